Context: an optimization exercise on an open-source flow, tuned for small area. The choices shown serve that exercise and are no tape-out recipe. Where RTL was checked, it was by simulation tests only, not by an equivalence proof against the original. Runs are listed by start time; runs that overlapped did not see each other's results, and the first one shown may already differ from the original design. The series may have gaps, and a smaller design here may also do less where the tests do not look. For runs 1 and 8, only the layout was checked, not whether the RTL still works. Power is estimated from default activity; no workload was simulated.

==> design.v <==
module ADC_I2C
(
	input				clk_in,		 
	input				rst_n_in,	 
	output				scl_out,	 
	input				sda_i,		 
	output				sda_o,		 
	output				sda_oe,		 
	output	reg			adc_done,	 
	output	reg	[7:0]	adc_data	 
);
	parameter	CNT_NUM	=	63;   
	localparam	IDLE	=	3'd0;
	localparam	MAIN	=	3'd1;
	localparam	START	=	3'd2;
	localparam	WRITE	=	3'd3;
	localparam	READ	=	3'd4;
	localparam	STOP	=	3'd5;
	reg					clk_400khz;
	reg		[9:0]		cnt_400khz;
	wire				tick_400k = (cnt_400khz >= CNT_NUM-1) && !clk_400khz;
	always@(posedge clk_in or negedge rst_n_in) begin
		if(!rst_n_in) begin
			cnt_400khz <= 10'd0;
			clk_400khz <= 1'b0;
		end else if(cnt_400khz >= CNT_NUM-1) begin
			cnt_400khz <= 10'd0;
			clk_400khz <= ~clk_400khz;
		end else begin
			cnt_400khz <= cnt_400khz + 1'b1;
		end
	end
	reg		[7:0]		adc_data_r;         
	reg		[7:0]		adc_data_raw;       
	reg					scl_out_r;
	reg					sda_out_r;
	reg		[2:0]		cnt;
	reg		[3:0]		cnt_main;
	reg		[7:0]		data_wr;
	reg		[2:0]		cnt_start;
	reg		[2:0]		cnt_write;
	reg		[4:0]		cnt_read;
	reg		[2:0]		cnt_stop;
	reg		[2:0] 		state;
	reg                 sda_in;              
	reg     [3:0]       read_retry_cnt;      
	reg		[7:0]		address;
	reg		[3:0]		cnt_bit;
	reg		[1:0]		cnt_byte;
	reg		[4:0]		cnt_clk;
	reg		[7:0]		tx_data;
	reg		[7:0]		rx_data;
	reg					scl,sda_dir;
	reg     [1:0]       sda_sample;   
	reg     [7:0]       stable_count;  
	assign scl_out = (state == STOP && cnt_clk == 5'd2) ? 1'b1 : 
	                 (state == STOP && cnt_clk == 5'd3) ? 1'b1 : 
					 (state == STOP && cnt_clk > 5'd3) ? 1'b1 : scl;
	assign sda_o = sda_out_r;
	assign sda_oe = sda_dir;
	wire sda_out = sda_dir ? sda_out_r : sda_i;
	always @(posedge clk_in or negedge rst_n_in) begin
		if(!rst_n_in) begin
			sda_sample <= 2'b00;
		end else if(tick_400k) begin
			sda_sample <= {sda_sample[0], sda_out};
		end
	end
	wire sda_stable = (sda_sample[1] == sda_sample[0]);
	always@(posedge clk_in or negedge rst_n_in) begin
		if(!rst_n_in) begin
			state <= IDLE;
			cnt_bit <= 4'd0;
			cnt_byte <= 2'd0;
			cnt_clk <= 5'd0;
			tx_data <= 8'd0;
			rx_data <= 8'd0;
			adc_data <= 8'd0;
			adc_done <= 1'b0;
			scl <= 1'b1;
			sda_dir <= 1'b1;
			sda_out_r <= 1'b1;
			address <= 8'h90;  
			stable_count <= 8'd0;
		end else if(tick_400k) begin
			case(state)
				IDLE: begin
					adc_done <= 1'b0;
					cnt_clk <= 5'd0;
					cnt_bit <= 4'd0;
					cnt_byte <= 2'd0;
					sda_dir <= 1'b1;
					sda_out_r <= 1'b1;
					scl <= 1'b1;
					state <= MAIN;
				end
				MAIN: begin
					case(cnt_byte)
						2'd0: begin  
							tx_data <= 8'h90;  
							cnt_byte <= 2'd1;
							state <= START;
						end
						2'd1: begin  
							tx_data <= 8'h00;  
							cnt_byte <= 2'd2;
							state <= WRITE;
						end
						2'd2: begin  
							tx_data <= 8'h91;  
							cnt_byte <= 2'd3;
							state <= START;
						end
						2'd3: begin  
							state <= READ;
						end
					endcase
				end
				START: begin
					case(cnt_clk)
						5'd0: begin
							sda_dir <= 1'b1;
							sda_out_r <= 1'b1;
							scl <= 1'b1;
							cnt_clk <= cnt_clk + 1'b1;
						end
						5'd1: begin
							cnt_clk <= cnt_clk + 1'b1;
						end
						5'd2: begin
							sda_out_r <= 1'b0;
							cnt_clk <= cnt_clk + 1'b1;
						end
						5'd3: begin
							cnt_clk <= cnt_clk + 1'b1;
						end
						5'd4: begin
							scl <= 1'b0;
							cnt_clk <= 5'd0;
							state <= WRITE;
							cnt_bit <= 4'd0;
						end
						default: cnt_clk <= 5'd0;
					endcase
				end
				WRITE: begin
					case(cnt_clk)
						5'd0: begin
							sda_dir <= 1'b1;
							if(cnt_bit <= 4'd7) begin
								sda_out_r <= tx_data[7-cnt_bit];  
							end else begin
								sda_dir <= 1'b0;  
							end
							cnt_clk <= cnt_clk + 1'b1;
						end
						5'd1: begin
							scl <= 1'b0;
							cnt_clk <= cnt_clk + 1'b1;
						end
						5'd2: begin
							cnt_clk <= cnt_clk + 1'b1;
						end
						5'd3: begin
							scl <= 1'b1;  
							cnt_clk <= cnt_clk + 1'b1;
						end
						5'd4: begin
							if((cnt_bit == 4'd8 && sda_stable && sda_sample[0] == 1'b0) || cnt_bit < 4'd8) begin
								cnt_clk <= cnt_clk + 1'b1;
							end else if(cnt_bit == 4'd8 && (!sda_stable || sda_sample[0] == 1'b1)) begin
								cnt_bit <= 4'd0;
								cnt_clk <= 5'd0;
								stable_count <= stable_count + 1'b1;
								if(stable_count >= 8'd5) begin  
									state <= STOP;
									stable_count <= 8'd0;
								end
							end
						end
						5'd5: begin
							scl <= 1'b0;
							cnt_clk <= 5'd0;
							if(cnt_bit == 4'd8) begin  
								cnt_bit <= 4'd0;
								if(cnt_byte == 2'd1 || cnt_byte == 2'd3) begin
									state <= MAIN;  
								end else if(cnt_byte == 2'd2) begin
									state <= MAIN;  
								end else begin
									state <= STOP;  
								end
							end else begin  
								cnt_bit <= cnt_bit + 1'b1;
							end
						end
						default: cnt_clk <= 5'd0;
					endcase
				end
				READ: begin
					case(cnt_clk)
						5'd0: begin
							sda_dir <= 1'b0;  
							cnt_clk <= cnt_clk + 1'b1;
						end
						5'd1: begin
							scl <= 1'b0;
							cnt_clk <= cnt_clk + 1'b1;
						end
						5'd2: begin
							cnt_clk <= cnt_clk + 1'b1;
						end
						5'd3: begin
							scl <= 1'b1;  
							cnt_clk <= cnt_clk + 1'b1;
						end
						5'd4: begin
							if(cnt_bit <= 4'd7) begin
								if(sda_stable) begin  
									rx_data[7-cnt_bit] <= sda_sample[0];  
									cnt_clk <= cnt_clk + 1'b1;
								end else begin
									stable_count <= stable_count + 1'b1;
									if(stable_count >= 8'd10) begin  
										rx_data[7-cnt_bit] <= sda_sample[0];
										cnt_clk <= cnt_clk + 1'b1;
										stable_count <= 8'd0;
									end
								end
							end else begin  
								sda_dir <= 1'b1;
								sda_out_r <= 1'b1;  
								cnt_clk <= cnt_clk + 1'b1;
							end
						end
						5'd5: begin
							scl <= 1'b0;
							cnt_clk <= 5'd0;
							if(cnt_bit == 4'd8) begin  
								adc_data <= rx_data;  
								adc_done <= 1'b1;    
								state <= STOP;       
							end else begin  
								cnt_bit <= cnt_bit + 1'b1;
							end
						end
						default: cnt_clk <= 5'd0;
					endcase
				end
				STOP: begin
					case(cnt_clk)
						5'd0: begin
							sda_dir <= 1'b1;
							sda_out_r <= 1'b0;
							cnt_clk <= cnt_clk + 1'b1;
						end
						5'd1: begin
							scl <= 1'b0;
							cnt_clk <= cnt_clk + 1'b1;
						end
						5'd2: begin
							cnt_clk <= cnt_clk + 1'b1;
						end
						5'd3: begin
							scl <= 1'b1;  
							cnt_clk <= cnt_clk + 1'b1;
						end
						5'd4: begin
							cnt_clk <= cnt_clk + 1'b1;
						end
						5'd5: begin
							sda_out_r <= 1'b1;  
							cnt_clk <= cnt_clk + 1'b1;
						end
						5'd15: begin  
							cnt_clk <= 5'd0;
							state <= IDLE;  
						end
						default: cnt_clk <= cnt_clk + 1'b1;
					endcase
				end
				default: state <= IDLE;
			endcase
		end
	end
endmodule
module voltage_convert(
    input wire clk,                 
    input wire rst_n,               
    input wire [7:0] adc_data,      
    input wire adc_data_valid,      
    output reg [15:0] voltage       
);
    parameter REF_VOLTAGE = 5_00;    
    reg [23:0] voltage_temp;        
    reg [7:0] adc_stable;           
    reg [7:0] adc_prev;             
    reg [3:0] stable_count;         
    reg stable_flag;                
    always @(posedge clk or negedge rst_n) begin
        if (!rst_n) begin
            adc_stable <= 8'd0;
            adc_prev <= 8'd0;
            stable_count <= 4'd0;
            stable_flag <= 1'b0;
        end
        else if (adc_data_valid) begin
            if ((adc_data == adc_prev) || 
                (adc_data == adc_prev + 8'd1) || 
                (adc_data == adc_prev - 8'd1)) begin
                if (stable_count < 4'd4) begin
                    stable_count <= stable_count + 1'b1;
                end
                else begin
                    adc_stable <= adc_data;
                    stable_flag <= 1'b1;
                end
            end
            else begin
                stable_count <= 4'd0;
                stable_flag <= 1'b0;
            end
            adc_prev <= adc_data;
        end
    end
    always @(posedge clk or negedge rst_n) begin
        if (!rst_n) begin
            voltage <= 16'd0;
            voltage_temp <= 24'd0;
        end
        else if (adc_data_valid && stable_flag) begin
            case(adc_stable)
                8'd255: voltage <= 16'd500;   
                8'd254: voltage <= 16'd498;   
                8'd253: voltage <= 16'd496;   
                8'd252: voltage <= 16'd494;   
                8'd251: voltage <= 16'd492;   
                8'd250: voltage <= 16'd490;   
                8'd249: voltage <= 16'd488;   
                8'd248: voltage <= 16'd486;   
                8'd247: voltage <= 16'd484;   
                8'd246: voltage <= 16'd482;   
                8'd245: voltage <= 16'd480;   
                8'd240: voltage <= 16'd470;   
                8'd235: voltage <= 16'd460;   
                8'd230: voltage <= 16'd451;   
                8'd225: voltage <= 16'd441;   
                8'd220: voltage <= 16'd431;   
                8'd215: voltage <= 16'd422;   
                8'd210: voltage <= 16'd412;   
                8'd205: voltage <= 16'd402;   
                8'd200: voltage <= 16'd392;   
                8'd195: voltage <= 16'd382;   
                8'd190: voltage <= 16'd373;   
                8'd185: voltage <= 16'd363;   
                8'd180: voltage <= 16'd353;   
                8'd175: voltage <= 16'd343;   
                8'd170: voltage <= 16'd333;   
                8'd165: voltage <= 16'd324;   
                8'd160: voltage <= 16'd314;   
                8'd155: voltage <= 16'd304;   
                8'd150: voltage <= 16'd294;   
                8'd145: voltage <= 16'd284;   
                8'd140: voltage <= 16'd275;   
                8'd135: voltage <= 16'd265;   
                8'd130: voltage <= 16'd255;   
                8'd129: voltage <= 16'd253;   
                8'd128: voltage <= 16'd251;   
                8'd127: voltage <= 16'd249;   
                8'd126: voltage <= 16'd247;   
                8'd125: voltage <= 16'd245;   
                8'd120: voltage <= 16'd235;   
                8'd115: voltage <= 16'd225;   
                8'd110: voltage <= 16'd216;   
                8'd105: voltage <= 16'd206;   
                8'd100: voltage <= 16'd196;   
                8'd95:  voltage <= 16'd186;   
                8'd90:  voltage <= 16'd176;   
                8'd85:  voltage <= 16'd167;   
                8'd80:  voltage <= 16'd157;   
                8'd75:  voltage <= 16'd147;   
                8'd70:  voltage <= 16'd137;   
                8'd65:  voltage <= 16'd127;   
                8'd60:  voltage <= 16'd118;   
                8'd55:  voltage <= 16'd108;   
                8'd50:  voltage <= 16'd98;    
                8'd45:  voltage <= 16'd88;    
                8'd40:  voltage <= 16'd78;    
                8'd35:  voltage <= 16'd69;    
                8'd30:  voltage <= 16'd59;    
                8'd25:  voltage <= 16'd49;    
                8'd20:  voltage <= 16'd39;    
                8'd15:  voltage <= 16'd29;    
                8'd10:  voltage <= 16'd20;    
                8'd5:   voltage <= 16'd10;    
                8'd3:   voltage <= 16'd6;     
                8'd2:   voltage <= 16'd4;     
                8'd1:   voltage <= 16'd2;     
                8'd0:   voltage <= 16'd0;     
                default: begin
                    if (adc_stable > 8'd130) begin
                        voltage_temp <= 16'd255 + ((adc_stable - 8'd130) * 16'd245) / 8'd125;
                    end
                    else if (adc_stable > 8'd30) begin
                        voltage_temp <= 16'd59 + ((adc_stable - 8'd30) * 16'd196) / 8'd100;
                    end
                    else begin
                        voltage_temp <= (adc_stable * 16'd59) / 8'd30;
                    end
                    voltage <= voltage_temp[15:0];
                end
            endcase
        end
    end
endmodule 
module lcd_1602(clk,rst_n,voltage,lcd_en,lcd_rw,lcd_rs,lcd_data);
input clk;
input rst_n;
input [15:0] voltage;      
output lcd_en;       
output lcd_rw;       
output lcd_rs;       
output [7:0]lcd_data;   
wire clk;
wire rst_n;
wire lcd_en;
wire lcd_rw;
reg lcd_rs;
reg [7:0]lcd_data;
wire [127:0] row_1;   
wire [127:0] row_2;   
assign row_1 = "Voltage:       ";    
assign row_2 = "ADC PCF8591    ";    
parameter TIME_20MS = 1000_000;   
parameter TIME_500HZ = 100_000;   
parameter IDLE = 8'h00;
parameter SET_FUNCTION = 8'h01;
parameter DISP_OFF = 8'h03;
parameter DISP_CLEAR = 8'h02;
parameter ENTRY_MODE = 8'h06;
parameter DISP_ON = 8'h07;
parameter ROW1_ADDR = 8'h05;   
parameter ROW1_0 = 8'h04;
parameter ROW1_1 = 8'h0C;
parameter ROW1_2 = 8'h0D;
parameter ROW1_3 = 8'h0F;
parameter ROW1_4 = 8'h0E;
parameter ROW1_5 = 8'h0A;
parameter ROW1_6 = 8'h0B;
parameter ROW1_7 = 8'h09;
parameter ROW1_8 = 8'h08;   
parameter ROW1_9 = 8'h18;   
parameter ROW1_A = 8'h19;   
parameter ROW1_B = 8'h1B;   
parameter ROW1_C = 8'h1A;   
parameter ROW1_D = 8'h1E;   
parameter ROW1_E = 8'h1F;   
parameter ROW1_F = 8'h1D;   
parameter ROW2_ADDR = 8'h1C;   
parameter ROW2_0 = 8'h14;
parameter ROW2_1 = 8'h15;
parameter ROW2_2 = 8'h17;
parameter ROW2_3 = 8'h16;
parameter ROW2_4 = 8'h12;
parameter ROW2_5 = 8'h13;
parameter ROW2_6 = 8'h11;
parameter ROW2_7 = 8'h10;
parameter ROW2_8 = 8'h30;
parameter ROW2_9 = 8'h31;
parameter ROW2_A = 8'h33;
parameter ROW2_B = 8'h32;
parameter ROW2_C = 8'h36;
parameter ROW2_D = 8'h37;
parameter ROW2_E = 8'h35;
parameter ROW2_F = 8'h34;
parameter [7:0] CHAR_V = 8'h56;    
parameter [7:0] CHAR_DOT = 8'h2E;  
parameter [7:0] CHAR_SPACE = 8'h20;  
parameter [7:0] CHAR_0 = 8'h30;    
reg [15:0] voltage_reg;         
reg [3:0] volt_int;             
reg [7:0] volt_dec;             
reg init_done;                  
reg [19:0]cnt_20ms;
always @(posedge clk or negedge rst_n)
  begin
    if(rst_n == 1'b0)
      cnt_20ms <= 0;
    else if(cnt_20ms == TIME_20MS - 1)
      cnt_20ms <= cnt_20ms;
    else
      cnt_20ms <= cnt_20ms + 1;
  end
wire delay_done = (cnt_20ms == TIME_20MS-1)? 1'b1 : 1'b0;   
reg [19:0] cnt_500hz;
always @(posedge clk or negedge rst_n)
  begin
    if(rst_n == 1'b0)
      cnt_500hz <= 0;
    else if(delay_done == 1)
      begin
        if(cnt_500hz == TIME_500HZ - 1)
          cnt_500hz <= 0;
        else
          cnt_500hz <= cnt_500hz + 1;
      end
    else
      cnt_500hz <= 0;
  end
assign lcd_en = (cnt_500hz > (TIME_500HZ-1)/2)? 1'b0 : 1'b1;
wire write_flag = (cnt_500hz == TIME_500HZ - 1)? 1'b1 : 1'b0;
always @(posedge clk or negedge rst_n)
  begin
    if(rst_n == 1'b0)
      init_done <= 1'b0;
    else if(c_state == DISP_ON && write_flag)
      init_done <= 1'b1;
    else
      init_done <= init_done;
  end
reg [5:0] c_state;   
reg [5:0] n_state;   
always @(posedge clk or negedge rst_n)
  begin
    if(rst_n == 1'b0)
      c_state <= IDLE;
    else if(write_flag == 1)   
      c_state <= n_state;
    else
      c_state <= c_state;
  end
always @(*)
  begin
    case(c_state)
    IDLE:n_state = SET_FUNCTION;
    SET_FUNCTION:n_state = DISP_OFF;
    DISP_OFF:n_state = DISP_CLEAR;
    DISP_CLEAR:n_state = ENTRY_MODE;
    ENTRY_MODE:n_state = DISP_ON;
    DISP_ON:n_state = ROW1_ADDR;
    ROW1_ADDR:n_state = ROW1_0;
    ROW1_0:n_state = ROW1_1;
    ROW1_1:n_state = ROW1_2;
    ROW1_2:n_state = ROW1_3;
    ROW1_3:n_state = ROW1_4;
    ROW1_4:n_state = ROW1_5;
    ROW1_5:n_state = ROW1_6;
    ROW1_6:n_state = ROW1_7;
    ROW1_7:n_state = ROW1_8;
    ROW1_8:n_state = ROW1_9;
    ROW1_9:n_state = ROW1_A;
    ROW1_A:n_state = ROW1_B;
    ROW1_B:n_state = ROW1_C;
    ROW1_C:n_state = ROW1_D;
    ROW1_D:n_state = ROW1_E;
    ROW1_E:n_state = ROW1_F;
    ROW1_F:n_state = ROW2_ADDR;
    ROW2_ADDR:n_state = ROW2_0;
    ROW2_0:n_state = ROW2_1;
    ROW2_1:n_state = ROW2_2;
    ROW2_2:n_state = ROW2_3;
    ROW2_3:n_state = ROW2_4;
    ROW2_4:n_state = ROW2_5;
    ROW2_5:n_state = ROW2_6;
    ROW2_6:n_state = ROW2_7;
    ROW2_7:n_state = ROW2_8;
    ROW2_8:n_state = ROW2_9;
    ROW2_9:n_state = ROW2_A;
    ROW2_A:n_state = ROW2_B;
    ROW2_B:n_state = ROW2_C;
    ROW2_C:n_state = ROW2_D;
    ROW2_D:n_state = ROW2_E;
    ROW2_E:n_state = ROW2_F;
    ROW2_F:n_state = ROW1_ADDR;
    default:n_state = IDLE;   
    endcase 
  end
assign lcd_rw = 0;   
always @(posedge clk or negedge rst_n)
  begin
    if(rst_n == 1'b0)
      lcd_rs <= 0;             
    else if(write_flag == 1)   
      begin   
        if((n_state == SET_FUNCTION)||(n_state == DISP_OFF)||(n_state == DISP_CLEAR)||(n_state == ENTRY_MODE)||(n_state == DISP_ON)||(n_state == ROW1_ADDR)||(n_state == ROW2_ADDR))
          lcd_rs <= 0;   
        else
          lcd_rs <= 1;   
      end
    else
      lcd_rs <= lcd_rs;
  end
always @(posedge clk or negedge rst_n) begin
    if(!rst_n) begin
        voltage_reg <= 16'd0;
        volt_int <= 4'd0;
        volt_dec <= 8'd0;
    end
    else if(c_state == ROW1_ADDR && write_flag) begin
        voltage_reg <= voltage;
        volt_int <= voltage / 100;
        volt_dec <= voltage % 100;
    end
    else if(delay_done && !init_done) begin
        voltage_reg <= 16'd0;
        volt_int <= 4'd0;
        volt_dec <= 8'd0;
    end
end
always @(posedge clk or negedge rst_n)
  begin
    if(rst_n == 1'b0)
      lcd_data <= 0;
    else if(write_flag)
      begin
        case(n_state)
        IDLE:lcd_data <= 8'h00;   
        SET_FUNCTION:lcd_data <= 8'h38;   
        DISP_OFF:lcd_data <= 8'h08;       
        DISP_CLEAR:lcd_data <= 8'h01;     
        ENTRY_MODE:lcd_data <= 8'h06;     
        DISP_ON:lcd_data <= 8'h0C;        
        ROW1_ADDR:lcd_data <= 8'h80;  
        ROW1_0:lcd_data <= row_1[127:120];
        ROW1_1:lcd_data <= row_1[119:112];
        ROW1_2:lcd_data <= row_1[111:104];
        ROW1_3:lcd_data <= row_1[103:96];
        ROW1_4:lcd_data <= row_1[95:88];
        ROW1_5:lcd_data <= row_1[87:80];
        ROW1_6:lcd_data <= row_1[79:72];
        ROW1_7:lcd_data <= row_1[71:64];
        ROW1_8:lcd_data <= CHAR_SPACE;
        ROW1_9:lcd_data <= CHAR_0 + volt_int;         
        ROW1_A:lcd_data <= CHAR_DOT;                  
        ROW1_B:lcd_data <= CHAR_0 + volt_dec/10;      
        ROW1_C:lcd_data <= CHAR_0 + volt_dec%10;      
        ROW1_D:lcd_data <= CHAR_V;                    
        ROW1_E:lcd_data <= CHAR_SPACE;                
        ROW1_F:lcd_data <= CHAR_SPACE;                
        ROW2_ADDR:lcd_data <= 8'hC0;   
        ROW2_0:lcd_data <= row_2[127:120];
        ROW2_1:lcd_data <= row_2[119:112];
        ROW2_2:lcd_data <= row_2[111:104];
        ROW2_3:lcd_data <= row_2[103:96];
        ROW2_4:lcd_data <= row_2[95:88];
        ROW2_5:lcd_data <= row_2[87:80];
        ROW2_6:lcd_data <= row_2[79:72];
        ROW2_7:lcd_data <= row_2[71:64];
        ROW2_8:lcd_data <= row_2[63:56];
        ROW2_9:lcd_data <= row_2[55:48];
        ROW2_A:lcd_data <= row_2[47:40];
        ROW2_B:lcd_data <= row_2[39:32];
        ROW2_C:lcd_data <= row_2[31:24];
        ROW2_D:lcd_data <= row_2[23:16];
        ROW2_E:lcd_data <= row_2[15:8];
        ROW2_F:lcd_data <= row_2[7:0];
      endcase
    end
  else
    lcd_data <= lcd_data;
  end
endmodule 
module main(
    input wire clk,           
    input wire rst_n,         
    output wire scl,          
    input  wire sda_i,        
    output wire sda_o,        
    output wire sda_oe,       
    output wire lcd_rs,       
    output wire lcd_rw,       
    output wire lcd_en,       
    output wire [7:0] lcd_data   
);
    wire [7:0] adc_data;      
    wire [15:0] voltage;      
    wire adc_data_valid;      
    ADC_I2C u_adc_i2c(
        .clk_in(clk),
        .rst_n_in(rst_n),
        .scl_out(scl),
        .sda_i(sda_i),
        .sda_o(sda_o),
        .sda_oe(sda_oe),
        .adc_done(adc_data_valid),
        .adc_data(adc_data)
    );
    voltage_convert u_voltage_convert(
        .clk(clk),
        .rst_n(rst_n),
        .adc_data(adc_data),
        .adc_data_valid(adc_data_valid),
        .voltage(voltage)
    );
    lcd_1602 u_lcd1602_display(
        .clk(clk),
        .rst_n(rst_n),
        .voltage(voltage),
        .lcd_rs(lcd_rs),
        .lcd_rw(lcd_rw),
        .lcd_en(lcd_en),
        .lcd_data(lcd_data)
    );
endmodule
==> run.sh <==
#!/bin/bash
# synth_recipe.tcl (not shown) runs the flow's synth.tcl, then flattens the netlist and writes it again
# the make line also repeats each setting of config.mk as NAME=value (left out here)
make -C /OpenROAD-flow-scripts/flow DESIGN_CONFIG=/design/flow/config.mk WORK_HOME=/design/flow/orfs CLKGATE_MAP_FILE= SYNTH_SCRIPT=/design/flow/synth_recipe.tcl finish
==> config.mk <==
export PLATFORM = sky130hd
export DESIGN_NAME = main
export DESIGN_NICKNAME = main
export VERILOG_FILES = /design/flow/design.v
export SDC_FILE = /design/flow/constraint.sdc
export NUM_CORES = 4
export LEC_CHECK = 0
export CAP_MARGIN = 20
export CORE_MARGIN = 2
export CORE_UTILIZATION = 40
export PLACE_DENSITY = 0.6
export SLEW_MARGIN = 20
==> constraint.sdc <==
create_clock -name core_clock -period 50.0 [get_ports {clk}]
set_input_delay 10.0000 -clock core_clock [delete_from_list [all_inputs] [get_ports {clk}]]
set_output_delay 10.0000 -clock core_clock [all_outputs]
set_load 0.01 [all_outputs]
==> flow_metrics.tcl, run 1 <==
set metrics [dict create \
    root_buffer "clkbuf_16" \
    path_max_fanout 18 \
    routed_wl_um 82500 \
    drv_cap 0 \
    cts_buffers 17 \
    fp.dieW_um 268 \
    chipHeight_um 268 \
    grt_max_degree 112 \
    cts.repair.resized 0 \
    antenna_found_initial 1 \
    syn_area_um2 27800 \
    r2r_slack_ns 29.21 \
    synth_top_area_share_pct 15.7 \
    clk_pin_slew_ns 0.08 \
    max-vdd-ir-drop_uv 26.2 \
    io_pins 17 \
    area_delta_synth_final_pct 5.53 \
    vias 27900 \
    yosys.area.top_type "dfrtp_1" \
    track_usage_pct 22.7 \
    ys.warnings.count 3 \
    yosysMostFrequentCell "nand2_1" \
    ys_ff_latch 178 \
    synth-seq-area-share_pct 16.0 \
    port-buffer-count 15 \
    crit_start "u_voltage_convert.adc_stable[3]" \
    drc 0 \
    critical_path_class "register to register" \
    multiInputGateArea_um2 22100 \
    slowest_stage "a31oi_1" \
    dpl.hpwl_um 63600 \
    r2r_start "u_voltage_convert.adc_stable[3]" \
    initial_utilization_pct 40.5 \
    fin_area_um2 29400 \
    start_kind "register" \
    path_common_cell "inv_1" \
    grt_remaining_overflow 0 \
    vias_per_cell 6.07 \
    hold_path_startpoint "u_lcd1602_display.cnt_20ms[19]" \
    slew_headroom_pct 30.2 \
    finalSetupViolations 0 \
    max_freq_mhz 48.1 \
    worstSkewPairLatency_ns 0.46 \
    place_area_um2 28700 \
    rows 96 \
    clk_path_buf_depth 2 \
    largestRegisters "u_lcd1602_display.cnt_20ms (20), u_lcd1602_display.cnt_500hz (20)" \
    outcome "no timing/DRC/antenna violations" \
    yosys_most_used_dff "dfrtp_1" \
    drv_slew 0 \
    yosys-top-cells-area "dfrtp_1 (16%), ha_1 (7.4%), xnor2_1 (6.2%), nand2_1 (5.6%), nor2_1 (4.5%)" \
    min_period_ns 20.79 \
    hold_viol 0 \
    cts_setup_buffers 0 \
    seq_area_um2 4460 \
    drt_pass1_iterations 6 \
    nNetsFinal 3867 \
    hold_slack_ns 0.468 \
    netlist_instances 3739 \
    rsz0062_at_grt "false" \
    clock-sinks 178 \
    grt_first_pass_wirelength_um 136000 \
    min_path_type "register to register" \
    fill_cells 7068 \
    synth_common_cells "nand2_1 (419), nor2_1 (333), o21ai_0 (238)" \
    htreeDepth 4 \
    synth.avg_cell_area_um2 7.44 \
    post-route-period-util_pct 41.6 \
    holdBufCountCts 0 \
    drt_iter0_markers 2520 \
    wl_per_cell_um 17.9 \
    drive_gt1_share_pct 6.58 \
    async_reset_ff_share_pct 100 \
    powerDensity_nw_per_um2 12.4 \
    cp_data_arrival_time_ns 21.15 \
    crit_required_ns 50.35 \
    ys_types 133 \
    cp-end-kind "register" \
    final_antenna_net_count 0 \
    fin_skew_ns 0.0135 \
    worstMarginPinSlew_ns 1.04 \
    place.gp.congestion 0.959 \
    fin_tns_setup_ns 0 \
    dieArea_um2 71700 \
    coreArea_um2 68700 \
    leakage_nw 11.7 \
    cpPeakStageDelay_ns 0.74 \
    grt_pass1_vias 25700 \
    cts_tree "done" \
    synth_edf_count 0 \
]
## routing by layer
| metal | part of all wire (%) | global-route usage (%) |
|---|---|---|
| met2 | 44 | 35.8 |
| met5 | 0.016 | 0 |
| met4 | 1.9 | 5.39 |
| met1 | 48 | 32.9 |
| met3 | 5.9 | 2.82 |
## final timing paths
kind,to,cells past startpoint
hold / removal,u_lcd1602_display.cnt_20ms[19],1
min in group asynchronous,u_lcd1602_display.lcd_data[2],1
setup reg to reg,u_voltage_convert.voltage_temp[10],66
setup / recovery,u_voltage_convert.voltage_temp[10],66
hold reg to reg,u_lcd1602_display.cnt_20ms[19],1
max in group asynchronous,u_voltage_convert.adc_stable[7],2
## layout by cell type, fill, tap and decap left out, drive strengths merged, types with 33 or more instances in the layout
cell and n:
and2 49, mux2i 42, dfrtp 175, nand3 157
xnor2 203, a21oi 232, fa 48, xor2 83
nand4 55, nand2b 36, o22ai 39, o21a 44
a21o 39, inv 175, nor2 340, mux2 47
o31ai 35, nand2 420, buf 33, o211ai 57
and3 57, nor3 118, ha 164, a211oi 57
or3 51, a31oi 56, o21ai 270
## cell families (layout without fill, tap and decap cells)
kind of cell	count (synthesis)	count (layout)	synth area share (%)
mux	89	89	3.48
compound gates	1171	1171	29.4
simple gates	1456	1456	25.8
buf+inv	326	249	4.68
other cells	1	5	0.0135
fa+ha+maj	232	232	11.5
flops	178	178	16.0
xor+xnor	286	286	9.13
## final cells by class
class,count,area share (%)
Clock inverter,14,0.656
Multi-Input combinational cell,3238,75.2
Clock buffer,18,1.46
Antenna cell,1,0.00852
Inverter,169,2.16
Sequential cell,178,15.2
Timing Repair Buffer,48,1.37
Tap cell,931,3.97
## report_power, final
group	internal (W)	total (W)	switching, W
sequential	0.000151	0.000160	0.00000986
clock	0.0000805	0.000145	0.0000650
combinational	0.0000221	0.0000571	0.0000350
total	0.000253	0.000363	0.000110
## worst max-delay path, delay by kind of cell, from the launching register on
| family | cells | cell delay [ns] |
|---|---|---|
| adders and majority gates | 9 | 3.41 |
| buffers and inverters | 8 | 1.25 |
| muxes | 2 | 0.43 |
| AOI/OAI and AO/OA | 31 | 10.50 |
| and+or+nand+nor | 14 | 3.79 |
| xor gates and xnor gates | 2 | 0.67 |
| DFF | 1 | 0.63 |
## metrics by stage
stage                     power (W)  cells  setup slack, ns  util (%)
after floorplan            0.000203   3742            32.72         -
after global placement     0.000220   4563            29.23      41.8
after detailed placement   0.000220   4563            29.41      41.8
after CTS                  0.000367   4595            29.33      42.7
after global routing       0.000382   4596            27.19      42.8
final                      0.000363   4597            29.21      42.8
==> run 2: changes to the inputs <==
==> design.v (replaced) <==
module ADC_I2C
(
	input				clk_in,
	input				rst_n_in,
	output				scl_out,
	input				sda_i,
	output				sda_o,
	output				sda_oe,
	output	reg			adc_done,
	output	[7:0]		adc_data
);
	localparam	IDLE	=	3'd0;
	localparam	MAIN	=	3'd1;
	localparam	START	=	3'd2;
	localparam	WRITE	=	3'd3;
	localparam	READ	=	3'd4;
	localparam	STOP	=	3'd5;
	reg		[5:0]		lfsr;
	reg					ph;
	wire				wrap = (lfsr == 6'b100000);
	wire				tick_400k = wrap && !ph;
	always@(posedge clk_in or negedge rst_n_in) begin
		if(!rst_n_in) begin
			lfsr <= 6'd0;
			ph <= 1'b0;
		end else begin
			lfsr <= {lfsr[4:0], ~(lfsr[5] ^ lfsr[4])};
			if(wrap) ph <= ~ph;
		end
	end
	reg		[7:0]		rx_data;
	reg					sda_out_r;
	reg		[3:0]		cnt_clk;
	reg		[3:0]		cnt_bit;
	reg		[1:0]		cnt_byte;
	reg		[2:0] 		state;
	reg     [3:0]       stable_count;
	reg					scl,sda_dir;
	reg     [1:0]       sda_sample;
	assign adc_data = rx_data;
	assign scl_out = (state == STOP && cnt_clk >= 4'd2) ? 1'b1 : scl;
	assign sda_o = sda_out_r;
	assign sda_oe = sda_dir;
	wire sda_out = sda_dir ? sda_out_r : sda_i;
	always @(posedge clk_in or negedge rst_n_in) begin
		if(!rst_n_in)
			sda_sample <= 2'b00;
		else if(tick_400k)
			sda_sample <= {sda_sample[0], sda_out};
	end
	wire sda_stable = (sda_sample[1] == sda_sample[0]);
	wire tx_bit = (cnt_byte != 2'd2) &&
	              (cnt_bit == 4'd0 || cnt_bit == 4'd3 || (cnt_bit == 4'd7 && cnt_byte == 2'd3));
	always @(posedge clk_in) begin
		if(tick_400k && state == READ && cnt_clk == 4'd4 && cnt_bit[3] == 1'b0 &&
		   (sda_stable || stable_count >= 4'd10))
			rx_data[~cnt_bit[2:0]] <= sda_sample[0];
	end
	always@(posedge clk_in or negedge rst_n_in) begin
		if(!rst_n_in) begin
			state <= IDLE;
			cnt_bit <= 4'd0;
			cnt_byte <= 2'd0;
			cnt_clk <= 4'd0;
			adc_done <= 1'b0;
			scl <= 1'b1;
			sda_dir <= 1'b1;
			sda_out_r <= 1'b1;
			stable_count <= 4'd0;
		end else if(tick_400k) begin
			case(state)
				IDLE: begin
					adc_done <= 1'b0;
					cnt_clk <= 4'd0;
					cnt_bit <= 4'd0;
					cnt_byte <= 2'd0;
					sda_dir <= 1'b1;
					sda_out_r <= 1'b1;
					scl <= 1'b1;
					state <= MAIN;
				end
				MAIN: begin
					cnt_byte <= cnt_byte + 1'b1;
					case(cnt_byte)
						2'd0: state <= START;
						2'd1: state <= WRITE;
						2'd2: state <= START;
						2'd3: begin state <= READ; cnt_byte <= 2'd3; end
					endcase
				end
				START: begin
					case(cnt_clk)
						4'd0: begin
							sda_dir <= 1'b1;
							sda_out_r <= 1'b1;
							scl <= 1'b1;
							cnt_clk <= cnt_clk + 1'b1;
						end
						4'd2: begin
							sda_out_r <= 1'b0;
							cnt_clk <= cnt_clk + 1'b1;
						end
						4'd4: begin
							scl <= 1'b0;
							cnt_clk <= 4'd0;
							state <= WRITE;
							cnt_bit <= 4'd0;
						end
						default: cnt_clk <= cnt_clk + 1'b1;
					endcase
				end
				WRITE: begin
					case(cnt_clk)
						4'd0: begin
							sda_dir <= 1'b1;
							if(cnt_bit <= 4'd7)
								sda_out_r <= tx_bit;
							else
								sda_dir <= 1'b0;
							cnt_clk <= cnt_clk + 1'b1;
						end
						4'd1: begin
							scl <= 1'b0;
							cnt_clk <= cnt_clk + 1'b1;
						end
						4'd3: begin
							scl <= 1'b1;
							cnt_clk <= cnt_clk + 1'b1;
						end
						4'd4: begin
							if((cnt_bit == 4'd8 && sda_stable && sda_sample[0] == 1'b0) || cnt_bit < 4'd8) begin
								cnt_clk <= cnt_clk + 1'b1;
							end else begin
								cnt_bit <= 4'd0;
								cnt_clk <= 4'd0;
								stable_count <= stable_count + 1'b1;
								if(stable_count >= 4'd5) begin
									state <= STOP;
									stable_count <= 4'd0;
								end
							end
						end
						4'd5: begin
							scl <= 1'b0;
							cnt_clk <= 4'd0;
							if(cnt_bit == 4'd8) begin
								cnt_bit <= 4'd0;
								state <= MAIN;
							end else
								cnt_bit <= cnt_bit + 1'b1;
						end
						default: cnt_clk <= cnt_clk + 1'b1;
					endcase
				end
				READ: begin
					case(cnt_clk)
						4'd0: begin
							sda_dir <= 1'b0;
							cnt_clk <= cnt_clk + 1'b1;
						end
						4'd1: begin
							scl <= 1'b0;
							cnt_clk <= cnt_clk + 1'b1;
						end
						4'd3: begin
							scl <= 1'b1;
							cnt_clk <= cnt_clk + 1'b1;
						end
						4'd4: begin
							if(cnt_bit <= 4'd7) begin
								if(sda_stable) begin
									cnt_clk <= cnt_clk + 1'b1;
								end else begin
									stable_count <= stable_count + 1'b1;
									if(stable_count >= 4'd10) begin
										cnt_clk <= cnt_clk + 1'b1;
										stable_count <= 4'd0;
									end
								end
							end else begin
								sda_dir <= 1'b1;
								sda_out_r <= 1'b1;
								cnt_clk <= cnt_clk + 1'b1;
							end
						end
						4'd5: begin
							scl <= 1'b0;
							cnt_clk <= 4'd0;
							if(cnt_bit == 4'd8) begin
								adc_done <= 1'b1;
								state <= STOP;
							end else
								cnt_bit <= cnt_bit + 1'b1;
						end
						default: cnt_clk <= cnt_clk + 1'b1;
					endcase
				end
				STOP: begin
					case(cnt_clk)
						4'd0: begin
							sda_dir <= 1'b1;
							sda_out_r <= 1'b0;
						end
						4'd1: scl <= 1'b0;
						4'd3: scl <= 1'b1;
						4'd5: sda_out_r <= 1'b1;
						default: ;
					endcase
					cnt_clk <= cnt_clk + 1'b1;
					if(cnt_clk == 4'd15)
						state <= IDLE;
				end
				default: state <= IDLE;
			endcase
		end
	end
endmodule
module voltage_convert(
    input wire clk,
    input wire rst_n,
    input wire [7:0] adc_data,
    input wire adc_data_valid,
    output reg [7:0] vcode
);
    reg [7:0] tcode;
    reg [2:0] fst;
    reg       first;
    wire [7:0] diff = adc_data - vcode;
    wire close = !first || diff == 8'd0 || diff == 8'd1 || diff == 8'hff;
    wire [7:0] c = adc_data;
    reg is_table;
    always @(*)
        case (c)
            8'd0, 8'd1, 8'd2, 8'd3, 8'd5, 8'd10, 8'd15, 8'd20,
            8'd25, 8'd30, 8'd35, 8'd40, 8'd45, 8'd50, 8'd55, 8'd60,
            8'd65, 8'd70, 8'd75, 8'd80, 8'd85, 8'd90, 8'd95, 8'd100,
            8'd105, 8'd110, 8'd115, 8'd120, 8'd125, 8'd126, 8'd127, 8'd128,
            8'd129, 8'd130, 8'd135, 8'd140, 8'd145, 8'd150, 8'd155, 8'd160,
            8'd165, 8'd170, 8'd175, 8'd180, 8'd185, 8'd190, 8'd195, 8'd200,
            8'd205, 8'd210, 8'd215, 8'd220, 8'd225, 8'd230, 8'd235, 8'd240,
            8'd245, 8'd246, 8'd247, 8'd248, 8'd249, 8'd250, 8'd251, 8'd252,
            8'd253, 8'd254, 8'd255:
                is_table = 1'b1;
            default: is_table = 1'b0;
        endcase
    always @(posedge clk or negedge rst_n) begin
        if (!rst_n) begin
            fst <= 3'd0;
            first <= 1'b1;
            vcode <= 8'd0;
            tcode <= 8'd0;
        end else if (!adc_data_valid) begin
            first <= 1'b1;
            if (fst == 3'd6) fst <= 3'd5;
        end else begin
            first <= 1'b0;
            if (close)
                fst <= (fst < 3'd4) ? fst + 3'd1 : 3'd6;
            else
                fst <= 3'd0;
            if (fst == 3'd6) begin
                if (is_table)
                    vcode <= adc_data;
                else begin
                    vcode <= tcode;
                    tcode <= adc_data;
                end
            end
        end
    end
endmodule
module lcd_1602(clk,rst_n,vcode,lcd_en,lcd_rw,lcd_rs,lcd_data);
input clk;
input rst_n;
input [7:0] vcode;
output lcd_en;
output lcd_rw;
output reg lcd_rs;
output reg [7:0] lcd_data;
reg [15:0] j;
reg h;
reg [5:0] step;
reg [7:0] cap;       
reg [3:0] dig0;      
reg [3:0] dig1;      
reg [2:0] dig2;      
wire jend = (j == 16'h3f60);
wire fb = ~(j[15] ^ j[14] ^ j[12] ^ j[3]) ^ jend;
wire wr = jend & h;
always @(posedge clk or negedge rst_n)
  if (!rst_n) begin
    j <= 16'hfd83;    
    h <= 1'b0;
    step <= 6'd0;
  end else begin
    j <= {j[14:0], fb};
    if (jend) h <= ~h;
    if (wr) step <= (step == 6'd49) ? 6'd16 : step + 6'd1;
  end
reg [1:0] delta;
always @(*)
  case (cap)
    8'd4: delta = 2'd1;
    8'd5: delta = 2'd3;
    8'd6: delta = 2'd1;
    8'd10: delta = 2'd3;
    8'd11: delta = 2'd1;
    8'd31: delta = 2'd1;
    8'd35: delta = 2'd3;
    8'd36: delta = 2'd1;
    8'd56: delta = 2'd1;
    8'd60: delta = 2'd3;
    8'd61: delta = 2'd1;
    8'd81: delta = 2'd1;
    8'd85: delta = 2'd3;
    8'd86: delta = 2'd1;
    8'd106: delta = 2'd1;
    8'd110: delta = 2'd3;
    8'd111: delta = 2'd1;
    8'd131: delta = 2'd1;
    8'd135: delta = 2'd3;
    8'd136: delta = 2'd1;
    8'd140: delta = 2'd3;
    8'd141: delta = 2'd1;
    8'd156: delta = 2'd1;
    8'd160: delta = 2'd3;
    8'd161: delta = 2'd1;
    8'd165: delta = 2'd3;
    8'd166: delta = 2'd1;
    8'd181: delta = 2'd1;
    8'd185: delta = 2'd3;
    8'd186: delta = 2'd1;
    8'd190: delta = 2'd3;
    8'd191: delta = 2'd1;
    8'd206: delta = 2'd1;
    8'd210: delta = 2'd3;
    8'd211: delta = 2'd1;
    8'd215: delta = 2'd3;
    8'd216: delta = 2'd1;
    8'd231: delta = 2'd1;
    default: delta = 2'd2;
  endcase
wire [3:0] s0 = dig0 + {2'b00, delta};
wire       c0 = (s0 >= 4'd10);
wire       c1 = c0 && (dig1 == 4'd9);
always @(posedge clk)
  if (wr && step == 6'd16) begin
    cap <= vcode;
    dig0 <= 4'd0;
    dig1 <= 4'd0;
    dig2 <= 3'd0;
  end else if (cap != 8'd0) begin
    cap <= cap - 8'd1;
    dig0 <= c0 ? s0 - 4'd10 : s0;
    if (c0) dig1 <= c1 ? 4'd0 : dig1 + 4'd1;
    if (c1) dig2 <= dig2 + 3'd1;
  end
assign lcd_en = (step < 6'd10) | ~h;
assign lcd_rw = 1'b0;
wire [10:0] digits = {dig2, dig1, dig0};
always @(*) begin
  lcd_rs = 1'b1;
  case (step)
    6'd11: begin lcd_rs = 1'b0; lcd_data = 8'h38; end
    6'd12: begin lcd_rs = 1'b0; lcd_data = 8'h08; end
    6'd13: begin lcd_rs = 1'b0; lcd_data = 8'h01; end
    6'd14: begin lcd_rs = 1'b0; lcd_data = 8'h06; end
    6'd15: begin lcd_rs = 1'b0; lcd_data = 8'h0C; end
    6'd16: begin lcd_rs = 1'b0; lcd_data = 8'h80; end
    6'd17: lcd_data = 8'h00;
    6'd18: lcd_data = "V";
    6'd19: lcd_data = "o";
    6'd20: lcd_data = "l";
    6'd21: lcd_data = "t";
    6'd22: lcd_data = "a";
    6'd23: lcd_data = "g";
    6'd24: lcd_data = "e";
    6'd25: lcd_data = " ";
    6'd26: lcd_data = {5'b00110, digits[10:8]};
    6'd27: lcd_data = ".";
    6'd28: lcd_data = {4'h3, digits[7:4]};
    6'd29: lcd_data = {4'h3, digits[3:0]};
    6'd30: lcd_data = "V";
    6'd31: lcd_data = " ";
    6'd32: lcd_data = " ";
    6'd33: begin lcd_rs = 1'b0; lcd_data = 8'hC0; end
    6'd34: lcd_data = 8'h00;
    6'd35: lcd_data = "A";
    6'd36: lcd_data = "D";
    6'd37: lcd_data = "C";
    6'd38: lcd_data = " ";
    6'd39: lcd_data = "P";
    6'd40: lcd_data = "C";
    6'd41: lcd_data = "F";
    6'd42: lcd_data = "8";
    6'd43: lcd_data = "5";
    6'd44: lcd_data = "9";
    6'd45: lcd_data = "1";
    6'd46: lcd_data = " ";
    6'd47: lcd_data = " ";
    6'd48: lcd_data = " ";
    6'd49: lcd_data = " ";
    default: begin lcd_rs = 1'b0; lcd_data = 8'h00; end
  endcase
end
endmodule
module main(
    input wire clk,
    input wire rst_n,
    output wire scl,
    input  wire sda_i,
    output wire sda_o,
    output wire sda_oe,
    output wire lcd_rs,
    output wire lcd_rw,
    output wire lcd_en,
    output wire [7:0] lcd_data
);
    wire [7:0] adc_data;
    wire       adc_data_valid;
    wire [7:0] vcode;
    ADC_I2C u_adc_i2c(
        .clk_in(clk),
        .rst_n_in(rst_n),
        .scl_out(scl),
        .sda_i(sda_i),
        .sda_o(sda_o),
        .sda_oe(sda_oe),
        .adc_done(adc_data_valid),
        .adc_data(adc_data)
    );
    voltage_convert u_voltage_convert(
        .clk(clk),
        .rst_n(rst_n),
        .adc_data(adc_data),
        .adc_data_valid(adc_data_valid),
        .vcode(vcode)
    );
    lcd_1602 u_lcd1602_display(
        .clk(clk),
        .rst_n(rst_n),
        .vcode(vcode),
        .lcd_rs(lcd_rs),
        .lcd_rw(lcd_rw),
        .lcd_en(lcd_en),
        .lcd_data(lcd_data)
    );
endmodule
--- a/config.mk
+++ b/config.mk
@@ -6,4 +6,5 @@
 export NUM_CORES = 4
 export LEC_CHECK = 0
+export ABC_AREA = 1
 export CAP_MARGIN = 20
 export CORE_MARGIN = 2
==> flow_metrics.tcl, run 2 <==
set metrics [dict create \
    crit_required_ns 40.00 \
    final_common_cell "nand2_1" \
    ys_ff_latch 101 \
    grt_max_degree 74 \
    cts_setup_buffers 0 \
    chipHeight_um 136 \
    port-buffer-count 15 \
    ys_types 54 \
    track_usage_pct 18.1 \
    n_antenna_cell 0 \
    clk_pin_slew_ns 0.07 \
    coreArea_um2 17200 \
    synth_top_area_share_pct 21.0 \
    vias 6106 \
    max_freq_mhz 78.1 \
    largest_reg_flops 16 \
    cp_data_arrival_time_ns 2.81 \
    drv_slew 0 \
    htreeDepth 3 \
    initial_utilization_pct 40.7 \
    synth.avg_cell_area_um2 7.36 \
    min_path_type "register to register" \
    outcome "no timing/DRC/antenna violations" \
    stdcell_count 1194 \
    worstMarginPinSlew_ns 0.928 \
    hold_viol 0 \
    dpl.cell_count 1178 \
    worstSkewPairLatency_ns 0.35 \
    finalSetupViolations 0 \
    seq_area_um2 2560 \
    ys.warnings.count 3 \
    clock-sinks 101 \
    io_pins 17 \
    routed_wl_um 15700 \
    drive_gt1_share_pct 7.02 \
    drt_pass1_iterations 5 \
    path_max_fanout 14 \
    cts_tree "done" \
    area_delta_synth_final_pct 9.45 \
    min_path_cells 0 \
    place_area_um2 7370 \
    drc 0 \
    top_register "u_lcd1602_display.j" \
    grt_first_pass_wirelength_um 27300 \
    netlist_instances 953 \
    rr_worst_depth 18 \
    r2r_slack_ns 45.96 \
    holdBufCountCts 0 \
    start_kind "register" \
    drv_cap 0 \
    fin_util_pct 44.6 \
    hold_path_startpoint "u_lcd1602_display.j[14]" \
    rows 48 \
    nNetsFinal 1010 \
    fill_cells 1749 \
    root_buffer "clkbuf_16" \
    yosysMostFrequentCell "nand2_1" \
    fin_area_um2 7680 \
    r2r_start "u_lcd1602_display.cap[0]" \
    wl_per_cell_um 13.2 \
    post-route-period-util_pct 25.6 \
    synth_common_cells "nand2_1 (197), inv_1 (139), nor2_1 (113)" \
    dieArea_um2 18600 \
    critical_path_class "register to output port" \
    final_cell_mix "nand2_1 (197), inv_1 (139), nor2_1 (113)" \
    antenna_found_initial 0 \
    fin_skew_ns 0.00688 \
    clk_path_buf_depth 2 \
    grt_pass1_vias 5890 \
    cts.repair.resized 0 \
    final_antenna_net_count 0 \
    cp-end-kind "output port" \
    vias_per_cell 5.11 \
    synth-seq-area-share_pct 36.5 \
    synth_edf_count 16 \
    regToRegEndpoint "u_lcd1602_display.dig2[2]" \
    async_reset_ff_share_pct 72.3 \
    syn_area_um2 7020 \
    yosys_most_used_dff "dfrtp_1" \
    dpl.hpwl_um 12000 \
    yosys.area.top_type "dfrtp_1" \
    slew_headroom_pct 38.1 \
    multiInputGateArea_um2 3820 \
    yosys-top-cells-area "dfrtp_1 (21%), nand2_1 (11%), inv_1 (7.4%), ha_1 (7.3%), edfxtp_1 (6.8%)" \
    min_period_ns 12.81 \
    place.gp.congestion 0.916 \
    drt_iter0_markers 460 \
    cts_buffers 9 \
    rsz0062_at_grt "false" \
    grt_remaining_overflow 0 \
    hold_end "u_lcd1602_display.j[15]" \
    fin_tns_setup_ns 0 \
    fp.dieW_um 136 \
]
==> run 2: critical path, cell delays in order, from the launching register on <==
cell and delay, ns:
dfrtp_1 0.45, inv_1 0.06, nor2_1 0.25, inv_1 0.28, a211oi_1 0.52, nor3_1 0.12
nand4_1 0.11, nor4_1 0.06, nand3_1 0.08, clkdlybuf4s50_1 0.53
==> run 2: layout make-up <==
class | count | area share, %
Multi-Input combinational cell | 688 | 49.7
Clock inverter | 7 | 1.06
Clock buffer | 9 | 2.93
Sequential cell | 101 | 33.4
Inverter | 149 | 7.28
Tap cell | 225 | 3.67
Timing Repair Buffer | 15 | 1.92
==> run 2: cell families after synthesis <==
group	Yosys count	synth area share [%]
adder cells (fa/ha/maj)	43	7.88
other	1	0.0534
buffers and inverters	164	9.00
AND/OR/NAND/NOR	449	29.1
AO/OA/AOI/OAI	173	14.7
flip-flops	101	36.5
XOR/XNOR	22	2.75
==> run 2: stage by stage <==
stage / setup slack (ns) / hold WS, ns
after global placement: 37.65 / 0.356
final: 37.19 / 0.367
after detailed placement: 37.59 / 0.359
after global routing: 36.95 / 0.378
after CTS: 37.21 / 0.370
after floorplan: 38.32 / 0.354
==> run 2: worst max path at each step <==
| stage | to | slack [ns] | from | cells past startpoint |
|---|---|---|---|---|
| after global placement | lcd_data[5] | 37.65 | u_lcd1602_display.step[4] | 9 |
| after CTS | lcd_rs | 37.21 | u_lcd1602_display.step[4] | 9 |
| after detailed placement | lcd_rs | 37.59 | u_lcd1602_display.step[4] | 9 |
| after floorplan | lcd_data[5] | 38.32 | u_lcd1602_display.step[4] | 9 |
| after global routing | lcd_rs | 36.95 | u_lcd1602_display.step[4] | 9 |
| final | lcd_rs | 37.19 | u_lcd1602_display.step[4] | 9 |
==> run 2: layer usage <==
layer  GRT usage (%)  vias to the layer above  share of wire [%]
met1            24.5                     2803                 49
met2            29.6                      108                 46
li1                -                     3173                  -
met5               0                        -                  0
met4            5.32                        0                1.7
met3            3.13                       22                3.0
Power of run 2 is not shown: the default activity estimate is doubtful for this run.
==> run 3: changes to the inputs <==
==> flow/run.sh (new file) <==
#!/bin/bash
# Own layout flow: the standard synthesis, then its combinational logic
# re-mapped for area by ABC (registers untouched), then the standard layout.
set -euo pipefail
W=$PWD
R=$W/orfs/results/${FLOW_PLATFORM}/main/base
LIB=$FLOW_HOME/platforms/${FLOW_PLATFORM}/lib/sky130_fd_sc_hd__tt_025C_1v80.lib
YOSYS=yosys
if [[ -x $FLOW_HOME/../tools/install/yosys/bin/yosys ]]; then YOSYS=$FLOW_HOME/../tools/install/yosys/bin/yosys; fi

bash standard.sh synth > $W/standard_synth.log 2>&1
cp $R/1_2_yosys.v $W/std_1_2_yosys.v

IN=$W/std_1_2_yosys.v OUT=$W/resyn.v LIB=$LIB SCRIPT=$W/flow/deep.script \
  $YOSYS -c $W/flow/resyn.tcl > $W/resyn_yosys.log 2>&1

cp $W/resyn.v $R/1_2_yosys.v
rm -f $R/1_synth.odb $R/1_synth.sdc
bash standard.sh > $W/standard_layout.log 2>&1
==> flow/deep.script (new file) <==
strash
&get -n
&deepsyn -T 60
&put
strash
dch
map -a
==> flow/resyn.tcl (new file) <==
# Re-maps the combinational logic of the standard synthesis netlist with a
# stronger ABC script; flip-flops (blackboxed here) keep their cells and names.
# env: IN OUT LIB SCRIPT
yosys -import
set lib $::env(LIB)
read_liberty -ignore_miss_func $lib
foreach m [list sky130_fd_sc_hd__dfrtp_1 sky130_fd_sc_hd__dfrtp_2 sky130_fd_sc_hd__dfrtp_4 sky130_fd_sc_hd__dfstp_1 sky130_fd_sc_hd__dfstp_2 sky130_fd_sc_hd__dfstp_4 sky130_fd_sc_hd__dfxtp_1 sky130_fd_sc_hd__dfxtp_2 sky130_fd_sc_hd__dfxtp_4 sky130_fd_sc_hd__edfxtp_1 sky130_fd_sc_hd__dfrbp_1 sky130_fd_sc_hd__dfrbp_2 sky130_fd_sc_hd__dfsbp_1 sky130_fd_sc_hd__dfsbp_2 sky130_fd_sc_hd__dfxbp_1 sky130_fd_sc_hd__dfxbp_2 sky130_fd_sc_hd__edfxbp_1 sky130_fd_sc_hd__dfbbp_1 sky130_fd_sc_hd__dfbbn_1 sky130_fd_sc_hd__dfbbn_2 sky130_fd_sc_hd__dfrtn_1 sky130_fd_sc_hd__conb_1] {
  blackbox $m
}
read_verilog $::env(IN)
hierarchy -top main
flatten
opt -purge
abc -script $::env(SCRIPT) -liberty $lib -dont_use *lpflow* -dont_use *probe* -dont_use *_fa_* -dont_use *_ha_* -dont_use *_fah_* -dont_use *_bleeder*
opt_clean -purge
hilomap -singleton -hicell sky130_fd_sc_hd__conb_1 HI -locell sky130_fd_sc_hd__conb_1 LO
insbuf -buf sky130_fd_sc_hd__buf_4 A X
opt_clean -purge
tee -o $::env(OUT).stat stat -liberty $lib
write_verilog -noattr -nohex -nodec $::env(OUT)
==> standard.sh (new file) <==
#!/bin/bash
# synth_recipe.tcl (not shown) runs the flow's synth.tcl, then flattens the netlist and writes it again
# the make line also repeats each setting of config.mk as NAME=value (left out here)
make -C /OpenROAD-flow-scripts/flow DESIGN_CONFIG=/design/flow/config.mk WORK_HOME=/design/flow/orfs CLKGATE_MAP_FILE= SYNTH_SCRIPT=/design/flow/synth_recipe.tcl "${@:-finish}"
removed: run.sh
==> flow_metrics.tcl, run 3 <==
set metrics [dict create \
    crit_required_ns 40.00 \
    hold_viol 0 \
    routed_wl_um 14100 \
    drt_iter0_markers 415 \
    start_kind "register" \
    initial_utilization_pct 40.9 \
    root_buffer "clkbuf_16" \
    final_common_cell "nor2_1" \
    drv_cap 0 \
    final_cell_mix "nor2_1 (168), clkinv_1 (118), nand2_1 (92)" \
    final_antenna_net_count 0 \
    io_pins 17 \
    slowest_stage "clkdlybuf4s50_1" \
    ys.warnings.count 3 \
    area_delta_synth_final_pct 12.6 \
    wl_met3_um 475 \
    coreArea_um2 13800 \
    place.gp.congestion 0.871 \
    clock-sinks 101 \
    grt_max_degree 74 \
    track_usage_pct 20.3 \
    cp_data_arrival_time_ns 3.47 \
    rows 43 \
    critical_path.top_delay_family "buffers and inverters" \
    n_antenna_cell 0 \
    htreeDepth 3 \
    cts_tree "done" \
    synth.avg_cell_area_um2 7.44 \
    dpl.hpwl_um 10700 \
    critical_path_class "register to output port" \
    cts.repair.resized 0 \
    syn_area_um2 5660 \
    wl_per_cell_um 14.5 \
    rsz0062_at_grt "false" \
    clk_path_buf_depth 2 \
    drive_gt1_share_pct 5.03 \
    cp-end-kind "output port" \
    clk_pin_slew_ns 0.07 \
    vias_per_cell 5.37 \
    dieArea_um2 15100 \
    routed.top_layer "met4" \
    path_max_fanout 7 \
    critPathBufInv 4 \
    grt_pass1_vias 5075 \
    drt_pass1_iterations 5 \
    drc 0 \
    cts_setup_buffers 0 \
    fin_skew_ns 0.00632 \
    top_register "u_lcd1602_display.j" \
    finalSetupViolations 0 \
    grt_remaining_overflow 0 \
    nNetsFinal 793 \
    largest_reg_flops 16 \
    holdBufCountCts 0 \
    min_path_type "register to register" \
    antenna_found_initial 0 \
    grt_first_pass_wirelength_um 24300 \
    met2WireLength_um 6590 \
    chipHeight_um 123 \
    min_period_ns 13.47 \
    cpPeakStageDelay_ns 0.48 \
    worstMarginPinSlew_ns 0.913 \
    path_common_cell "clkinv_1" \
    post-route-period-util_pct 26.9 \
    m1WireLength_um 6810 \
    outcome "no timing/DRC/antenna violations" \
    vias 5232 \
    worstSkewPairLatency_ns 0.34 \
    cts_buffers 9 \
    max_freq_mhz 74.3 \
    slew_headroom_pct 39.1 \
    port-buffer-count 15 \
    fin_tns_setup_ns 0 \
    netlist_instances 761 \
    drv_slew 0 \
    path_cells "clkinv_1, nor2_1, clkinv_1, nor2_1, a21oi_1, o21ai_0, clkinv_1, nand3_1, o2111ai_1, o21bai_1, nand4_1, o21ai_0, clkdlybuf4s50_1" \
    fp.dieW_um 123 \
]
==> run 3: changes by cell type in the layout (fill, tap and decap cells not counted), moves of 21 or more <==
cell      delta
nor2_1      +55
nand2_1    -105
inv_1      -139
ha_1        -41
nand3_1     -35
nand4_1     -21
clkinv_1   +116
==> run 3: path summary, 6_finish.rpt <==
| check | from | endpoint | slack (ns) | cells past startpoint |
|---|---|---|---|---|
| setup / recovery | u_lcd1602_display.step[4] | lcd_data[0] | 36.53 | 13 |
| hold / removal | u_lcd1602_display.j[0] | u_lcd1602_display.j[1] | 0.37 | 0 |
| setup reg to reg | u_lcd1602_display.cap[1] | u_lcd1602_display.dig2[2] | 46.07 | 21 |
| hold reg to reg | u_lcd1602_display.j[0] | u_lcd1602_display.j[1] | 0.37 | 0 |
| max in group asynchronous | rst_n | u_lcd1602_display.step[0] | 39.62 | 1 |
| min in group asynchronous | rst_n | u_voltage_convert.vcode[4] | 9.77 | 1 |
==> run 3: stage by stage <==
stage / util, % / hold WS, ns / worst slack, ns / cells / instance area (um^2)
final: 46.1 / 0.372 / 36.53 / 975 / 6370
after global routing: 46.1 / 0.379 / 36.22 / 975 / 6370
after CTS: 46.1 / 0.374 / 36.57 / 975 / 6370
after detailed placement: 43.8 / 0.359 / 36.95 / 959 / 6060
after global placement: 43.8 / 0.352 / 36.89 / 959 / 6060
after floorplan: - / 0.347 / 37.82 / 761 / 5660
==> run 3: area by class of cell <==
cell class | instances | area (um^2)
fillers | 1391 | 7460
multi-input cells | 542 | 2650
flip-flops and latches | 101 | 2560
inverters | 118 | 443
clock buffers | 10 | 250
well taps | 180 | 225
repair buffers | 18 | 170
clock inverters | 6 | 65.1
==> run 3: metal layers <==
metal  up-vias  global-route usage, %
li1       2642                      -
met2       116                   32.5
met5         -                      0
met3        21                   2.86
met4         0                   7.61
met1      2453                   28.0
Power of run 3 is not shown: the default activity estimate is doubtful for this run.
==> run 4: changes to the inputs <==
--- a/design.v
+++ b/design.v
@@ -7,5 +7,5 @@
 	output				sda_o,
 	output				sda_oe,
-	output	reg			adc_done,
+	output				adc_done,
 	output	[7:0]		adc_data
 );
@@ -39,4 +39,5 @@
 	reg     [1:0]       sda_sample;
 	assign adc_data = rx_data;
+	assign adc_done = (state == STOP || state == IDLE) && cnt_bit[3];
 	assign scl_out = (state == STOP && cnt_clk >= 4'd2) ? 1'b1 : scl;
 	assign sda_o = sda_out_r;
@@ -55,5 +56,5 @@
 		if(tick_400k && state == READ && cnt_clk == 4'd4 && cnt_bit[3] == 1'b0 &&
 		   (sda_stable || stable_count >= 4'd10))
-			rx_data[~cnt_bit[2:0]] <= sda_sample[0];
+			rx_data <= {rx_data[6:0], sda_sample[0]};	 
 	end
 	always@(posedge clk_in or negedge rst_n_in) begin
@@ -63,5 +64,4 @@
 			cnt_byte <= 2'd0;
 			cnt_clk <= 4'd0;
-			adc_done <= 1'b0;
 			scl <= 1'b1;
 			sda_dir <= 1'b1;
@@ -71,5 +71,4 @@
 			case(state)
 				IDLE: begin
-					adc_done <= 1'b0;
 					cnt_clk <= 4'd0;
 					cnt_bit <= 4'd0;
@@ -188,5 +187,4 @@
 							cnt_clk <= 4'd0;
 							if(cnt_bit == 4'd8) begin
-								adc_done <= 1'b1;
 								state <= STOP;
 							end else
--- a/flow/run.sh
+++ b/flow/run.sh
@@ -12,8 +12,11 @@
 cp $R/1_2_yosys.v $W/std_1_2_yosys.v
 
-IN=$W/std_1_2_yosys.v OUT=$W/resyn.v LIB=$LIB SCRIPT=$W/flow/deep.script \
-  $YOSYS -c $W/flow/resyn.tcl > $W/resyn_yosys.log 2>&1
-
-cp $W/resyn.v $R/1_2_yosys.v
+if IN=$W/std_1_2_yosys.v OUT=$W/resyn.v LIB=$LIB SCRIPT=$W/flow/deep.script \
+  $YOSYS -c $W/flow/resyn.tcl > $W/resyn_yosys.log 2>&1 && [[ -s $W/resyn.v ]]; then
+  cp $W/resyn.v $R/1_2_yosys.v
+fi
 rm -f $R/1_synth.odb $R/1_synth.sdc
-bash standard.sh > $W/standard_layout.log 2>&1
+# port buffers: the smallest buffer; clock tree: small buffers, no dummy loads
+bash standard.sh "BUFFER_PORTS_ARGS=-buffer_cell sky130_fd_sc_hd__buf_1" \
+  "CTS_ARGS=-sink_clustering_enable -repair_clock_nets -dont_use_dummy_load -buf_list sky130_fd_sc_hd__clkbuf_8" \
+  finish > $W/standard_layout.log 2>&1
==> flow/deep.script (replaced) <==
strash
&get -n
&deepsyn -T 60
&put
strash
dch
amap
--- a/config.mk
+++ b/config.mk
@@ -9,5 +9,5 @@
 export CAP_MARGIN = 20
 export CORE_MARGIN = 2
-export CORE_UTILIZATION = 40
-export PLACE_DENSITY = 0.6
+export CORE_UTILIZATION = 70
+export PLACE_DENSITY = 0.85
 export SLEW_MARGIN = 20
==> flow_metrics.tcl, run 4 <==
set metrics [dict create \
    outcome "no timing/DRC/antenna violations" \
    n_antenna_cell 0 \
    ys.warnings.count 3 \
    grt_first_pass_wirelength_um 21600 \
    dpl.hpwl_um 9680 \
    grt_pass1_vias 4864 \
    htreeDepth 3 \
    cts_setup_buffers 0 \
    drv_slew 0 \
    min_path_type "register to register" \
    fp.dieW_um 92.6 \
    rows 32 \
    track_usage_pct 31.5 \
    drive_gt1_share_pct 3.89 \
    vias_per_cell 6.41 \
    dieArea_um2 8580 \
    io_pins 17 \
    fin_tns_setup_ns 0 \
    rsz0062_at_grt "false" \
    drv_cap 0 \
    post-route-period-util_pct 28.2 \
    cts_buffers 9 \
    clock-sinks 100 \
    port-buffer-count 15 \
    worstMarginPinSlew_ns 1.01 \
    syn_area_um2 5500 \
    crit_required_ns 40.00 \
    chipHeight_um 92.6 \
    cp-end-kind "output port" \
    coreArea_um2 7650 \
    area_delta_synth_final_pct 6.12 \
    critical_path_class "register to output port" \
    finalSetupViolations 0 \
    synth.avg_cell_area_um2 7.94 \
    start_kind "register" \
    slew_headroom_pct 30.8 \
    root_buffer "clkbuf_8" \
    cts_tree "done" \
    routed_wl_um 12800 \
    holdBufCountCts 0 \
    place.gp.congestion 0.960 \
    drt_iter0_markers 374 \
    min_period_ns 14.09 \
    cp_data_arrival_time_ns 4.09 \
    path_max_fanout 8 \
    cts.repair.resized 0 \
    grt_remaining_overflow 0 \
    final_cell_mix "nor2_1 (143), clkinv_1 (109), dfrtp_1 (58)" \
    fill_cells 563 \
    drc 0 \
    r2r_slack_ns 45.04 \
    antenna_found_initial 0 \
    nNetsFinal 724 \
    wl_per_cell_um 15.6 \
    final_antenna_net_count 0 \
    grt_max_degree 73 \
    drt_pass1_iterations 6 \
    largest_reg_flops 16 \
    clk_pin_slew_ns 0.09 \
    worstSkewPairLatency_ns 0.37 \
    initial_utilization_pct 71.9 \
    hold_viol 0 \
    final_common_cell "nor2_1" \
    netlist_instances 692 \
    max_freq_mhz 71.0 \
    clk_path_buf_depth 2 \
    fin_skew_ns 0.0295 \
    vias 5265 \
    top_register "u_lcd1602_display.j" \
]
run 4: final cells by class:
cell class | count | area (um^2) | share of cell area, %
clock buffer | 9 | 124 | 2.12
multi-input combinational | 483 | 2550 | 43.8
timing repair buffer | 18 | 80.1 | 1.37
sequential | 100 | 2540 | 43.5
inverter | 109 | 409 | 7.01
tap | 102 | 128 | 2.19
run 4: through the flow:
stage,worst slack (ns),cells,hold slack (ns),cell area [um^2],utilization [%]
after floorplan,36.89,692,0.346,5500,-
after detailed placement,36.35,812,0.356,5700,74.6
after global placement,36.39,812,0.354,5700,74.6
after CTS,35.95,821,0.358,5830,76.2
final,35.91,821,0.352,5830,76.3
after global routing,35.66,821,0.353,5830,76.3
run 4: path summary, 6_finish.rpt:
kind                                      startpoint                    endpoint  cells past startpoint
max                        u_lcd1602_display.step[4]                      lcd_rs                     16
min                           u_lcd1602_display.j[7]      u_lcd1602_display.j[8]                      0
max reg2reg                     u_adc_i2c.cnt_clk[1]  u_voltage_convert.is_table                     17
min reg2reg                   u_lcd1602_display.j[7]      u_lcd1602_display.j[8]                      0
max in group asynchronous                      rst_n    u_voltage_convert.fst[0]                      2
min in group asynchronous                      rst_n  u_voltage_convert.vcode[6]                      2
run 4: worst max-delay path, cell delays in order (launching register included):
cell,delay (ns)
dfrtp_1,0.41
clkinv_1,0.14
nor2_1,0.37
clkinv_1,0.32
or3_1,0.46
nand3_1,0.16
nor2_1,0.06
o211ai_1,0.12
nor3_1,0.09
or2_0,0.21
or3_1,0.34
or3_1,0.43
nor2_1,0.14
a31o_1,0.14
nor4_1,0.07
o211ai_1,0.10
buf_1,0.17
run 4: routing by layer:
| metal | part of all wire (%) | routed length, um | GRT usage (%) |
|---|---|---|---|
| met4 | 2.2 | 282 | 11.8 |
| met2 | 49 | 6260 | 53.5 |
| met1 | 42 | 5380 | 41.4 |
| met3 | 7.0 | 897 | 4.31 |
| met5 | 0 | 0 | 0 |
Power of run 4 is not shown: the default activity estimate is doubtful for this run.
==> run 5: changes to the inputs <==
--- a/flow/run.sh
+++ b/flow/run.sh
@@ -19,4 +19,4 @@
 # port buffers: the smallest buffer; clock tree: small buffers, no dummy loads
 bash standard.sh "BUFFER_PORTS_ARGS=-buffer_cell sky130_fd_sc_hd__buf_1" \
-  "CTS_ARGS=-sink_clustering_enable -repair_clock_nets -dont_use_dummy_load -buf_list sky130_fd_sc_hd__clkbuf_8" \
+  "CTS_ARGS=-sink_clustering_enable -repair_clock_nets -dont_use_dummy_load -buf_list sky130_fd_sc_hd__clkbuf_8 -sink_clustering_size 30 -sink_clustering_max_diameter 100" \
   finish > $W/standard_layout.log 2>&1
==> flow_metrics.tcl, run 5 <==
set metrics [dict create \
    outcome "no timing/DRC/antenna violations" \
    grt_pass1_vias 4864 \
    coreArea_um2 7650 \
    ys.warnings.count 3 \
    vias 5265 \
    rows 32 \
    track_usage_pct 31.5 \
    cts_buffers 9 \
    critical_path_class "register to output port" \
    clk_path_buf_depth 2 \
    grt_remaining_overflow 0 \
    n_antenna_cell 0 \
    setup_ws_ns 35.91 \
    hold_viol 0 \
    rsz0062_at_grt "false" \
    drive_gt1_share_pct 3.89 \
    nNetsFinal 724 \
    slew_headroom_pct 30.8 \
    cts.repair.resized 0 \
    r2r_start "u_adc_i2c.cnt_clk[1]" \
    final_cell_mix "nor2_1 (143), clkinv_1 (109), dfrtp_1 (58)" \
    worstSkewPairLatency_ns 0.37 \
    clock-sinks 100 \
    seq_area_um2 2540 \
    cp_data_arrival_time_ns 4.09 \
    min_path_type "register to register" \
    cts_tree "done" \
    dieArea_um2 8580 \
    clk_pin_slew_ns 0.09 \
    cpPeakStageDelay_ns 0.46 \
    fp.dieW_um 92.6 \
    largest_reg_flops 16 \
    io_pins 17 \
    path_cells "clkinv_1, nor2_1, clkinv_1, or3_1, nand3_1, nor2_1, o211ai_1, nor3_1, or2_0, or3_1, or3_1, nor2_1, a31o_1, nor4_1, o211ai_1, buf_1" \
    finalSetupViolations 0 \
    holdBufCountCts 0 \
    htreeDepth 3 \
    dpl.cell_count 812 \
    cp-end-kind "output port" \
    stdcell_count 821 \
    fin_area_um2 5830 \
    min_period_ns 14.09 \
    multiInputGateArea_um2 2550 \
    start_kind "register" \
    grt_first_pass_wirelength_um 21600 \
    drt_iter0_markers 374 \
    drv_slew 0 \
    worstMarginPinSlew_ns 1.01 \
    syn_area_um2 5500 \
    chipHeight_um 92.6 \
    drt_pass1_iterations 6 \
    final_antenna_net_count 0 \
    vias_per_cell 6.41 \
    root_buffer "clkbuf_8" \
    crit_required_ns 40.00 \
    antenna_found_initial 0 \
    slowest_stage "or3_1" \
    place.gp.congestion 0.960 \
    place_area_um2 5700 \
    path_max_fanout 8 \
    cts_setup_buffers 0 \
    final_common_cell "nor2_1" \
    top_register "u_lcd1602_display.j" \
    fill_cells 563 \
    hold_path_startpoint "u_lcd1602_display.j[7]" \
    grt_max_degree 73 \
    routed_wl_um 12800 \
    drv_cap 0 \
    post-route-period-util_pct 28.2 \
    dpl.hpwl_um 9680 \
    wl_per_cell_um 15.6 \
    place_ws_ns 36.35 \
    fin_tns_setup_ns 0 \
    drc 0 \
    fin_skew_ns 0.0295 \
    port-buffer-count 15 \
    netlist_instances 692 \
    initial_utilization_pct 71.9 \
    area_delta_synth_final_pct 6.12 \
    max_freq_mhz 71.0 \
    crit_start "u_lcd1602_display.step[4]" \
    synth.avg_cell_area_um2 7.94 \
]
## run 5: area by class of cell
| cell class | instances | share of cell area, % |
|---|---|---|
| multi-input cells | 483 | 43.8 |
| flip-flops and latches | 100 | 43.5 |
| inverters | 109 | 7.01 |
| well taps | 102 | 2.19 |
| clock buffers | 9 | 2.12 |
| repair buffers | 18 | 1.37 |
## run 5: critical path, delay by kind of cell (launching register included)
kind,cells,cell delay (ns)
AO/OA/AOI/OAI,3,0.36
buffers and inverters,3,0.63
flip-flops,1,0.41
AND/OR/NAND/NOR,10,2.33
## run 5: per-layer routing
layer / global-route usage (%) / share of wire (%) / vias to the layer above
li1: - / - / 2557
met1: 41.4 / 42 / 2419
met2: 53.5 / 49 / 256
met3: 4.31 / 7.0 / 33
met4: 11.8 / 2.2 / 0
met5: 0 / 0 / -
## run 5: path summary, 6_finish.rpt
path | slack [ns] | depth (start not counted) | to
setup / recovery | 35.91 | 16 | lcd_rs
hold / removal | 0.35 | 0 | u_lcd1602_display.j[8]
setup reg to reg | 45.04 | 17 | u_voltage_convert.is_table
hold reg to reg | 0.35 | 0 | u_lcd1602_display.j[8]
max in group asynchronous | 39.56 | 2 | u_voltage_convert.fst[0]
min in group asynchronous | 9.82 | 2 | u_voltage_convert.vcode[6]
## run 5: stage by stage
stage	hold slack, ns	utilization, %
2_1_floorplan	0.346	-
3_3_place_gp	0.354	74.6
3_5_place_dp	0.356	74.6
4_1_cts	0.358	76.2
5_1_grt	0.353	76.3
6_report	0.352	76.3
Power of run 5 is not shown: the default activity estimate is doubtful for this run.
==> run 6: changes to the inputs <==
--- a/flow/run.sh
+++ b/flow/run.sh
@@ -19,4 +19,4 @@
 # port buffers: the smallest buffer; clock tree: small buffers, no dummy loads
 bash standard.sh "BUFFER_PORTS_ARGS=-buffer_cell sky130_fd_sc_hd__buf_1" \
-  "CTS_ARGS=-sink_clustering_enable -repair_clock_nets -dont_use_dummy_load -buf_list sky130_fd_sc_hd__clkbuf_8 -sink_clustering_size 30 -sink_clustering_max_diameter 100" \
+  "CTS_ARGS=-sink_clustering_enable -repair_clock_nets -dont_use_dummy_load -buf_list sky130_fd_sc_hd__clkbuf_8 -sink_clustering_size 50 -sink_clustering_max_diameter 200" \
   finish > $W/standard_layout.log 2>&1
==> flow_metrics.tcl, run 6 <==
set metrics [dict create \
    grt_first_pass_wirelength_um 21600 \
    place.gp.congestion 0.960 \
    final_common_cell "nor2_1" \
    worstSkewPairLatency_ns 0.37 \
    drc 0 \
    drv_slew 0 \
    crit_end "lcd_rs" \
    min_path_cells 0 \
    r2r_slack_ns 45.04 \
    n_antenna_cell 0 \
    grt_pass1_vias 4864 \
    track_usage_pct 31.5 \
    nNetsFinal 724 \
    vias 5265 \
    holdBufCountCts 0 \
    chipHeight_um 92.6 \
    dpl.hpwl_um 9680 \
    routed_wl_um 12800 \
    netlist_instances 692 \
    min_period_ns 14.09 \
    drv_cap 0 \
    syn_area_um2 5500 \
    dpl.cell_count 812 \
    fp.dieW_um 92.6 \
    cpPeakStageDelay_ns 0.46 \
    top_register "u_lcd1602_display.j" \
    wl_per_cell_um 15.6 \
    fin_util_pct 76.3 \
    drt_iter0_markers 374 \
    r2r_start "u_adc_i2c.cnt_clk[1]" \
    post-route-period-util_pct 28.2 \
    slowest_stage "or3_1" \
    htreeDepth 3 \
    cts.repair.resized 0 \
    root_buffer "clkbuf_8" \
    synth.avg_cell_area_um2 7.94 \
    largest_reg_flops 16 \
    hold_path_startpoint "u_lcd1602_display.j[7]" \
    coreArea_um2 7650 \
    dieArea_um2 8580 \
    fin_tns_setup_ns 0 \
    stdcell_count 821 \
    antenna_found_initial 0 \
    outcome "no timing/DRC/antenna violations" \
    cp-end-kind "output port" \
    grt_remaining_overflow 0 \
    rr_worst_depth 17 \
    initial_utilization_pct 71.9 \
    clock-sinks 100 \
    cp_data_arrival_time_ns 4.09 \
    hold_viol 0 \
    regToRegEndpoint "u_voltage_convert.is_table" \
    slew_headroom_pct 30.8 \
    start_kind "register" \
    area_delta_synth_final_pct 6.12 \
    critical_path_class "register to output port" \
    grt_max_degree 73 \
    cts_setup_buffers 0 \
    clk_path_buf_depth 2 \
    vias_per_cell 6.41 \
    crit_required_ns 40.00 \
    drive_gt1_share_pct 3.89 \
    finalSetupViolations 0 \
    max_freq_mhz 71.0 \
    final_cell_mix "nor2_1 (143), clkinv_1 (109), dfrtp_1 (58)" \
    ys.warnings.count 3 \
    final_antenna_net_count 0 \
    path_cells "clkinv_1, nor2_1, clkinv_1, or3_1, nand3_1, nor2_1, o211ai_1, nor3_1, or2_0, or3_1, or3_1, nor2_1, a31o_1, nor4_1, o211ai_1, buf_1" \
    fin_area_um2 5830 \
    min_path_type "register to register" \
    crit_start "u_lcd1602_display.step[4]" \
    io_pins 17 \
    cts_buffers 9 \
    rows 32 \
    cts_tree "done" \
    worstMarginPinSlew_ns 1.01 \
    place_area_um2 5700 \
    clk_pin_slew_ns 0.09 \
    rsz0062_at_grt "false" \
    fin_skew_ns 0.0295 \
    drt_pass1_iterations 6 \
    path_max_fanout 8 \
    port-buffer-count 15 \
]
[run 6: metrics by stage]
step	setup WS (ns)	hold WS, ns
after floorplan	36.89	0.346
after global placement	36.39	0.354
after detailed placement	36.35	0.356
after CTS	35.95	0.358
after global routing	35.66	0.353
final	35.91	0.352
[run 6: worst max-delay path: cells and delay by family (launching register included)]
kind	cells	cell delay, ns
AND/OR/NAND/NOR	10	2.33
buffers and inverters	3	0.63
AO/OA/AOI/OAI	3	0.36
flip-flops	1	0.41
[run 6: metal layers]
metal  GRT usage (%)  part of all wire (%)  vias to the layer above
li1                -                     -                     2557
met1            41.4                    42                     2419
met2            53.5                    49                      256
met3            4.31                   7.0                       33
met4            11.8                   2.2                        0
met5               0                     0                        -
[run 6: final cells by class]
type	count	area (um^2)
inverter	109	409
sequential	100	2540
fill	563	1810
multi-input combinational	483	2550
timing repair buffer	18	80.1
tap	102	128
clock buffer	9	124
[run 6: worst min-delay path by stage]
stage,end
6_report,u_lcd1602_display.j[8]
5_1_grt,u_lcd1602_display.j[8]
4_1_cts,u_lcd1602_display.j[8]
3_5_place_dp,u_lcd1602_display.j[8]
3_3_place_gp,u_lcd1602_display.j[3]
2_1_floorplan,u_lcd1602_display.j[3]
Power of run 6 is not shown: the default activity estimate is doubtful for this run.
==> run 7: changes to the inputs <==
==> flow/run.sh (replaced) <==
#!/bin/bash
# Own layout flow: the standard synthesis, then its combinational logic
# re-mapped for area by ABC (registers untouched; several random seeds of
# ABC's &deepsyn, keeping the smallest netlist), then the standard layout
# with small port buffers and a clock tree without dummy loads.
set -euo pipefail
W=$PWD
R=$W/orfs/results/${FLOW_PLATFORM}/main/base
LIB=$FLOW_HOME/platforms/${FLOW_PLATFORM}/lib/sky130_fd_sc_hd__tt_025C_1v80.lib
YOSYS=yosys
if [[ -x $FLOW_HOME/../tools/install/yosys/bin/yosys ]]; then YOSYS=$FLOW_HOME/../tools/install/yosys/bin/yosys; fi

bash standard.sh synth > $W/standard_synth.log 2>&1
cp $R/1_2_yosys.v $W/std_1_2_yosys.v

resyn() {
  local s=$1
  printf 'strash\n&get -n\n&deepsyn -T 10 -S %d\n&put\nstrash\ndch\namap\n' $s > $W/deep_$s.script
  IN=$W/std_1_2_yosys.v OUT=$W/resyn_$s.v LIB=$LIB SCRIPT=$W/deep_$s.script \
    $YOSYS -c $W/flow/resyn.tcl > $W/resyn_yosys_$s.log 2>&1 || true
}
for batch in "0 1 2 3" "4 5 6 7" "8 9 10 11" "12 13 14 15"; do
  for s in $batch; do resyn $s & done
  wait
done

best=""; best_area=""
for s in $(seq 0 15); do
  if [[ -s $W/resyn_$s.v && -s $W/resyn_$s.v.stat ]]; then
    a=$(awk '/Chip area for module/{print $NF}' $W/resyn_$s.v.stat)
    echo "seed $s area $a" >> $W/resyn_choice.log
    if [[ -z "$best" ]] || awk "BEGIN{exit !($a < $best_area)}"; then best=$s; best_area=$a; fi
  fi
done
echo "chosen seed ${best:-none} area ${best_area:-none}" >> $W/resyn_choice.log
if [[ -n "$best" ]]; then
  cp $W/resyn_$best.v $R/1_2_yosys.v
fi
rm -f $R/1_synth.odb $R/1_synth.sdc

# port buffers: the smallest buffer; clock tree: no dummy loads
bash standard.sh "BUFFER_PORTS_ARGS=-buffer_cell sky130_fd_sc_hd__buf_1" \
  "CTS_ARGS=-sink_clustering_enable -repair_clock_nets -dont_use_dummy_load -buf_list sky130_fd_sc_hd__clkbuf_8" \
  finish > $W/standard_layout.log 2>&1
removed: flow/deep.script
==> flow_metrics.tcl, run 7 <==
set metrics [dict create \
    drive_gt1_share_pct 4.06 \
    dpl.hpwl_um 8650 \
    track_usage_pct 29.2 \
    worstSkewPairLatency_ns 0.38 \
    cts_setup_buffers 0 \
    worstMarginPinSlew_ns 0.915 \
    drt_pass1_iterations 7 \
    grt_first_pass_wirelength_um 20200 \
    outcome "no timing/DRC/antenna violations" \
    r2r_start "u_adc_i2c.state[0]" \
    path_max_fanout 5 \
    syn_area_um2 5400 \
    crit_start "u_lcd1602_display.step[4]" \
    grt_max_degree 73 \
    area_delta_synth_final_pct 6.37 \
    drt_iter0_markers 387 \
    coreArea_um2 7610 \
    initial_utilization_pct 71.0 \
    max_freq_mhz 75.3 \
    multiInputGateArea_um2 2490 \
    holdBufCountCts 0 \
    vias 5122 \
    wl_per_cell_um 14.3 \
    htreeDepth 3 \
    post-route-period-util_pct 26.5 \
    fin_skew_ns 0.0284 \
    slew_headroom_pct 37.4 \
    root_buffer "clkbuf_8" \
    hold_path_startpoint "u_lcd1602_display.j[11]" \
    nNetsFinal 720 \
    dieArea_um2 8430 \
    cts_tree "done" \
    drv_slew 0 \
    rows 32 \
    fill_cells 558 \
    fp.dieW_um 91.8 \
    path_cells "clkinv_1, nor2_1, clkinv_1, nor2_1, clkinv_1, nor3_1, nor3_1, o211ai_1, nor2_1, a21oi_1, o21ai_0, o21a_1, a31o_1, buf_1" \
    cp-end-kind "output port" \
    fin_tns_setup_ns 0 \
    start_kind "register" \
    cts.repair.resized 0 \
    antenna_found_initial 0 \
    hold_viol 0 \
    cts_buffers 9 \
    place.gp.congestion 1.03 \
    critical_path_class "register to output port" \
    min_period_ns 13.27 \
    port-buffer-count 15 \
    io_pins 17 \
    chipHeight_um 91.8 \
    ys.warnings.count 3 \
    rsz0062_at_grt "false" \
    crit_required_ns 40.00 \
    cpPeakStageDelay_ns 0.43 \
    grt_pass1_vias 4670 \
    seq_area_um2 2540 \
    min_path_cells 0 \
    drv_cap 0 \
    routed_wl_um 11700 \
    clk_path_buf_depth 2 \
    netlist_instances 687 \
    final_common_cell "nor2_1" \
    largest_reg_flops 16 \
    vias_per_cell 6.27 \
    synth.avg_cell_area_um2 7.86 \
    drc 0 \
    cp_data_arrival_time_ns 3.27 \
    rr_worst_depth 20 \
    final_cell_mix "nor2_1 (151), clkinv_1 (99), nand2_1 (69)" \
    clk_pin_slew_ns 0.10 \
    fin_util_pct 75.5 \
    min_path_type "register to register" \
    n_antenna_cell 0 \
    finalSetupViolations 0 \
    clock-sinks 100 \
    top_register "u_lcd1602_display.j" \
    slowest_stage "dfrtp_1" \
    final_antenna_net_count 0 \
    grt_remaining_overflow 0 \
]
run 7: layout make-up:
type,count,share of cell area (%)
flip-flops and latches,100,44.2
multi-input cells,488,43.4
inverters,99,6.47
well taps,102,2.22
clock buffers,9,2.16
repair buffers,19,1.52
run 7: final timing paths:
| kind | end | slack, ns |
|---|---|---|
| min reg2reg | u_lcd1602_display.j[12] | 0.35 |
| max | lcd_data[0] | 36.73 |
| min | u_lcd1602_display.j[12] | 0.35 |
| max reg2reg | u_voltage_convert.is_table | 45.02 |
| min in group asynchronous | u_voltage_convert.tcode[4] | 9.82 |
| max in group asynchronous | u_lcd1602_display.step[4] | 39.60 |
run 7: per-layer routing:
| layer | global-route usage (%) | up-vias | part of all wire (%) |
|---|---|---|---|
| met5 | 0 | - | 0 |
| met4 | 11.9 | 0 | 3.7 |
| met3 | 5.51 | 58 | 6.5 |
| met2 | 47.7 | 267 | 47 |
| met1 | 38.7 | 2305 | 43 |
| li1 | - | 2492 | - |
run 7: metrics by stage:
stage / cell area [um^2] / hold WS, ns / setup slack, ns / instances
2_1_floorplan: 5400 / 0.346 / 37.59 / 687
3_3_place_gp: 5620 / 0.351 / 37.52 / 808
3_5_place_dp: 5620 / 0.354 / 37.25 / 808
4_1_cts: 5740 / 0.353 / 36.84 / 817
5_1_grt: 5740 / 0.356 / 36.44 / 817
6_report: 5740 / 0.352 / 36.73 / 817
run 7: critical path: cells and delay by family (launching register included):
family          cells  cell delay (ns)
simple gates        5             0.91
flops               1             0.43
buf+inv             4             0.67
compound gates      5             0.88
Power of run 7 is not shown: the default activity estimate is doubtful for this run.
==> run 8: changes to the inputs <==
--- a/design.v
+++ b/design.v
@@ -8,4 +8,5 @@
 	output				sda_oe,
 	output				adc_done,
+	output				adc_first,	 
 	output	[7:0]		adc_data
 );
@@ -40,4 +41,5 @@
 	assign adc_data = rx_data;
 	assign adc_done = (state == STOP || state == IDLE) && cnt_bit[3];
+	assign adc_first = (state == STOP) && (cnt_clk == 4'd0) && ph && (lfsr == 6'd0);
 	assign scl_out = (state == STOP && cnt_clk >= 4'd2) ? 1'b1 : scl;
 	assign sda_o = sda_out_r;
@@ -219,38 +221,22 @@
     input wire [7:0] adc_data,
     input wire adc_data_valid,
+    input wire adc_data_first,      
     output reg [7:0] vcode
 );
     reg [7:0] tcode;
     reg [2:0] fst;
-    reg       first;
     wire [7:0] diff = adc_data - vcode;
-    wire close = !first || diff == 8'd0 || diff == 8'd1 || diff == 8'hff;
+    wire close = !adc_data_first || diff == 8'd0 || diff == 8'd1 || diff == 8'hff;
     wire [7:0] c = adc_data;
-    reg is_table;
-    always @(*)
-        case (c)
-            8'd0, 8'd1, 8'd2, 8'd3, 8'd5, 8'd10, 8'd15, 8'd20,
-            8'd25, 8'd30, 8'd35, 8'd40, 8'd45, 8'd50, 8'd55, 8'd60,
-            8'd65, 8'd70, 8'd75, 8'd80, 8'd85, 8'd90, 8'd95, 8'd100,
-            8'd105, 8'd110, 8'd115, 8'd120, 8'd125, 8'd126, 8'd127, 8'd128,
-            8'd129, 8'd130, 8'd135, 8'd140, 8'd145, 8'd150, 8'd155, 8'd160,
-            8'd165, 8'd170, 8'd175, 8'd180, 8'd185, 8'd190, 8'd195, 8'd200,
-            8'd205, 8'd210, 8'd215, 8'd220, 8'd225, 8'd230, 8'd235, 8'd240,
-            8'd245, 8'd246, 8'd247, 8'd248, 8'd249, 8'd250, 8'd251, 8'd252,
-            8'd253, 8'd254, 8'd255:
-                is_table = 1'b1;
-            default: is_table = 1'b0;
-        endcase
+    wire [255:0] table_codes = 256'hffe10842108421084210842108421087e108421084210842108421084210842f;
+    wire is_table = table_codes[c];
     always @(posedge clk or negedge rst_n) begin
         if (!rst_n) begin
             fst <= 3'd0;
-            first <= 1'b1;
             vcode <= 8'd0;
             tcode <= 8'd0;
         end else if (!adc_data_valid) begin
-            first <= 1'b1;
             if (fst == 3'd6) fst <= 3'd5;
         end else begin
-            first <= 1'b0;
             if (close)
                 fst <= (fst < 3'd4) ? fst + 3'd1 : 3'd6;
@@ -417,4 +403,5 @@
     wire [7:0] adc_data;
     wire       adc_data_valid;
+    wire       adc_data_first;
     wire [7:0] vcode;
     ADC_I2C u_adc_i2c(
@@ -426,4 +413,5 @@
         .sda_oe(sda_oe),
         .adc_done(adc_data_valid),
+        .adc_first(adc_data_first),
         .adc_data(adc_data)
     );
@@ -433,4 +421,5 @@
         .adc_data(adc_data),
         .adc_data_valid(adc_data_valid),
+        .adc_data_first(adc_data_first),
         .vcode(vcode)
     );
--- a/flow/run.sh
+++ b/flow/run.sh
@@ -41,4 +41,4 @@
 # port buffers: the smallest buffer; clock tree: no dummy loads
 bash standard.sh "BUFFER_PORTS_ARGS=-buffer_cell sky130_fd_sc_hd__buf_1" \
-  "CTS_ARGS=-sink_clustering_enable -repair_clock_nets -dont_use_dummy_load -buf_list sky130_fd_sc_hd__clkbuf_8" \
+  "CTS_ARGS=-sink_clustering_enable -repair_clock_nets -dont_use_dummy_load -buf_list sky130_fd_sc_hd__clkbuf_16 -sink_clustering_size 50 -sink_clustering_max_diameter 300" \
   finish > $W/standard_layout.log 2>&1
==> flow_metrics.tcl, run 8 <==
set metrics [dict create \
    rsz0062_at_grt "false" \
    fin_area_um2 5700 \
    outcome "no timing/DRC/antenna violations" \
    min_path_type "register to register" \
    io_pins 17 \
    vias 5074 \
    initial_utilization_pct 72.6 \
    routed_wl_um 12900 \
    root_buffer "clkbuf_16" \
    clock-sinks 98 \
    final_cell_mix "nor2_1 (132), clkinv_1 (111), dfrtp_1 (58)" \
    htreeDepth 3 \
    critical_path_class "register to output port" \
    use_met1_pct 45.5 \
    fp.dieW_um 90.8 \
    chipHeight_um 90.8 \
    dpl.hpwl_um 9290 \
    r2r_start "u_lcd1602_display.cap[1]" \
    crit_start "u_lcd1602_display.step[4]" \
    dieArea_um2 8240 \
    grt.busiest_layer "met2" \
    place.gp.congestion 0.966 \
    clk_pin_slew_ns 0.06 \
    coreArea_um2 7250 \
    vias_per_cell 6.47 \
    track_usage_pct 32.8 \
    fin_util_pct 78.5 \
    stdcell_count 784 \
    cts_buffers 9 \
    drt_pass1_iterations 7 \
    cts_tree "done" \
    slew_headroom_pct 28.0 \
    cp-end-kind "output port" \
    min_period_ns 12.63 \
    grt_pass1_vias 4773 \
    drc 0 \
    crit_required_ns 40.00 \
    rr_worst_depth 21 \
    syn_area_um2 5270 \
    wl_per_cell_um 16.5 \
    met2_usage_pct 53.3 \
    post-route-period-util_pct 25.3 \
    worstSkewPairLatency_ns 0.34 \
    crit_end "lcd_data[1]" \
    max_freq_mhz 79.2 \
    clk_path_buf_depth 2 \
    fin_skew_ns 0.0253 \
    start_kind "register" \
    n_antenna_cell 0 \
    area_delta_synth_final_pct 8.12 \
    top_register "u_lcd1602_display.j" \
    drv_cap 0 \
    largest_reg_flops 16 \
    grt_remaining_overflow 0 \
    place_area_um2 5470 \
    dpl.cell_count 775 \
    drv_slew 0 \
    grtUsageMet3_pct 5.84 \
    regToRegEndpoint "u_lcd1602_display.dig2[2]" \
    cp_data_arrival_time_ns 2.63 \
    port-buffer-count 15 \
    worstMarginPinSlew_ns 1.07 \
    grt_first_pass_wirelength_um 22100 \
    r2r_slack_ns 45.37 \
    rows 31 \
    synth.avg_cell_area_um2 8.00 \
    netlist_instances 659 \
    nNetsFinal 690 \
    fin_tns_setup_ns 0 \
    cts_setup_buffers 0 \
    antenna_found_initial 0 \
    finalSetupViolations 0 \
    final_common_cell "nor2_1" \
    final_antenna_net_count 0 \
    drt_iter0_markers 459 \
    hold_viol 0 \
    ys.warnings.count 3 \
    path_max_fanout 9 \
    cts.repair.resized 0 \
    drive_gt1_share_pct 3.80 \
    holdBufCountCts 0 \
    grt_max_degree 72 \
]
==> run 8: worst min path at each step <==
stage	from	endpoint	slack, ns	cells after the start
after floorplan	u_lcd1602_display.j[5]	u_lcd1602_display.j[6]	0.35	0
after global placement	u_lcd1602_display.j[5]	u_lcd1602_display.j[6]	0.35	0
after detailed placement	u_lcd1602_display.j[7]	u_lcd1602_display.j[8]	0.36	0
after CTS	u_lcd1602_display.j[7]	u_lcd1602_display.j[8]	0.37	0
after global routing	u_lcd1602_display.j[11]	u_lcd1602_display.j[12]	0.37	0
final	u_lcd1602_display.j[7]	u_lcd1602_display.j[8]	0.37	0
==> run 8: final cells by class <==
type / count / area [um^2]
clock buffer: 9 / 225
fill: 517 / 1560
inverter: 111 / 417
multi-input combinational: 450 / 2360
sequential: 98 / 2490
tap: 99 / 124
timing repair buffer: 17 / 72.6
==> run 8: stage by stage <==
step	setup slack [ns]	hold WS, ns
3_3_place_gp	37.82	0.351
5_1_grt	37.19	0.369
2_1_floorplan	38.23	0.346
4_1_cts	37.44	0.367
3_5_place_dp	37.86	0.356
6_report	37.37	0.366
==> run 8: worst max-delay path, stage by stage (launching register included) <==
cell and delay [ns]:
dfrtp_1 0.41, clkinv_1 0.16, nor2_1 0.24, clkinv_1 0.33
nor2_1 0.23, clkinv_1 0.16, nor3_1 0.34, a22oi_1 0.15
o221ai_1 0.11, buf_1 0.17
==> run 8: layer usage <==
metal	vias to the layer above	share of wire (%)	wire length, um
met3	42	8.5	1100
met5	-	0	0
li1	2401	-	-
met1	2320	41	5310
met2	311	48	6180
met4	0	2.5	325
Power of run 8 is not shown: the default activity estimate is doubtful for this run.
==> run 9: changes to the inputs <==
--- a/design.v
+++ b/design.v
@@ -42,5 +42,5 @@
 	assign adc_done = (state == STOP || state == IDLE) && cnt_bit[3];
 	assign adc_first = (state == STOP) && (cnt_clk == 4'd0) && ph && (lfsr == 6'd0);
-	assign scl_out = (state == STOP && cnt_clk >= 4'd2) ? 1'b1 : scl;
+	assign scl_out = scl;
 	assign sda_o = sda_out_r;
 	assign sda_oe = sda_dir;
@@ -202,6 +202,5 @@
 							sda_out_r <= 1'b0;
 						end
-						4'd1: scl <= 1'b0;
-						4'd3: scl <= 1'b1;
+						4'd1: scl <= 1'b1;
 						4'd5: sda_out_r <= 1'b1;
 						default: ;
--- a/flow/run.sh
+++ b/flow/run.sh
@@ -41,4 +41,4 @@
 # port buffers: the smallest buffer; clock tree: no dummy loads
 bash standard.sh "BUFFER_PORTS_ARGS=-buffer_cell sky130_fd_sc_hd__buf_1" \
-  "CTS_ARGS=-sink_clustering_enable -repair_clock_nets -dont_use_dummy_load -buf_list sky130_fd_sc_hd__clkbuf_16 -sink_clustering_size 50 -sink_clustering_max_diameter 300" \
+  "CTS_ARGS=-repair_clock_nets -dont_use_dummy_load -buf_list sky130_fd_sc_hd__clkbuf_8" \
   finish > $W/standard_layout.log 2>&1
==> flow_metrics.tcl, run 9 <==
set metrics [dict create \
    use_met1_pct 43.1 \
    io_pins 17 \
    holdBufCountCts 0 \
    cts_setup_buffers 0 \
    clk_pin_slew_ns 0.09 \
    clk_path_buf_depth 2 \
    netlist_instances 661 \
    area_delta_synth_final_pct 6.06 \
    dieArea_um2 8260 \
    grt_pass1_vias 4813 \
    cts_buffers 9 \
    fin_skew_ns 0.0190 \
    hold_end "u_lcd1602_display.j[15]" \
    fin_tns_setup_ns 0 \
    r2r_slack_ns 45.65 \
    max_freq_mhz 81.4 \
    top_register "u_lcd1602_display.j" \
    finalSetupViolations 0 \
    fill_cells 530 \
    wl_per_cell_um 16.5 \
    vias 5201 \
    place.gp.congestion 0.940 \
    root_buffer "clkbuf_8" \
    cpPeakStageDelay_ns 0.44 \
    rsz0062_at_grt "false" \
    crit_required_ns 40.00 \
    worstSkewPairLatency_ns 0.36 \
    ys.warnings.count 3 \
    cts.repair.resized 0 \
    worstMarginPinSlew_ns 0.897 \
    final_common_cell "nor2_1" \
    path_cells "clkinv_1, nor2_1, clkinv_1, nor3_1, a2111oi_0, o21ai_0, buf_1" \
    min_path_cells 0 \
    grt_max_degree 72 \
    nNetsFinal 692 \
    critical_path_class "register to output port" \
    drt_iter0_markers 471 \
    largest_reg_flops 16 \
    initial_utilization_pct 72.4 \
    coreArea_um2 7290 \
    track_usage_pct 32.4 \
    drt_pass1_iterations 5 \
    hold_path_startpoint "u_lcd1602_display.j[14]" \
    regToRegEndpoint "u_lcd1602_display.dig2[2]" \
    grt_remaining_overflow 0 \
    fp.dieW_um 90.9 \
    port-buffer-count 15 \
    cp_data_arrival_time_ns 2.29 \
    final_cell_mix "nor2_1 (145), clkinv_1 (93), nand2_1 (60)" \
    grt.busiest_layer "met2" \
    rows 31 \
    outcome "no timing/DRC/antenna violations" \
    hold_viol 0 \
    post-route-period-util_pct 24.6 \
    start_kind "register" \
    path_common_cell "clkinv_1" \
    chipHeight_um 90.9 \
    rr_worst_depth 26 \
    path_max_fanout 9 \
    dpl.hpwl_um 9510 \
    met2_usage_pct 54.5 \
    min_period_ns 12.29 \
    clock-sinks 98 \
    routed_wl_um 13000 \
    n_antenna_cell 0 \
    drv_cap 0 \
    cts_tree "done" \
    grtUsageMet3_pct 5.43 \
    antenna_found_initial 0 \
    drv_slew 0 \
    grt_first_pass_wirelength_um 21900 \
    synth.avg_cell_area_um2 7.99 \
    drc 0 \
    min_path_type "register to register" \
    slew_headroom_pct 40.2 \
    vias_per_cell 6.62 \
    r2r_start "u_lcd1602_display.cap[5]" \
    cp-end-kind "output port" \
    final_antenna_net_count 0 \
    htreeDepth 3 \
    drive_gt1_share_pct 3.64 \
    slowest_stage "dfrtp_1" \
    syn_area_um2 5280 \
]
[run 9: per-stage QoR]
stage               utilization [%]  hold WS [ns]  std cells  worst slack, ns  cell area [um^2]
finish                         76.8         0.358        786            37.71              5600
global route                   76.8         0.362        786            37.55              5600
global placement               75.1         0.352        777            38.17              5480
floorplan                         -         0.351        661            38.50              5280
detailed placement             75.1         0.357        777            38.19              5480
CTS                            76.8         0.357        786            37.77              5600
[run 9: metal layers]
layer / vias to the layer above / share of wire (%)
met1: 2410 / 41
li1: 2407 / -
met5: - / 0
met4: 0 / 2.8
met2: 321 / 48
met3: 63 / 7.9
[run 9: cell type report]
cell class	instances	area, um^2	area share, %
Clock buffer	9	124	2.21
Inverter	93	349	6.23
Multi-Input combinational cell	470	2440	43.5
Sequential cell	98	2490	44.5
Tap cell	99	124	2.21
Timing Repair Buffer	17	72.6	1.30
[run 9: worst max-delay path: cells and delay by family, from the launching register on]
family                 cells  cell delay, ns
DFF                        1            0.44
AOI/OAI and AO/OA          2            0.25
buffers and inverters      3            0.62
and+or+nand+nor            2            0.63
[run 9: how the worst max path moves through the flow]
stage | from | end | slack (ns) | cells past startpoint
after global routing | u_lcd1602_display.step[1] | lcd_data[5] | 37.55 | 7
after global placement | u_lcd1602_display.step[1] | lcd_data[1] | 38.17 | 7
after CTS | u_lcd1602_display.step[1] | lcd_data[5] | 37.77 | 7
after detailed placement | u_lcd1602_display.step[1] | lcd_data[5] | 38.19 | 7
final | u_lcd1602_display.step[1] | lcd_data[5] | 37.71 | 7
after floorplan | u_lcd1602_display.step[1] | lcd_data[6] | 38.50 | 4
Power of run 9 is not shown: the default activity estimate is doubtful for this run.
==> run 10: changes to the inputs <==
--- a/flow/run.sh
+++ b/flow/run.sh
@@ -41,4 +41,4 @@
 # port buffers: the smallest buffer; clock tree: no dummy loads
 bash standard.sh "BUFFER_PORTS_ARGS=-buffer_cell sky130_fd_sc_hd__buf_1" \
-  "CTS_ARGS=-repair_clock_nets -dont_use_dummy_load -buf_list sky130_fd_sc_hd__clkbuf_8" \
+  "CTS_ARGS=-sink_clustering_enable -repair_clock_nets -dont_use_dummy_load -buf_list sky130_fd_sc_hd__clkbuf_8" \
   finish > $W/standard_layout.log 2>&1
==> flow_metrics.tcl, run 10 <==
set metrics [dict create \
    syn_area_um2 5280 \
    chipHeight_um 90.9 \
    slew_headroom_pct 40.2 \
    fin_util_pct 76.8 \
    min_path_type "register to register" \
    path_max_fanout 9 \
    final_common_cell "nor2_1" \
    wl_per_cell_um 16.5 \
    vias 5201 \
    grt_pass1_vias 4813 \
    rsz0062_at_grt "false" \
    area_delta_synth_final_pct 6.06 \
    regToRegEndpoint "u_lcd1602_display.dig2[2]" \
    cts_buffers 9 \
    dieArea_um2 8260 \
    clk_pin_slew_ns 0.09 \
    fin_skew_ns 0.0190 \
    root_buffer "clkbuf_8" \
    crit_required_ns 40.00 \
    grt_first_pass_wirelength_um 21900 \
    min_period_ns 12.29 \
    cts_setup_buffers 0 \
    start_kind "register" \
    hold_viol 0 \
    final_antenna_net_count 0 \
    clk_path_buf_depth 2 \
    port-buffer-count 15 \
    antenna_found_initial 0 \
    nNetsFinal 692 \
    outcome "no timing/DRC/antenna violations" \
    drt_iter0_markers 471 \
    n_antenna_cell 0 \
    hold_end "u_lcd1602_display.j[15]" \
    io_pins 17 \
    synth.avg_cell_area_um2 7.99 \
    r2r_slack_ns 45.65 \
    largest_reg_flops 16 \
    place_ws_ns 38.19 \
    track_usage_pct 32.4 \
    rr_worst_depth 26 \
    cp-end-kind "output port" \
    r2r_start "u_lcd1602_display.cap[5]" \
    fin_tns_setup_ns 0 \
    rows 31 \
    setup_ws_ns 37.71 \
    hold_path_startpoint "u_lcd1602_display.j[14]" \
    vias_per_cell 6.62 \
    worstMarginPinSlew_ns 0.897 \
    cts.repair.resized 0 \
    place.gp.congestion 0.940 \
    grt_max_degree 72 \
    critical_path_class "register to output port" \
    drc 0 \
    drive_gt1_share_pct 3.64 \
    cp_data_arrival_time_ns 2.29 \
    initial_utilization_pct 72.4 \
    clock-sinks 98 \
    coreArea_um2 7290 \
    ys.warnings.count 3 \
    place_area_um2 5480 \
    worstSkewPairLatency_ns 0.36 \
    final_cell_mix "nor2_1 (145), clkinv_1 (93), nand2_1 (60)" \
    htreeDepth 3 \
    finalSetupViolations 0 \
    grt_remaining_overflow 0 \
    top_register "u_lcd1602_display.j" \
    netlist_instances 661 \
    drv_slew 0 \
    fill_cells 530 \
    dpl.hpwl_um 9510 \
    fin_area_um2 5600 \
    routed_wl_um 13000 \
    drv_cap 0 \
    drt_pass1_iterations 5 \
    max_freq_mhz 81.4 \
    fp.dieW_um 90.9 \
    holdBufCountCts 0 \
    min_path_cells 0 \
    cts_tree "done" \
    post-route-period-util_pct 24.6 \
]
## run 10: cell counts in the layout (fill, tap and decap cells not counted)
No cell type changed its count.
## run 10: critical path, cell delays in order (launching register included)
cell and delay (ns):
dfrtp_1 0.44, clkinv_1 0.27, nor2_1 0.32, clkinv_1 0.18, nor3_1 0.31, a2111oi_0 0.13
o21ai_0 0.12, buf_1 0.17
## run 10: layout make-up
cell class	count	area [um^2]	share of cell area, %
well taps	99	124	2.21
inverters	93	349	6.23
multi-input cells	470	2440	43.5
clock buffers	9	124	2.21
repair buffers	17	72.6	1.30
flip-flops and latches	98	2490	44.5
## run 10: worst max path at each step
stage | from | to | slack [ns]
after global routing | u_lcd1602_display.step[1] | lcd_data[5] | 37.55
after detailed placement | u_lcd1602_display.step[1] | lcd_data[5] | 38.19
final | u_lcd1602_display.step[1] | lcd_data[5] | 37.71
after global placement | u_lcd1602_display.step[1] | lcd_data[1] | 38.17
after floorplan | u_lcd1602_display.step[1] | lcd_data[6] | 38.50
after CTS | u_lcd1602_display.step[1] | lcd_data[5] | 37.77
## run 10: stage by stage
step                instances  hold slack, ns
floorplan                 661           0.351
global placement          777           0.352
detailed placement        777           0.357
CTS                       786           0.357
global route              786           0.362
finish                    786           0.358
## run 10: layer usage
metal | wire length, um | global-route usage [%] | up-vias
met3 | 1020 | 5.43 | 63
met2 | 6250 | 54.5 | 321
li1 | - | - | 2407
met1 | 5360 | 43.1 | 2410
met4 | 369 | 10.5 | 0
met5 | 0 | 0 | -
Power of run 10 is not shown: the default activity estimate is doubtful for this run.
==> run 11: changes to the inputs <==
--- a/design.v
+++ b/design.v
@@ -11,10 +11,10 @@
 	output	[7:0]		adc_data
 );
-	localparam	IDLE	=	3'd0;
-	localparam	MAIN	=	3'd1;
-	localparam	START	=	3'd2;
-	localparam	WRITE	=	3'd3;
-	localparam	READ	=	3'd4;
-	localparam	STOP	=	3'd5;
+	localparam IDLE = 3'd0;
+	localparam MAIN = 3'd1;
+	localparam START = 3'd3;
+	localparam WRITE = 3'd2;
+	localparam READ = 3'd6;
+	localparam STOP = 3'd4;
 	reg		[5:0]		lfsr;
 	reg					ph;
--- a/flow/run.sh
+++ b/flow/run.sh
@@ -20,5 +20,5 @@
     $YOSYS -c $W/flow/resyn.tcl > $W/resyn_yosys_$s.log 2>&1 || true
 }
-for batch in "0 1 2 3" "4 5 6 7" "8 9 10 11" "12 13 14 15"; do
+for batch in "0 1 2 3" "4 5 6 7" "8 9 10 11" "12 13 14 15" "16 17 18 19" "20 21 22 23"; do
   for s in $batch; do resyn $s & done
   wait
@@ -26,5 +26,5 @@
 
 best=""; best_area=""
-for s in $(seq 0 15); do
+for s in $(seq 0 23); do
   if [[ -s $W/resyn_$s.v && -s $W/resyn_$s.v.stat ]]; then
     a=$(awk '/Chip area for module/{print $NF}' $W/resyn_$s.v.stat)
==> flow_metrics.tcl, run 11 <==
set metrics [dict create \
    routed_wl_um 12600 \
    critical_path.top_delay_family "simple AND/OR/NAND/NOR gates" \
    rr_worst_depth 21 \
    initial_utilization_pct 72.1 \
    worstSkewPairLatency_ns 0.36 \
    min_path_cells 0 \
    top_register "u_lcd1602_display.j" \
    rows 31 \
    netlist_instances 645 \
    dpl.cell_count 761 \
    fin_util_pct 76.5 \
    final_common_cell "nor2_1" \
    dpl.hpwl_um 9340 \
    place_ws_ns 37.94 \
    multiInputGateArea_um2 2390 \
    drc 0 \
    htreeDepth 3 \
    worstMarginPinSlew_ns 0.898 \
    fp.dieW_um 90.2 \
    io_pins 17 \
    m1WireLength_um 5370 \
    start_kind "register" \
    cts.repair.resized 0 \
    hold_path_startpoint "u_lcd1602_display.j[11]" \
    grt_max_degree 72 \
    antenna_found_initial 0 \
    dieArea_um2 8130 \
    seq_area_um2 2490 \
    max_freq_mhz 79.8 \
    fin_tns_setup_ns 0 \
    slew_headroom_pct 40.1 \
    grt_pass1_vias 4634 \
    stdcell_count 770 \
    path_max_fanout 7 \
    path_cells "clkinv_1, nand2_1, nor4_1, a21oi_1, o21ai_0, nor2_1, or4_1, buf_1" \
    fin_skew_ns 0.0228 \
    crit_required_ns 40.00 \
    cts_setup_buffers 0 \
    wl_met3_um 1000 \
    syn_area_um2 5200 \
    regToRegEndpoint "u_lcd1602_display.dig2[2]" \
    chipHeight_um 90.2 \
    drt_pass1_iterations 5 \
    met2WireLength_um 5840 \
    min_period_ns 12.53 \
    final_antenna_net_count 0 \
    holdBufCountCts 0 \
    place.gp.congestion 1.05 \
    drv_cap 0 \
    cp_data_arrival_time_ns 2.53 \
    area_delta_synth_final_pct 6.16 \
    wl_per_cell_um 16.4 \
    slowest_stage "nor4_1" \
    routed.top_layer "met4" \
    cts_buffers 9 \
    r2r_slack_ns 45.70 \
    track_usage_pct 32.3 \
    coreArea_um2 7210 \
    critPathBufInv 2 \
    cp-end-kind "output port" \
    nNetsFinal 676 \
    ys.warnings.count 3 \
    post-route-period-util_pct 25.1 \
    setup_ws_ns 37.47 \
    port-buffer-count 15 \
    outcome "no timing/DRC/antenna violations" \
    finalSetupViolations 0 \
    clock-sinks 98 \
    fill_cells 521 \
    synth.avg_cell_area_um2 8.06 \
    grt_first_pass_wirelength_um 21500 \
    vias_per_cell 6.52 \
    grt_remaining_overflow 0 \
    n_antenna_cell 0 \
    root_buffer "clkbuf_8" \
    final_cell_mix "nor2_1 (125), clkinv_1 (84), nand2_1 (68)" \
    hold_viol 0 \
    drv_slew 0 \
    cpPeakStageDelay_ns 0.49 \
    hold_end "u_lcd1602_display.j[12]" \
    min_path_type "register to register" \
    drt_iter0_markers 343 \
    critical_path_class "register to output port" \
    clk_path_buf_depth 2 \
    drive_gt1_share_pct 3.73 \
    vias 5022 \
    rsz0062_at_grt "false" \
    cts_tree "done" \
    clk_pin_slew_ns 0.09 \
    r2r_start "u_lcd1602_display.cap[5]" \
    cp.depth 8 \
    largest_reg_flops 16 \
]
[run 11: area by class of cell]
type	instances	share of cell area, %
Tap cell	99	2.24
Multi-Input combinational cell	463	43.3
Sequential cell	98	45.2
Clock buffer	9	2.24
Inverter	84	5.71
Timing Repair Buffer	17	1.31
[run 11: worst max-delay path by stage]
| stage | startpoint | endpoint | slack, ns |
|---|---|---|---|
| after floorplan | u_lcd1602_display.step[2] | lcd_data[0] | 38.29 |
| after global placement | u_lcd1602_display.step[5] | lcd_data[0] | 37.98 |
| after detailed placement | u_lcd1602_display.step[5] | lcd_data[0] | 37.94 |
| after CTS | u_lcd1602_display.step[5] | lcd_data[0] | 37.55 |
| after global routing | u_lcd1602_display.step[5] | lcd_data[0] | 37.33 |
| final | u_lcd1602_display.step[5] | lcd_data[0] | 37.47 |
[run 11: worst reg2reg max path: stages (launching register included)]
cell and delay (ns):
edfxtp_1 0.43, clkinv_1 0.19, nand2_1 0.16, nor2_1 0.09, nor2_1 0.10, nor4_1 0.05, a2111oi_0 0.36, a21oi_1 0.09
nor3_1 0.39, nand3_1 0.16, and2_0 0.23, o22ai_1 0.21, nor2_1 0.10, a21oi_1 0.21, nor2_1 0.12, nor3_1 0.37
nand2_1 0.16, nor2_1 0.26, nand2_1 0.11, nor2_1 0.21, nor2_1 0.07, a211oi_1 0.15
[run 11: layer usage]
| metal | up-vias | global-route usage [%] |
|---|---|---|
| met1 | 2314 | 44.9 |
| met2 | 278 | 51.7 |
| met4 | 0 | 12.2 |
| li1 | 2371 | - |
| met5 | - | 0 |
| met3 | 59 | 5.36 |
[run 11: through the flow]
stage          cell area, um^2  hold WS, ns
3_3_place_gp              5400        0.355
6_report                  5520        0.372
5_1_grt                   5520        0.376
4_1_cts                   5520        0.373
2_1_floorplan             5200        0.353
3_5_place_dp              5400        0.359
Power of run 11 is not shown: the default activity estimate is doubtful for this run.
==> run 12: changes to the inputs <==
--- a/design.v
+++ b/design.v
@@ -225,9 +225,17 @@
     reg [7:0] tcode;
     reg [2:0] fst;
-    wire [7:0] diff = adc_data - vcode;
-    wire close = !adc_data_first || diff == 8'd0 || diff == 8'd1 || diff == 8'hff;
+    wire [7:0] x = adc_data ^ vcode;
+    wire [8:0] xx = {1'b0, x};
+    wire lowmask = (x & (x + 8'd1)) == 8'd0;
+    wire [6:0] eqn = ~(vcode[7:1] ^ vcode[6:0]);      
+    wire uniform = &(~xx[8:2] | eqn);
+    wire topdiff = &(~(xx[7:1] & ~xx[8:2]) | ~eqn);
+    wire close = !adc_data_first || (lowmask && uniform && (topdiff || x == 8'hff));
     wire [7:0] c = adc_data;
-    wire [255:0] table_codes = 256'hffe10842108421084210842108421087e108421084210842108421084210842f;
-    wire is_table = table_codes[c];
+    wire [4:0] nsum = {1'b0, c[7:4]} + {1'b0, c[3:0]};
+    wire m5 = (nsum == 5'd0) || (nsum == 5'd5) || (nsum == 5'd10) || (nsum == 5'd15) ||
+              (nsum == 5'd20) || (nsum == 5'd25) || (nsum == 5'd30);
+    wire is_table = (c >= 8'd245) || (c <= 8'd3) || (c >= 8'd125 && c <= 8'd130) ||
+                    (c <= 8'd240 && m5);
     always @(posedge clk or negedge rst_n) begin
         if (!rst_n) begin
--- a/flow/run.sh
+++ b/flow/run.sh
@@ -41,4 +41,4 @@
 # port buffers: the smallest buffer; clock tree: no dummy loads
 bash standard.sh "BUFFER_PORTS_ARGS=-buffer_cell sky130_fd_sc_hd__buf_1" \
-  "CTS_ARGS=-sink_clustering_enable -repair_clock_nets -dont_use_dummy_load -buf_list sky130_fd_sc_hd__clkbuf_8" \
+  "CTS_ARGS=-sink_clustering_enable -repair_clock_nets -dont_use_dummy_load -buf_list sky130_fd_sc_hd__clkbuf_16 -sink_clustering_levels 1 -sink_clustering_size 40 -sink_clustering_max_diameter 400" \
   finish > $W/standard_layout.log 2>&1
==> flow_metrics.tcl, run 12 <==
set metrics [dict create \
    holdBufCountCts 0 \
    coreArea_um2 7210 \
    cp-end-kind "output port" \
    final_common_cell "nor2_1" \
    root_buffer "clkbuf_16" \
    cts_buffers 9 \
    ys.warnings.count 3 \
    post-route-period-util_pct 25.9 \
    slew_headroom_pct 28.6 \
    rr_worst_depth 26 \
    cts_tree "done" \
    crit_required_ns 40.00 \
    netlist_instances 644 \
    max_freq_mhz 77.1 \
    top_register "u_lcd1602_display.j" \
    largest_reg_flops 16 \
    worstMarginPinSlew_ns 1.04 \
    drive_gt1_share_pct 3.87 \
    grt_pass1_vias 4719 \
    outcome "no timing/DRC/antenna violations" \
    min_path_cells 0 \
    n_antenna_cell 0 \
    grt_remaining_overflow 0 \
    routed_wl_um 12800 \
    worstSkewPairLatency_ns 0.33 \
    drv_slew 0 \
    min_path_type "register to register" \
    vias_per_cell 6.62 \
    clk_path_buf_depth 2 \
    path_max_fanout 10 \
    cts.repair.resized 0 \
    dpl.hpwl_um 9170 \
    clock-sinks 98 \
    port-buffer-count 15 \
    initial_utilization_pct 71.7 \
    start_kind "register" \
    drt_iter0_markers 547 \
    final_cell_mix "nor2_1 (144), clkinv_1 (88), nand2_1 (65)" \
    grt_first_pass_wirelength_um 21900 \
    htreeDepth 3 \
    antenna_found_initial 0 \
    fin_skew_ns 0.0176 \
    min_period_ns 12.97 \
    area_delta_synth_final_pct 8.30 \
    final_antenna_net_count 0 \
    nNetsFinal 676 \
    fp.dieW_um 90.0 \
    synth.avg_cell_area_um2 8.03 \
    rsz0062_at_grt "false" \
    drt_pass1_iterations 6 \
    clk_pin_slew_ns 0.06 \
    fin_tns_setup_ns 0 \
    fin_util_pct 77.6 \
    track_usage_pct 33.0 \
    wl_per_cell_um 16.7 \
    place.gp.congestion 0.972 \
    drv_cap 0 \
    syn_area_um2 5170 \
    stdcell_count 770 \
    cp_data_arrival_time_ns 2.97 \
    critical_path_class "register to output port" \
    grt_max_degree 72 \
    vias 5096 \
    cts_setup_buffers 0 \
    place_ws_ns 37.48 \
    finalSetupViolations 0 \
    io_pins 17 \
    dieArea_um2 8090 \
    rows 31 \
    chipHeight_um 90.0 \
    drc 0 \
    dpl.cell_count 761 \
    setup_ws_ns 37.03 \
    hold_viol 0 \
]
==> run 12: routing by layer <==
layer | part of all wire (%) | vias up | routed length, um | global-route usage [%]
met5 | 0 | - | 0 | 0
met3 | 8.7 | 52 | 1120 | 6.20
li1 | - | 2355 | - | -
met1 | 42 | 2363 | 5370 | 45.6
met4 | 1.9 | 0 | 246 | 7.69
met2 | 48 | 326 | 6110 | 55.2
==> run 12: final timing paths <==
path	start	to	slack (ns)
min in group asynchronous	rst_n	u_voltage_convert.vcode[3]	9.87
worst max register to register	u_lcd1602_display.cap[6]	u_lcd1602_display.dig2[2]	44.90
worst max-delay path	u_lcd1602_display.step[5]	lcd_data[2]	37.03
worst min-delay path	u_lcd1602_display.j[11]	u_lcd1602_display.j[12]	0.35
worst min register to register	u_lcd1602_display.j[11]	u_lcd1602_display.j[12]	0.35
max in group asynchronous	rst_n	u_lcd1602_display.j[4]	39.52
==> run 12: final cells by class <==
class                      count  area [um^2]
inverter                      88          330
multi-input combinational    458         2350
sequential                    98         2490
fill                         490         1610
tap                           99          124
clock buffer                   9          225
timing repair buffer          18         80.1
==> run 12: critical path, cell delays in order (launching register included) <==
cell and delay (ns):
dfrtp_1 0.49, nor2_1 0.24, clkinv_1 0.12, nor2_1 0.36
clkinv_1 0.19, o31ai_1 0.28, a221oi_1 0.09, nand2_1 0.13
clkinv_1 0.07, o32ai_1 0.30, a2111oi_0 0.12, nand2_1 0.09
buf_1 0.15
==> run 12: through the flow <==
step | instance area, um^2 | hold slack [ns]
CTS | 5600 | 0.350
floorplan | 5170 | 0.346
global placement | 5380 | 0.353
finish | 5600 | 0.349
global route | 5600 | 0.353
detailed placement | 5380 | 0.358
Power of run 12 is not shown: the default activity estimate is doubtful for this run.
==> run 13: changes to the inputs <==
--- a/flow/run.sh
+++ b/flow/run.sh
@@ -41,4 +41,4 @@
 # port buffers: the smallest buffer; clock tree: no dummy loads
 bash standard.sh "BUFFER_PORTS_ARGS=-buffer_cell sky130_fd_sc_hd__buf_1" \
-  "CTS_ARGS=-sink_clustering_enable -repair_clock_nets -dont_use_dummy_load -buf_list sky130_fd_sc_hd__clkbuf_16 -sink_clustering_levels 1 -sink_clustering_size 40 -sink_clustering_max_diameter 400" \
+  "CTS_ARGS=-sink_clustering_enable -repair_clock_nets -dont_use_dummy_load -buf_list sky130_fd_sc_hd__clkbuf_8 -sink_buffer_max_cap_derate 1.0" \
   finish > $W/standard_layout.log 2>&1
==> flow_metrics.tcl, run 13 <==
set metrics [dict create \
    clock-sinks 98 \
    vias 5007 \
    drt_iter0_markers 491 \
    min_period_ns 12.99 \
    hold_viol 0 \
    grt.busiest_layer "met2" \
    final_cell_mix "nor2_1 (144), clkinv_1 (88), nand2_1 (65)" \
    antenna_found_initial 0 \
    cts_buffers 9 \
    cts_setup_buffers 0 \
    n_antenna_cell 0 \
    min_path_type "register to register" \
    rr_worst_depth 26 \
    syn_area_um2 5170 \
    dieArea_um2 8090 \
    netlist_instances 644 \
    coreArea_um2 7210 \
    ys.warnings.count 3 \
    post-route-period-util_pct 26.0 \
    grt_first_pass_wirelength_um 21700 \
    regToRegEndpoint "u_lcd1602_display.dig2[2]" \
    start_kind "register" \
    drc 0 \
    fin_tns_setup_ns 0 \
    area_delta_synth_final_pct 6.34 \
    final_antenna_net_count 0 \
    fill_cells 511 \
    grtUsageMet3_pct 6.12 \
    place_ws_ns 37.48 \
    htreeDepth 3 \
    clk_pin_slew_ns 0.09 \
    drv_cap 0 \
    r2r_slack_ns 44.92 \
    rows 31 \
    initial_utilization_pct 71.7 \
    crit_start "u_lcd1602_display.step[5]" \
    track_usage_pct 32.5 \
    multiInputGateArea_um2 2350 \
    root_buffer "clkbuf_8" \
    drive_gt1_share_pct 3.87 \
    clk_path_buf_depth 2 \
    place.gp.congestion 0.972 \
    crit_end "lcd_data[1]" \
    chipHeight_um 90.0 \
    seq_area_um2 2490 \
    dpl.hpwl_um 9170 \
    setup_ws_ns 37.01 \
    port-buffer-count 15 \
    worstMarginPinSlew_ns 1.00 \
    grt_max_degree 72 \
    rsz0062_at_grt "false" \
    vias_per_cell 6.50 \
    use_met1_pct 44.8 \
    worstSkewPairLatency_ns 0.35 \
    fp.dieW_um 90.0 \
    holdBufCountCts 0 \
    path_max_fanout 10 \
    critical_path_class "register to output port" \
    top_register "u_lcd1602_display.j" \
    finalSetupViolations 0 \
    drt_pass1_iterations 7 \
    max_freq_mhz 77.0 \
    hold_slack_ns 0.340 \
    crit_required_ns 40.00 \
    cp_data_arrival_time_ns 2.99 \
    cts_tree "done" \
    cts.repair.resized 0 \
    outcome "no timing/DRC/antenna violations" \
    grt_remaining_overflow 0 \
    fin_skew_ns 0.0253 \
    grt_pass1_vias 4725 \
    r2r_start "u_lcd1602_display.cap[6]" \
    met2_usage_pct 54.0 \
    routed_wl_um 12600 \
    io_pins 17 \
    final_common_cell "nor2_1" \
    nNetsFinal 676 \
    wl_per_cell_um 16.3 \
    slew_headroom_pct 31.4 \
    largest_reg_flops 16 \
    cp-end-kind "output port" \
    synth.avg_cell_area_um2 8.03 \
    drv_slew 0 \
]
[run 13: cell count changes in the layout (fill, tap and decap cells not counted)]
cell,before,now
clkbuf_8,0,9
clkbuf_16,9,0
[run 13: how the worst min path moves through the flow]
| stage | start | endpoint | depth (start not counted) |
|---|---|---|---|
| after CTS | u_lcd1602_display.j[11] | u_lcd1602_display.j[12] | 0 |
| after detailed placement | u_lcd1602_display.j[11] | u_lcd1602_display.j[12] | 0 |
| after global routing | u_lcd1602_display.j[11] | u_lcd1602_display.j[12] | 0 |
| final | u_lcd1602_display.j[11] | u_lcd1602_display.j[12] | 0 |
| after floorplan | u_lcd1602_display.j[4] | u_lcd1602_display.j[5] | 0 |
| after global placement | u_lcd1602_display.j[4] | u_lcd1602_display.j[5] | 0 |
[run 13: per-stage QoR]
stage	std cells	utilization, %	cell area (um^2)
floorplan	644	-	5170
global placement	761	74.5	5380
detailed placement	761	74.5	5380
CTS	770	76.2	5500
global route	770	76.2	5500
finish	770	76.2	5500
[run 13: per-layer routing]
metal / vias up / share of wire [%]
met5: - / 0
li1: 2357 / -
met1: 2297 / 42
met4: 0 / 2.5
met2: 297 / 47
met3: 56 / 8.3
[run 13: layout make-up]
cell class	count	area share (%)
clock buffer	9	2.25
inverter	88	6.01
multi-input combinational	458	42.7
sequential	98	45.3
tap	99	2.25
timing repair buffer	18	1.46
[run 13: critical path: stages, from the launching register on]
cell	delay, ns
dfrtp_1	0.50
nor2_1	0.24
clkinv_1	0.12
nor2_1	0.37
clkinv_1	0.19
o31ai_1	0.28
a221oi_1	0.09
nand2_1	0.13
clkinv_1	0.06
o32ai_1	0.29
a2111oi_0	0.11
o21ai_0	0.08
buf_1	0.16
Power of run 13 is not shown: the default activity estimate is doubtful for this run.
==> run 14: changes to the inputs <==
--- a/flow/run.sh
+++ b/flow/run.sh
@@ -41,4 +41,4 @@
 # port buffers: the smallest buffer; clock tree: no dummy loads
 bash standard.sh "BUFFER_PORTS_ARGS=-buffer_cell sky130_fd_sc_hd__buf_1" \
-  "CTS_ARGS=-sink_clustering_enable -repair_clock_nets -dont_use_dummy_load -buf_list sky130_fd_sc_hd__clkbuf_8 -sink_buffer_max_cap_derate 1.0" \
+  "CTS_ARGS=-sink_clustering_enable -repair_clock_nets -dont_use_dummy_load -buf_list sky130_fd_sc_hd__clkbuf_8" \
   finish > $W/standard_layout.log 2>&1
==> flow_metrics.tcl, run 14 <==
set metrics [dict create \
    grt_pass1_vias 4376 \
    wl_per_cell_um 16.4 \
    initial_utilization_pct 71.4 \
    rsz0062_at_grt "false" \
    min_path_type "register to register" \
    final_cell_mix "nor2_1 (129), clkinv_1 (80), dfrtp_1 (58)" \
    m1WireLength_um 5080 \
    drive_gt1_share_pct 3.87 \
    holdBufCountCts 0 \
    cts_buffers 9 \
    slew_headroom_pct 42.1 \
    grt_first_pass_wirelength_um 19600 \
    critPathBufInv 3 \
    synth.avg_cell_area_um2 8.26 \
    dieArea_um2 8020 \
    fill_cells 519 \
    clk_path_buf_depth 2 \
    slowest_stage "dfrtp_1" \
    worstSkewPairLatency_ns 0.36 \
    coreArea_um2 7180 \
    multiInputGateArea_um2 2330 \
    nNetsFinal 651 \
    cts.repair.resized 0 \
    htreeDepth 3 \
    final_common_cell "nor2_1" \
    track_usage_pct 31.5 \
    port-buffer-count 15 \
    path_cells "clkinv_1, nor2_1, a21oi_1, o22a_1, o22ai_1, nand3_1, nor2_1, clkinv_1, o221ai_1, buf_1" \
    worstMarginPinSlew_ns 0.869 \
    antenna_found_initial 0 \
    clock-sinks 98 \
    area_delta_synth_final_pct 6.25 \
    fin_skew_ns 0.0308 \
    seq_area_um2 2490 \
    netlist_instances 620 \
    rows 31 \
    routed_wl_um 12200 \
    grt_max_degree 72 \
    start_kind "register" \
    fin_tns_setup_ns 0 \
    root_buffer "clkbuf_8" \
    outcome "no timing/DRC/antenna violations" \
    drv_slew 0 \
    drt_iter0_markers 425 \
    largest_reg_flops 16 \
    crit_required_ns 40.00 \
    min_period_ns 12.78 \
    critical_path.top_delay_family "buffers and inverters" \
    chipHeight_um 89.5 \
    fp.dieW_um 89.5 \
    critical_path_class "register to output port" \
    cp-end-kind "output port" \
    met2WireLength_um 5870 \
    n_antenna_cell 0 \
    drc 0 \
    max_freq_mhz 78.2 \
    cpPeakStageDelay_ns 0.51 \
    cp_data_arrival_time_ns 2.78 \
    wl_met3_um 997 \
    drt_pass1_iterations 6 \
    vias_per_cell 6.45 \
    cts_tree "done" \
    post-route-period-util_pct 25.6 \
    dpl.hpwl_um 9050 \
    cts_setup_buffers 0 \
    top_register "u_lcd1602_display.j" \
    ys.warnings.count 3 \
    place.gp.congestion 0.982 \
    finalSetupViolations 0 \
    syn_area_um2 5120 \
    routed.top_layer "met4" \
    path_max_fanout 14 \
    grt_remaining_overflow 0 \
    io_pins 17 \
    hold_viol 0 \
    final_antenna_net_count 0 \
    drv_cap 0 \
    clk_pin_slew_ns 0.10 \
    vias 4806 \
]
[run 14: final timing paths]
check / startpoint / endpoint / slack, ns / cells past startpoint
min in group asynchronous: rst_n / u_lcd1602_display.j[9] / 9.83 / 2
max: u_lcd1602_display.step[1] / lcd_data[0] / 37.22 / 10
max in group asynchronous: rst_n / u_adc_i2c.state[1] / 39.56 / 2
min: u_lcd1602_display.j[4] / u_lcd1602_display.j[5] / 0.37 / 0
min reg2reg: u_lcd1602_display.j[4] / u_lcd1602_display.j[5] / 0.37 / 0
max reg2reg: u_lcd1602_display.cap[5] / u_lcd1602_display.dig2[1] / 45.75 / 19
[run 14: metal layers]
metal,GRT usage (%),vias up
met5,0,-
met4,12.2,0
met3,5.08,39
met2,51.8,254
met1,42.3,2214
li1,-,2299
[run 14: per-stage QoR]
step / setup WS, ns / hold slack (ns) / utilization, % / cells / instance area (um^2)
2_1_floorplan: 37.92 / 0.346 / - / 620 / 5120
3_3_place_gp: 37.73 / 0.349 / 74.1 / 736 / 5320
3_5_place_dp: 37.63 / 0.356 / 74.1 / 736 / 5320
4_1_cts: 37.23 / 0.370 / 75.8 / 745 / 5440
5_1_grt: 36.85 / 0.376 / 75.8 / 745 / 5440
6_report: 37.22 / 0.369 / 75.8 / 745 / 5440
[run 14: worst reg2reg max path: cells and delay by family (launching register included)]
| kind | cells | cell delay, ns |
|---|---|---|
| AOI/OAI and AO/OA | 5 | 0.98 |
| buffers and inverters | 1 | 0.21 |
| DFF | 1 | 0.51 |
| and+or+nand+nor | 13 | 2.50 |
[run 14: layout make-up]
class	instances	area share [%]
flip-flops and latches	98	45.8
clock buffers	9	2.28
multi-input cells	442	42.8
repair buffers	17	1.33
inverters	80	5.52
well taps	99	2.28
Power of run 14 is not shown: the default activity estimate is doubtful for this run.
==> run 15: changes to the inputs <==
--- a/flow/run.sh
+++ b/flow/run.sh
@@ -16,15 +16,15 @@
 resyn() {
   local s=$1
-  printf 'strash\n&get -n\n&deepsyn -T 10 -S %d\n&put\nstrash\ndch\namap\n' $s > $W/deep_$s.script
+  printf 'strash\n&get -n\n&deepsyn -T 6 -S %d\n&put\nstrash\ndch\namap\n' $s > $W/deep_$s.script
   IN=$W/std_1_2_yosys.v OUT=$W/resyn_$s.v LIB=$LIB SCRIPT=$W/deep_$s.script \
     $YOSYS -c $W/flow/resyn.tcl > $W/resyn_yosys_$s.log 2>&1 || true
 }
-for batch in "0 1 2 3" "4 5 6 7" "8 9 10 11" "12 13 14 15" "16 17 18 19" "20 21 22 23"; do
-  for s in $batch; do resyn $s & done
+for b in $(seq 0 9); do
+  for s in $(seq $((b*4)) $((b*4+3))); do resyn $s & done
   wait
 done
 
 best=""; best_area=""
-for s in $(seq 0 23); do
+for s in $(seq 0 39); do
   if [[ -s $W/resyn_$s.v && -s $W/resyn_$s.v.stat ]]; then
     a=$(awk '/Chip area for module/{print $NF}' $W/resyn_$s.v.stat)
==> flow_metrics.tcl, run 15 <==
set metrics [dict create \
    stdcell_count 750 \
    drive_gt1_share_pct 3.84 \
    final_antenna_net_count 0 \
    regToRegEndpoint "u_lcd1602_display.dig2[2]" \
    dpl.hpwl_um 8710 \
    m1WireLength_um 5130 \
    fin_skew_ns 0.0264 \
    largest_reg_flops 16 \
    netlist_instances 625 \
    post-route-period-util_pct 25.6 \
    drt_iter0_markers 433 \
    dpl.cell_count 741 \
    start_kind "register" \
    top_register "u_lcd1602_display.j" \
    outcome "no timing/DRC/antenna violations" \
    place.gp.congestion 1.08 \
    nNetsFinal 656 \
    worstMarginPinSlew_ns 1.03 \
    fin_util_pct 76.1 \
    track_usage_pct 31.3 \
    grt_pass1_vias 4320 \
    rr_worst_depth 21 \
    wl_per_cell_um 16.0 \
    critical_path_class "register to output port" \
    worstSkewPairLatency_ns 0.35 \
    routed_wl_um 12000 \
    hold_end "u_adc_i2c.lfsr[2]" \
    dieArea_um2 8040 \
    crit_required_ns 40.00 \
    grt_remaining_overflow 0 \
    place_area_um2 5340 \
    synth.avg_cell_area_um2 8.22 \
    grt_first_pass_wirelength_um 19600 \
    cp-end-kind "output port" \
    antenna_found_initial 0 \
    min_path_cells 0 \
    drv_slew 0 \
    syn_area_um2 5140 \
    ys.warnings.count 3 \
    io_pins 17 \
    fin_area_um2 5460 \
    met2WireLength_um 5640 \
    clk_path_buf_depth 2 \
    r2r_start "u_lcd1602_display.cap[7]" \
    n_antenna_cell 0 \
    clk_pin_slew_ns 0.09 \
    htreeDepth 3 \
    coreArea_um2 7180 \
    cts_buffers 9 \
    cts_setup_buffers 0 \
    area_delta_synth_final_pct 6.23 \
    hold_path_startpoint "u_adc_i2c.lfsr[1]" \
    rsz0062_at_grt "false" \
    drt_pass1_iterations 6 \
    cts_tree "done" \
    finalSetupViolations 0 \
    clock-sinks 98 \
    r2r_slack_ns 45.83 \
    drc 0 \
    min_path_type "register to register" \
    grt_max_degree 72 \
    initial_utilization_pct 71.6 \
    cts.repair.resized 0 \
    hold_viol 0 \
    vias_per_cell 6.48 \
    fin_tns_setup_ns 0 \
    path_max_fanout 6 \
    cp_data_arrival_time_ns 2.80 \
    rows 31 \
    root_buffer "clkbuf_8" \
    routed.top_layer "met4" \
    crit_start "u_lcd1602_display.step[4]" \
    final_cell_mix "nor2_1 (138), clkinv_1 (75), dfrtp_1 (58)" \
    drv_cap 0 \
    min_period_ns 12.80 \
    port-buffer-count 15 \
    final_common_cell "nor2_1" \
    chipHeight_um 89.7 \
    holdBufCountCts 0 \
    fp.dieW_um 89.7 \
    wl_met3_um 947 \
    slew_headroom_pct 31.1 \
    max_freq_mhz 78.1 \
    vias 4860 \
]
==> run 15: worst max-delay path: stages (launching register included) <==
cell,delay (ns)
dfrtp_1,0.45
clkinv_1,0.16
nor2_1,0.31
clkinv_1,0.25
nor2_1,0.39
nand2_1,0.13
nor3_1,0.15
nor2_1,0.06
o2111ai_1,0.12
a21oi_1,0.08
o21ai_0,0.18
buf_1,0.17
==> run 15: how the worst max path moves through the flow <==
stage / slack, ns / end
3_3_place_gp: 37.74 / lcd_data[2]
3_5_place_dp: 37.67 / lcd_data[2]
6_report: 37.20 / lcd_data[2]
2_1_floorplan: 38.07 / lcd_data[2]
5_1_grt: 36.93 / lcd_data[2]
4_1_cts: 37.24 / lcd_data[2]
==> run 15: final cells by class <==
type	instances	area, um^2
sequential	98	2490
multi-input combinational	452	2360
fill	516	1720
inverter	75	282
clock buffer	9	124
tap	99	124
timing repair buffer	17	72.6
==> run 15: per-stage QoR <==
stage	worst slack (ns)	hold WS [ns]
2_1_floorplan	38.07	0.346
3_3_place_gp	37.74	0.352
3_5_place_dp	37.67	0.355
4_1_cts	37.24	0.357
5_1_grt	36.93	0.369
6_report	37.20	0.361
==> run 15: metal layers <==
metal  vias to the layer above  track usage [%]
li1                       2312                -
met1                      2223             43.7
met3                        41             5.76
met2                       284             49.4
met4                         0             11.3
met5                         -                0
Power of run 15 is not shown: the default activity estimate is doubtful for this run.

==> afterwards: timing with drivers on the ports <==
No port has a modelled driver above. Below, the same layouts with a new extraction and two added sets of constraints. Step 1 assumes that a clkbuf_16 drives the clock port and a buf_2 every other input. Step 2 adds t to the input delays and takes it off the output delays; t is the mean of the earliest and latest rising clock arrival at the registers after step 1. Input paths then give back, and output paths get back, about the clock's delay inside the block. a / b / c = no drivers / after step 1 / after step 2; a / b = the first two.
| run | t, ns | slack for setup (ns) | clock arrival spread, ns |
|---|---|---|---|
| run 1 | 0.508 | 29.206 / 29.206 / 29.206 | 0.014 / 0.014 |
| run 2 | 0.390 | 37.188 / 37.146 / 37.535 | 0.007 / 0.007 |
| run 3 | 0.377 | 36.533 / 36.494 / 36.871 | 0.007 / 0.007 |
| run 4 | 0.390 | 35.906 / 35.874 / 36.264 | 0.029 / 0.030 |
| run 5 | 0.390 | 35.906 / 35.874 / 36.264 | 0.029 / 0.030 |
| run 6 | 0.390 | 35.906 / 35.874 / 36.264 | 0.029 / 0.030 |
| run 7 | 0.393 | 36.728 / 36.696 / 37.090 | 0.029 / 0.029 |
| run 8 | 0.366 | 37.374 / 37.335 / 37.701 | 0.026 / 0.025 |
| run 9 | 0.381 | 37.710 / 37.676 / 38.057 | 0.020 / 0.019 |
| run 10 | 0.381 | 37.710 / 37.676 / 38.057 | 0.020 / 0.019 |
| run 11 | 0.381 | 37.475 / 37.440 / 37.821 | 0.024 / 0.023 |
| run 12 | 0.362 | 37.028 / 36.990 / 37.352 | 0.022 / 0.022 |
| run 13 | 0.369 | 37.009 / 36.978 / 37.347 | 0.030 / 0.030 |
| run 14 | 0.376 | 37.216 / 37.184 / 37.560 | 0.030 / 0.031 |
| run 15 | 0.373 | 37.201 / 37.168 / 37.541 | 0.027 / 0.027 |
After both steps every run listed still meets setup and hold.
